What follows belongs to an exercise in optimizing a design on an open flow for small area, a short achievable clock period and few clock cycles per item; a production flow would make more cautious choices. Function was checked by simulation only, so behaviour that the tests miss may differ from the original. The runs stand in the order in which they began. Some may have run side by side, so a run need not build on the results above it, and the first need not be the original design. Not every run is shown, and edits may drop behaviour that the tests do not exercise.

### design/flow/config.mk
export PLATFORM = sky130hd
export DESIGN_NAME = haraka_s_core
export DESIGN_NICKNAME = haraka_s_core
export VERILOG_FILES = /design/flow/design.v
export SDC_FILE = /design/flow/constraint.sdc
export NUM_CORES = 4
export LEC_CHECK = 0
export CAP_MARGIN = 20
export CORE_MARGIN = 2
export CORE_UTILIZATION = 50
export SETUP_SLACK_MARGIN = 0.3
export SLEW_MARGIN = 20
export SYNTH_HIERARCHICAL = 1
export SYNTH_MINIMUM_KEEP_SIZE = 0
### design/flow/constraint.sdc
create_clock -name core_clock -period 7.8 [get_ports {clk}]
set_input_delay 1.5600 -clock core_clock [delete_from_list [all_inputs] [get_ports {clk}]]
set_output_delay 1.5600 -clock core_clock [all_outputs]
set_load 0.01 [all_outputs]
### design/flow/design.v
module g_xor (a, b, y);
	input a, b;
	output y;
	assign y = a ^ b;
endmodule
module g_xnor (a, b, y);
	input a, b;
	output y;
	assign y = ~(a ^ b);
endmodule
module g_nand (a, b, y);
	input a, b;
	output y;
	assign y = ~(a & b);
endmodule
module g_andn (a, b, y);
	input a, b;
	output y;
	assign y = a & ~b;
endmodule
module haraka_s_core (clk, reset, in_valid, in_ready, in_first, in_block, out_valid, out_rate);
	input clk;
	input reset;
	input in_valid;
	output in_ready;
	input in_first;
	input [256-1:0] in_block;
	output out_valid;
	output [256-1:0] out_rate;
	logic [511:0] st;         
	logic [3:0] rnd;
	logic active;             
	logic ready_q;            
	logic take_q;             
	logic self_q;             
	logic sell_q;             
	logic valid_q;
	logic [511:0] sr;
	wire [511:0] lin, fin, m, nxt, sb, dm;
	wire [3:0] dsel;
	wire acc = take_q & in_valid;
	always_comb
		for (int l = 0; l < 4; l++)
			for (int c = 0; c < 4; c++)
				for (int r = 0; r < 4; r++)
					sr[128*l + 8*(4*c + r) +: 8] = st[128*l + 8*(4*((c + r) % 4) + r) +: 8];
	genvar c;
	generate
		for (c = 0; c < 16; c++) begin : mc
			wire [31:0] mi, mo;
			assign mi = sr[32*c +: 32];
			assign lin[32*c +: 32] = mo;
			wire [7:0] t0, t1, t2, t3, u0, u1, u2, u3, x0, x1, x2, x3;
			g_xor gt0_0 (.a(mi[0]), .b(mi[8]), .y(t0[0]));
			g_xor gt0_1 (.a(mi[1]), .b(mi[9]), .y(t0[1]));
			g_xor gt0_2 (.a(mi[2]), .b(mi[10]), .y(t0[2]));
			g_xor gt0_3 (.a(mi[3]), .b(mi[11]), .y(t0[3]));
			g_xor gt0_4 (.a(mi[4]), .b(mi[12]), .y(t0[4]));
			g_xor gt0_5 (.a(mi[5]), .b(mi[13]), .y(t0[5]));
			g_xor gt0_6 (.a(mi[6]), .b(mi[14]), .y(t0[6]));
			g_xor gt0_7 (.a(mi[7]), .b(mi[15]), .y(t0[7]));
			g_xor gt1_0 (.a(mi[8]), .b(mi[16]), .y(t1[0]));
			g_xor gt1_1 (.a(mi[9]), .b(mi[17]), .y(t1[1]));
			g_xor gt1_2 (.a(mi[10]), .b(mi[18]), .y(t1[2]));
			g_xor gt1_3 (.a(mi[11]), .b(mi[19]), .y(t1[3]));
			g_xor gt1_4 (.a(mi[12]), .b(mi[20]), .y(t1[4]));
			g_xor gt1_5 (.a(mi[13]), .b(mi[21]), .y(t1[5]));
			g_xor gt1_6 (.a(mi[14]), .b(mi[22]), .y(t1[6]));
			g_xor gt1_7 (.a(mi[15]), .b(mi[23]), .y(t1[7]));
			g_xor gt2_0 (.a(mi[16]), .b(mi[24]), .y(t2[0]));
			g_xor gt2_1 (.a(mi[17]), .b(mi[25]), .y(t2[1]));
			g_xor gt2_2 (.a(mi[18]), .b(mi[26]), .y(t2[2]));
			g_xor gt2_3 (.a(mi[19]), .b(mi[27]), .y(t2[3]));
			g_xor gt2_4 (.a(mi[20]), .b(mi[28]), .y(t2[4]));
			g_xor gt2_5 (.a(mi[21]), .b(mi[29]), .y(t2[5]));
			g_xor gt2_6 (.a(mi[22]), .b(mi[30]), .y(t2[6]));
			g_xor gt2_7 (.a(mi[23]), .b(mi[31]), .y(t2[7]));
			g_xor gt3_0 (.a(mi[24]), .b(mi[0]), .y(t3[0]));
			g_xor gt3_1 (.a(mi[25]), .b(mi[1]), .y(t3[1]));
			g_xor gt3_2 (.a(mi[26]), .b(mi[2]), .y(t3[2]));
			g_xor gt3_3 (.a(mi[27]), .b(mi[3]), .y(t3[3]));
			g_xor gt3_4 (.a(mi[28]), .b(mi[4]), .y(t3[4]));
			g_xor gt3_5 (.a(mi[29]), .b(mi[5]), .y(t3[5]));
			g_xor gt3_6 (.a(mi[30]), .b(mi[6]), .y(t3[6]));
			g_xor gt3_7 (.a(mi[31]), .b(mi[7]), .y(t3[7]));
			g_xor gu0_0 (.a(mi[8]), .b(t2[0]), .y(u0[0]));
			g_xor gu0_1 (.a(mi[9]), .b(t2[1]), .y(u0[1]));
			g_xor gu0_2 (.a(mi[10]), .b(t2[2]), .y(u0[2]));
			g_xor gu0_3 (.a(mi[11]), .b(t2[3]), .y(u0[3]));
			g_xor gu0_4 (.a(mi[12]), .b(t2[4]), .y(u0[4]));
			g_xor gu0_5 (.a(mi[13]), .b(t2[5]), .y(u0[5]));
			g_xor gu0_6 (.a(mi[14]), .b(t2[6]), .y(u0[6]));
			g_xor gu0_7 (.a(mi[15]), .b(t2[7]), .y(u0[7]));
			g_xor gu1_0 (.a(mi[16]), .b(t3[0]), .y(u1[0]));
			g_xor gu1_1 (.a(mi[17]), .b(t3[1]), .y(u1[1]));
			g_xor gu1_2 (.a(mi[18]), .b(t3[2]), .y(u1[2]));
			g_xor gu1_3 (.a(mi[19]), .b(t3[3]), .y(u1[3]));
			g_xor gu1_4 (.a(mi[20]), .b(t3[4]), .y(u1[4]));
			g_xor gu1_5 (.a(mi[21]), .b(t3[5]), .y(u1[5]));
			g_xor gu1_6 (.a(mi[22]), .b(t3[6]), .y(u1[6]));
			g_xor gu1_7 (.a(mi[23]), .b(t3[7]), .y(u1[7]));
			g_xor gu2_0 (.a(mi[24]), .b(t0[0]), .y(u2[0]));
			g_xor gu2_1 (.a(mi[25]), .b(t0[1]), .y(u2[1]));
			g_xor gu2_2 (.a(mi[26]), .b(t0[2]), .y(u2[2]));
			g_xor gu2_3 (.a(mi[27]), .b(t0[3]), .y(u2[3]));
			g_xor gu2_4 (.a(mi[28]), .b(t0[4]), .y(u2[4]));
			g_xor gu2_5 (.a(mi[29]), .b(t0[5]), .y(u2[5]));
			g_xor gu2_6 (.a(mi[30]), .b(t0[6]), .y(u2[6]));
			g_xor gu2_7 (.a(mi[31]), .b(t0[7]), .y(u2[7]));
			g_xor gu3_0 (.a(mi[0]), .b(t1[0]), .y(u3[0]));
			g_xor gu3_1 (.a(mi[1]), .b(t1[1]), .y(u3[1]));
			g_xor gu3_2 (.a(mi[2]), .b(t1[2]), .y(u3[2]));
			g_xor gu3_3 (.a(mi[3]), .b(t1[3]), .y(u3[3]));
			g_xor gu3_4 (.a(mi[4]), .b(t1[4]), .y(u3[4]));
			g_xor gu3_5 (.a(mi[5]), .b(t1[5]), .y(u3[5]));
			g_xor gu3_6 (.a(mi[6]), .b(t1[6]), .y(u3[6]));
			g_xor gu3_7 (.a(mi[7]), .b(t1[7]), .y(u3[7]));
			assign x0[0] = t0[7];
			assign x0[2] = t0[1];
			assign x0[7:5] = t0[6:4];
			g_xor gx0_1 (.a(t0[0]), .b(t0[7]), .y(x0[1]));
			g_xor gx0_3 (.a(t0[2]), .b(t0[7]), .y(x0[3]));
			g_xor gx0_4 (.a(t0[3]), .b(t0[7]), .y(x0[4]));
			assign x1[0] = t1[7];
			assign x1[2] = t1[1];
			assign x1[7:5] = t1[6:4];
			g_xor gx1_1 (.a(t1[0]), .b(t1[7]), .y(x1[1]));
			g_xor gx1_3 (.a(t1[2]), .b(t1[7]), .y(x1[3]));
			g_xor gx1_4 (.a(t1[3]), .b(t1[7]), .y(x1[4]));
			assign x2[0] = t2[7];
			assign x2[2] = t2[1];
			assign x2[7:5] = t2[6:4];
			g_xor gx2_1 (.a(t2[0]), .b(t2[7]), .y(x2[1]));
			g_xor gx2_3 (.a(t2[2]), .b(t2[7]), .y(x2[3]));
			g_xor gx2_4 (.a(t2[3]), .b(t2[7]), .y(x2[4]));
			assign x3[0] = t3[7];
			assign x3[2] = t3[1];
			assign x3[7:5] = t3[6:4];
			g_xor gx3_1 (.a(t3[0]), .b(t3[7]), .y(x3[1]));
			g_xor gx3_3 (.a(t3[2]), .b(t3[7]), .y(x3[3]));
			g_xor gx3_4 (.a(t3[3]), .b(t3[7]), .y(x3[4]));
			g_xor go0_0 (.a(x0[0]), .b(u0[0]), .y(mo[0]));
			g_xor go0_1 (.a(x0[1]), .b(u0[1]), .y(mo[1]));
			g_xor go0_2 (.a(x0[2]), .b(u0[2]), .y(mo[2]));
			g_xor go0_3 (.a(x0[3]), .b(u0[3]), .y(mo[3]));
			g_xor go0_4 (.a(x0[4]), .b(u0[4]), .y(mo[4]));
			g_xor go0_5 (.a(x0[5]), .b(u0[5]), .y(mo[5]));
			g_xor go0_6 (.a(x0[6]), .b(u0[6]), .y(mo[6]));
			g_xor go0_7 (.a(x0[7]), .b(u0[7]), .y(mo[7]));
			g_xor go1_0 (.a(x1[0]), .b(u1[0]), .y(mo[8]));
			g_xor go1_1 (.a(x1[1]), .b(u1[1]), .y(mo[9]));
			g_xor go1_2 (.a(x1[2]), .b(u1[2]), .y(mo[10]));
			g_xor go1_3 (.a(x1[3]), .b(u1[3]), .y(mo[11]));
			g_xor go1_4 (.a(x1[4]), .b(u1[4]), .y(mo[12]));
			g_xor go1_5 (.a(x1[5]), .b(u1[5]), .y(mo[13]));
			g_xor go1_6 (.a(x1[6]), .b(u1[6]), .y(mo[14]));
			g_xor go1_7 (.a(x1[7]), .b(u1[7]), .y(mo[15]));
			g_xor go2_0 (.a(x2[0]), .b(u2[0]), .y(mo[16]));
			g_xor go2_1 (.a(x2[1]), .b(u2[1]), .y(mo[17]));
			g_xor go2_2 (.a(x2[2]), .b(u2[2]), .y(mo[18]));
			g_xor go2_3 (.a(x2[3]), .b(u2[3]), .y(mo[19]));
			g_xor go2_4 (.a(x2[4]), .b(u2[4]), .y(mo[20]));
			g_xor go2_5 (.a(x2[5]), .b(u2[5]), .y(mo[21]));
			g_xor go2_6 (.a(x2[6]), .b(u2[6]), .y(mo[22]));
			g_xor go2_7 (.a(x2[7]), .b(u2[7]), .y(mo[23]));
			g_xor go3_0 (.a(x3[0]), .b(u3[0]), .y(mo[24]));
			g_xor go3_1 (.a(x3[1]), .b(u3[1]), .y(mo[25]));
			g_xor go3_2 (.a(x3[2]), .b(u3[2]), .y(mo[26]));
			g_xor go3_3 (.a(x3[3]), .b(u3[3]), .y(mo[27]));
			g_xor go3_4 (.a(x3[4]), .b(u3[4]), .y(mo[28]));
			g_xor go3_5 (.a(x3[5]), .b(u3[5]), .y(mo[29]));
			g_xor go3_6 (.a(x3[6]), .b(u3[6]), .y(mo[30]));
			g_xor go3_7 (.a(x3[7]), .b(u3[7]), .y(mo[31]));
		end
	endgenerate
	function automatic [511:0] mix(input [511:0] x);
		mix = {x[32*14 +: 32], x[32*6 +: 32],  x[32*10 +: 32], x[32*2 +: 32],
		       x[32*5 +: 32],  x[32*13 +: 32], x[32*1 +: 32],  x[32*9 +: 32],
		       x[32*4 +: 32],  x[32*12 +: 32], x[32*0 +: 32],  x[32*8 +: 32],
		       x[32*15 +: 32], x[32*7 +: 32],  x[32*11 +: 32], x[32*3 +: 32]};
	endfunction
	assign fin = mix(lin);
	assign m = (fin & {512{self_q}}) | (lin & {512{sell_q}});
	assign nxt = {m[511:256], m[255:0] ^ (in_block & {256{ready_q}})};
	assign dsel = ready_q ? 4'd0 : rnd + 4'd1;
	assign dm =
		({512{dsel == 4'd0}} & 512'h6cbd3a1056f88bd37f93e5573a8401e172bb3bdb34a340318d654cb9723a4f85b7b0e16eac9f6cf7b282fa483014f8150463ef0068803f41d1af2ea4817379b8) |
		({512{dsel == 4'd1}} & 512'heee9fe6d8458f83ada31311a2cb0bc6fd31036feae715e20b7ad24e14a7d94e74e0c88c0c74719b422b1c5bead650113187e0487969f2ddbf97dab0015d3139f) |
		({512{dsel == 4'd2}} & 512'h4f9371844723fa02cd66f286592885f8628046ff804fc3edcf09aa2ba67bba6451e49dbb223e5b8c0b215f7dbcd0afd3dd3ec3f1eb717f7eada5d6cbf8e6cb9c) |
		({512{dsel == 4'd3}} & 512'h6e5d5070d57c8868fffbbbfbd090fb149078fd00435b506539581c270f6b71a9dd4b560aa7abbd9852042e8528b55175fb25906f4a8c70f29955adc000dfafaa) |
		({512{dsel == 4'd4}} & 512'ha7c57bc70bb2564d1eec976b01b23acbedd32858a2d092caa17e2d5b9b159346d4e5c3f25e9ab2469261d5339757b2ad5e67bd4c50cd8732c83b9566f4c7f022) |
		({512{dsel == 4'd5}} & 512'h13e1523c14d001d8f7c5ef8dad36da4a5a77225f4cbd26502dee17623a772cba0945c713de6757f26a638ba23eb02abf8a3c28f1adec5264a2e17eb0e9f97b28) |
		({512{dsel == 4'd6}} & 512'hba28a87f0c1775e30781aedea94ed5d343b6fcaa727163515761df13379d0d329cef74eb6db5675d95bdfa3aef459adf4b55ff9af922e665971a7382bf040559) |
		({512{dsel == 4'd7}} & 512'ha71fc1b246439eaff0280f62de4699df8d9697c90ad1d27ab83ff39a877247c8e1848fcc95f569813241a1e7b38af49bd76bb958d1659fc820ab284ed0d116c6) |
		({512{dsel == 4'd8}} & 512'h694c030ca234f2dd182651196b844b384babefd7bcc9ed94be8bc8d34370be961a54c5b4dcad746ce801c17d9a6f72db679087b8aa9392a522c7ff3d7769f5e6) |
		({512{dsel == 4'd9}} & 512'h223fc0334186fc1100e176b7a8f143c28ceee4986d4bdf43f61d6d90a06cd4d29dfab33e871c3d3a5ef59c85845a0c88e6f5080f17aad3c1f764efceeb1c170f);
	genvar s;
	generate
		for (s = 0; s < 64; s++) begin : sbox
			wire U0, U1, U2, U3, U4, U5, U6, U7, D0, D1, D2, D3, D4, D5, D6, D7;
			wire T1, T2, T3, T4, T5, T6, T7, T8, T9, T10, T11, T12, T13, T14, T15, T16;
			wire T17, T18, T19, T20, T21, T22, T23, T24, T25, T26, T27, M1, M2, M3, M4, M5;
			wire M6, M7, M8, M9, M10, M11, M12, M13, M14, M15, M16, M17, M18, M19, M20, M21;
			wire M22, M23, M24, M25, M26, M27, M28, M29, M30, M31, M32, M33, M34, M35, M36, M37;
			wire M38, M39, M40, M41, M42, M43, M44, M45, M46, M47, M48, M49, M50, M51, M52, M53;
			wire M54, M55, M56, M57, M58, M59, M60, M61, M62, M63, L0, L1, L2, L3, L4, L5;
			wire L6, L7, L8, L9, L10, L11, L12, L13, L14, L15, L16, P5, L17, L18, L19, L20;
			wire L21, L22, L23, L24, L25, L26, L27, L28, L29, P0, P1, P2, P3, P4, P6, P7;
			wire S0, S1, S2, S3, S4, S5, S6, S7;
			assign {U0, U1, U2, U3, U4, U5, U6, U7} = nxt[8*s +: 8];
			assign {D0, D1, D2, D3, D4, D5, D6, D7} = dm[8*s +: 8];
			assign sb[8*s +: 8] = {S0, S1, S2, S3, S4, S5, S6, S7};
			g_xor gT1 (.a(U0), .b(U3), .y(T1));
			g_xor gT2 (.a(U0), .b(U5), .y(T2));
			g_xor gT3 (.a(U0), .b(U6), .y(T3));
			g_xor gT4 (.a(U3), .b(U5), .y(T4));
			g_xor gT5 (.a(U4), .b(U6), .y(T5));
			g_xor gT6 (.a(T1), .b(T5), .y(T6));
			g_xor gT7 (.a(U1), .b(U2), .y(T7));
			g_xor gT8 (.a(U7), .b(T6), .y(T8));
			g_xor gT9 (.a(U7), .b(T7), .y(T9));
			g_xor gT10 (.a(T6), .b(T7), .y(T10));
			g_xor gT11 (.a(U1), .b(U5), .y(T11));
			g_xor gT12 (.a(U2), .b(U5), .y(T12));
			g_xor gT13 (.a(T3), .b(T4), .y(T13));
			g_xor gT14 (.a(T6), .b(T11), .y(T14));
			g_xor gT15 (.a(T5), .b(T11), .y(T15));
			g_xor gT16 (.a(T5), .b(T12), .y(T16));
			g_xor gT17 (.a(T9), .b(T16), .y(T17));
			g_xor gT18 (.a(U3), .b(U7), .y(T18));
			g_xor gT19 (.a(T7), .b(T18), .y(T19));
			g_xor gT20 (.a(T1), .b(T19), .y(T20));
			g_xor gT21 (.a(U6), .b(U7), .y(T21));
			g_xor gT22 (.a(T7), .b(T21), .y(T22));
			g_xor gT23 (.a(T2), .b(T22), .y(T23));
			g_xor gT24 (.a(T2), .b(T10), .y(T24));
			g_xor gT25 (.a(T20), .b(T17), .y(T25));
			g_xor gT26 (.a(T3), .b(T16), .y(T26));
			g_xor gT27 (.a(T1), .b(T12), .y(T27));
			g_nand gM1 (.a(T13), .b(T6), .y(M1));
			g_nand gM2 (.a(T23), .b(T8), .y(M2));
			g_xnor gM3 (.a(T14), .b(M1), .y(M3));
			g_nand gM4 (.a(T19), .b(U7), .y(M4));
			g_xor gM5 (.a(M4), .b(M1), .y(M5));
			g_nand gM6 (.a(T3), .b(T16), .y(M6));
			g_nand gM7 (.a(T22), .b(T9), .y(M7));
			g_xnor gM8 (.a(T26), .b(M6), .y(M8));
			g_nand gM9 (.a(T20), .b(T17), .y(M9));
			g_xor gM10 (.a(M9), .b(M6), .y(M10));
			g_nand gM11 (.a(T1), .b(T15), .y(M11));
			g_nand gM12 (.a(T4), .b(T27), .y(M12));
			g_xor gM13 (.a(M12), .b(M11), .y(M13));
			g_nand gM14 (.a(T2), .b(T10), .y(M14));
			g_xor gM15 (.a(M14), .b(M11), .y(M15));
			g_xnor gM16 (.a(M3), .b(M2), .y(M16));
			g_xor gM17 (.a(M5), .b(T24), .y(M17));
			g_xnor gM18 (.a(M8), .b(M7), .y(M18));
			g_xor gM19 (.a(M10), .b(M15), .y(M19));
			g_xor gM20 (.a(M16), .b(M13), .y(M20));
			g_xor gM21 (.a(M17), .b(M15), .y(M21));
			g_xor gM22 (.a(M18), .b(M13), .y(M22));
			g_xor gM23 (.a(M19), .b(T25), .y(M23));
			g_xor gM24 (.a(M22), .b(M23), .y(M24));
			g_nand gM25 (.a(M22), .b(M20), .y(M25));
			g_xnor gM26 (.a(M21), .b(M25), .y(M26));
			g_xor gM27 (.a(M20), .b(M21), .y(M27));
			g_xnor gM28 (.a(M23), .b(M25), .y(M28));
			g_nand gM29 (.a(M28), .b(M27), .y(M29));
			g_nand gM30 (.a(M26), .b(M24), .y(M30));
			g_nand gM31 (.a(M20), .b(M23), .y(M31));
			g_andn gM32 (.a(M27), .b(M31), .y(M32));
			g_xnor gM33 (.a(M27), .b(M25), .y(M33));
			g_nand gM34 (.a(M21), .b(M22), .y(M34));
			g_andn gM35 (.a(M24), .b(M34), .y(M35));
			g_xnor gM36 (.a(M24), .b(M25), .y(M36));
			g_xnor gM37 (.a(M21), .b(M29), .y(M37));
			g_xor gM38 (.a(M32), .b(M33), .y(M38));
			g_xnor gM39 (.a(M23), .b(M30), .y(M39));
			g_xor gM40 (.a(M35), .b(M36), .y(M40));
			g_xor gM41 (.a(M38), .b(M40), .y(M41));
			g_xor gM42 (.a(M37), .b(M39), .y(M42));
			g_xor gM43 (.a(M37), .b(M38), .y(M43));
			g_xor gM44 (.a(M39), .b(M40), .y(M44));
			g_xor gM45 (.a(M42), .b(M41), .y(M45));
			g_nand gM46 (.a(M44), .b(T6), .y(M46));
			g_nand gM47 (.a(M40), .b(T8), .y(M47));
			g_nand gM48 (.a(M39), .b(U7), .y(M48));
			g_nand gM49 (.a(M43), .b(T16), .y(M49));
			g_nand gM50 (.a(M38), .b(T9), .y(M50));
			g_nand gM51 (.a(M37), .b(T17), .y(M51));
			g_nand gM52 (.a(M42), .b(T15), .y(M52));
			g_nand gM53 (.a(M45), .b(T27), .y(M53));
			g_nand gM54 (.a(M41), .b(T10), .y(M54));
			g_nand gM55 (.a(M44), .b(T13), .y(M55));
			g_nand gM56 (.a(M40), .b(T23), .y(M56));
			g_nand gM57 (.a(M39), .b(T19), .y(M57));
			g_nand gM58 (.a(M43), .b(T3), .y(M58));
			g_nand gM59 (.a(M38), .b(T22), .y(M59));
			g_nand gM60 (.a(M37), .b(T20), .y(M60));
			g_nand gM61 (.a(M42), .b(T1), .y(M61));
			g_nand gM62 (.a(M45), .b(T4), .y(M62));
			g_nand gM63 (.a(M41), .b(T2), .y(M63));
			g_xor gL0 (.a(M61), .b(M62), .y(L0));
			g_xor gL1 (.a(M50), .b(M56), .y(L1));
			g_xor gL2 (.a(M46), .b(M48), .y(L2));
			g_xor gL3 (.a(M47), .b(M55), .y(L3));
			g_xor gL4 (.a(M54), .b(M58), .y(L4));
			g_xor gL5 (.a(M49), .b(M61), .y(L5));
			g_xnor gL6 (.a(M62), .b(L5), .y(L6));
			g_xnor gL7 (.a(M46), .b(L3), .y(L7));
			g_xor gL8 (.a(M51), .b(M59), .y(L8));
			g_xor gL9 (.a(M52), .b(M53), .y(L9));
			g_xnor gL10 (.a(M53), .b(L4), .y(L10));
			g_xnor gL11 (.a(M60), .b(L2), .y(L11));
			g_xor gL12 (.a(M48), .b(M51), .y(L12));
			g_xnor gL13 (.a(M50), .b(L0), .y(L13));
			g_xor gL14 (.a(M52), .b(M61), .y(L14));
			g_xnor gL15 (.a(M55), .b(L1), .y(L15));
			g_xnor gL16 (.a(M56), .b(L0), .y(L16));
			g_xnor gP5 (.a(M57), .b(D5), .y(P5));
			g_xor gL17 (.a(P5), .b(L1), .y(L17));
			g_xnor gL18 (.a(M58), .b(L8), .y(L18));
			g_xnor gL19 (.a(M63), .b(L4), .y(L19));
			g_xor gL20 (.a(L0), .b(L1), .y(L20));
			g_xor gL21 (.a(L1), .b(L7), .y(L21));
			g_xor gL22 (.a(L3), .b(L12), .y(L22));
			g_xor gL23 (.a(L18), .b(L2), .y(L23));
			g_xor gL24 (.a(L15), .b(L9), .y(L24));
			g_xor gL25 (.a(L6), .b(L10), .y(L25));
			g_xor gL26 (.a(L7), .b(L9), .y(L26));
			g_xor gL27 (.a(L8), .b(L10), .y(L27));
			g_xor gL28 (.a(L11), .b(L14), .y(L28));
			g_xor gL29 (.a(L11), .b(L17), .y(L29));
			g_xor gP0 (.a(L6), .b(D0), .y(P0));
			g_xor gS0 (.a(P0), .b(L24), .y(S0));
			g_xor gP1 (.a(L16), .b(D1), .y(P1));
			g_xnor gS1 (.a(P1), .b(L26), .y(S1));
			g_xor gP2 (.a(L19), .b(D2), .y(P2));
			g_xnor gS2 (.a(P2), .b(L28), .y(S2));
			g_xor gP3 (.a(L6), .b(D3), .y(P3));
			g_xor gS3 (.a(P3), .b(L21), .y(S3));
			g_xor gP4 (.a(L20), .b(D4), .y(P4));
			g_xor gS4 (.a(P4), .b(L22), .y(S4));
			g_xor gS5 (.a(L25), .b(L29), .y(S5));
			g_xor gP6 (.a(L13), .b(D6), .y(P6));
			g_xnor gS6 (.a(P6), .b(L27), .y(S6));
			g_xor gP7 (.a(L6), .b(D7), .y(P7));
			g_xnor gS7 (.a(P7), .b(L23), .y(S7));
		end
	endgenerate
	always_ff @(posedge clk)
		if (acc | ~ready_q)
			st <= sb;
	logic [3:0] rnd_n;
	logic active_n, ready_n;
	always_comb begin
		rnd_n = rnd;
		active_n = active;
		if (acc) begin
			active_n = 1'b1;
			rnd_n = 4'd0;
		end else if (active && rnd != 4'd9)
			rnd_n = rnd + 4'd1;
		else
			active_n = 1'b0;
		ready_n = ~active_n | (rnd_n == 4'd9);
	end
	always_ff @(posedge clk or posedge reset) begin
		if (reset) begin
			rnd <= 4'd9;
			active <= 1'b0;
			ready_q <= 1'b1;
			take_q <= 1'b0;
			self_q <= 1'b1;
			sell_q <= 1'b0;
			valid_q <= 1'b0;
		end else begin
			rnd <= rnd_n;
			active <= active_n;
			ready_q <= ready_n;
			take_q <= ready_n & in_valid & ~acc;
			self_q <= rnd_n[0] & ~(ready_n & in_first);
			sell_q <= ~rnd_n[0];
			valid_q <= active_n & (rnd_n == 4'd9);
		end
	end
	assign in_ready = take_q;
	assign out_valid = valid_q;
	assign out_rate = fin[255:0];
endmodule
### design/flow/run.sh
#!/bin/bash
# synth_recipe.tcl (not shown) runs the flow's synth.tcl, then flattens the netlist and writes it again
# the make line also repeats each setting of config.mk as NAME=value (left out here)
make -C /OpenROAD-flow-scripts/flow DESIGN_CONFIG=/design/flow/config.mk WORK_HOME=/design/flow/orfs CLKGATE_MAP_FILE= SYNTH_SCRIPT=/design/flow/synth_recipe.tcl finish
==> results of run 1 <==
## layer usage
layer | global-route usage | vias to the layer above | wire, um
met5 | 0 | - | 144
met4 | 0.2735 | 20 | 37550
met3 | 0.07548 | 988 | 41740
met2 | 0.6141 | 4422 | 203800
met1 | 0.5213 | 45461 | 193600
li1 | - | 42233 | -
## worst paths after layout
kind | start | to | slack, ns | cells past startpoint
worst min register to register | active | active | 0.59 | 2
worst max-delay path | st[247] | st[361] | 0.58 | 20
max in group asynchronous | reset | rnd[0] | 6.15 | 2
min in group asynchronous | reset | sell_q | 1.33 | 2
worst min-delay path | active | active | 0.59 | 2
worst max register to register | st[247] | st[361] | 0.58 | 20
## modules after synthesis (local to each module, per instance)
module	cells	flip-flops and latches
g_xnor	1	0
g_nand	1	0
g_andn	1	0
g_xor	1	0
haraka_s_core	2630	522
## layout by cell type (no fill, tap or decap), types with 128 or more instances in the layout
cell type / netlist / routed
sky130_fd_sc_hd__a22o_1: 256 / 256
sky130_fd_sc_hd__a22oi_1: 258 / 250
sky130_fd_sc_hd__buf_4: 261 / 583
sky130_fd_sc_hd__clkdlybuf4s50_1: 0 / 517
sky130_fd_sc_hd__edfxtp_1: 512 / 512
sky130_fd_sc_hd__nand2_1: 2470 / 2462
sky130_fd_sc_hd__nand3_1: 168 / 166
sky130_fd_sc_hd__nor2b_4: 128 / 128
sky130_fd_sc_hd__xnor2_1: 1541 / 1539
sky130_fd_sc_hd__xor2_1: 6977 / 6891
## area by class of cell
class	instances	area [um2]
timing repair buffer	1119	9940
clock buffer	86	2046
antenna	10	25.02
multi-input combinational	12004	93100
fill	20168	94860
inverter	29	108.9
sequential	522	15640
clock inverter	57	739.5
tap	2958	3701
## per-stage QoR
stage	instance area, um2	worst slack [ns]	std cells	hold slack, ns	utilization
CTS	124600	0.4795	16775	0.5820	0.5661
global route	125300	0.2018	16776	0.6441	0.5690
floorplan	111000	1.673	13062	0.5200	-
finish	125300	0.5776	16785	0.5927	0.5691
global placement	121800	0.5293	16629	0.5639	0.5532
detailed placement	121800	0.5046	16632	0.5699	0.5534
## logic make-up (layout without fill, tap and decap cells)
logic type	count (synthesis)	count (layout)	synth area share
adders and majority gates	2	2	0.0002254
muxes	1	1	0.0001015
xor gates and xnor gates	8522	8522	0.6729
and+or+nand+nor	2891	2891	0.1141
AOI/OAI and AO/OA	588	588	0.04364
other	0	10	0
DFF	522	522	0.1408
buffers and inverters	536	1291	0.02816
## worst register-to-register path, cell delays in order (launching register included)
cell and delay, ns:
sky130_fd_sc_hd__edfxtp_1 0.71, sky130_fd_sc_hd__xor2_2 0.40, sky130_fd_sc_hd__xor2_1 0.77, sky130_fd_sc_hd__a22o_1 0.63, sky130_fd_sc_hd__xor2_1 0.24, sky130_fd_sc_hd__xor2_1 0.44, sky130_fd_sc_hd__xor2_1 0.33, sky130_fd_sc_hd__nand2_1 0.11
sky130_fd_sc_hd__xor2_1 0.22, sky130_fd_sc_hd__xor2_1 0.19, sky130_fd_sc_hd__xor2_1 0.24, sky130_fd_sc_hd__xor2_1 0.29, sky130_fd_sc_hd__nor2b_4 0.21, sky130_fd_sc_hd__xor2_1 0.36, sky130_fd_sc_hd__xor2_1 0.33, sky130_fd_sc_hd__xor2_1 0.21
sky130_fd_sc_hd__nand2_1 0.13, sky130_fd_sc_hd__xor2_1 0.43, sky130_fd_sc_hd__xnor2_1 0.16, sky130_fd_sc_hd__xor2_1 0.17, sky130_fd_sc_hd__xnor2_1 0.40
## state kept, by name, summed over array words and instances, names as in the netlist
register	cells
rnd	4
take_q	1
active	1
st	512
self_q	1
sell_q	1
ready_q	1
valid_q	1
==> notes.md, run 1 <==
Timing:
- The portion of the clock cycle consumed by the worst path in the final layout is 0.9260.
- Setup repair after global routing could not meet its margin everywhere.
- For the pin with the worst max-slew slack, the measured transition is 1.268 ns.
- Setup violations remaining at the end of the flow were counted as 0.
- The final number of max-transition violations is 0.
- The worst path in the final design needs a cycle of 7.222 ns, including I/O delays and setup.
- The number of hold-slack violations in the final timing report is 0.
- For this run, the top clock speed supported by timing is 138.5 MHz.
- The total negative setup slack is 0 ns.
- The final clock skew is 0.03865 ns.
- The remaining max-slew budget at the tightest pin is 0.1488.

Global routing:
- The global router's overall resource usage is 0.4050.
- The via count of the first global-routing pass is 90860.
- Entering global routing, the biggest net connects 136 pins.
- The total overflow left after global routing is 0.
- The wire length of the first global-routing pass is 655900 um.
- The number of antenna violations at the first check in global routing came to 37.

Clocking:
- The number of levels in the clock H-tree is 3.
- The number of buffers on the longest clock path is 3.
- For this design, the sink count on the clock tree is 522.
- Once the clock tree was built, the setup fixing pass inserted 0 buffers.
- The number of gates resized after CTS was 0.
- Clock tree synthesis inserted a total of between 70 and 80 buffers.
- Hold repair after CTS inserted 0 buffers.
- Clock-pin slew was measured on the worst setup and hold paths at roughly 0.06 ns.
- The TritonCTS clock tree is yes.
- For the worst-skew pair, the clock arrives at the later sink with an insertion delay of around 0.73 ns.
- The root buffer cell is sky130_fd_sc_hd__clkbuf_16.

Setup path:
- The cell family contributing the most delay on the critical path is XOR/XNOR gates.
- By instance count, the cell type seen most on the critical path is sky130_fd_sc_hd__xor2_1.
- STA classifies the critical path endpoint as a flip-flop.
- The critical path goes through xor2_2, xor2_1, a22o_1, xor2_1, xor2_1, xor2_1, nand2_1, xor2_1, xor2_1, xor2_1, xor2_1, nor2b_4, xor2_1, xor2_1, xor2_1, nand2_1, xor2_1, xnor2_1, xor2_1, xnor2_1.
- The worst setup path is of the reg2reg kind.
- The cell at the slowest stage of the critical path is sky130_fd_sc_hd__xor2_1.
- The data arrival time of the critical path is 7.67 ns.
- The number of buffers and inverters on the critical path is 0.
- The biggest cell delay along the critical path is 0.76 ns.
- Of all nets on the critical path, the largest fanout is 6.
- The required time reported for the critical path endpoint is 8.25 ns.
- The worst setup path is launched from a flip-flop.

Drt:
- The count of TritonRoute iterations in the first routing pass is 6.
- The final layout contains routed wiring with a total length of about 480000 um.
- In the final routed layout, each cell accounts on average for between 20 and 30 um.
- The number of DRC markers in iteration 0 is about 10000.
- The number of routed nets with antenna violations is 0.
- The routed layout has 93124 vias.
- After detailed routing, the number of vias per cell comes to 5.548.
- After detailed routing, the number of remaining DRC violations is 0.

Logic synthesis:
- For this run, the number of Yosys warnings is 7.
- The cell type with the highest aggregate area in the netlist is sky130_fd_sc_hd__xor2_1.
- The commonest cells after synthesis are 6977 x sky130_fd_sc_hd__xor2_1, 2470 x sky130_fd_sc_hd__nand2_1, 1541 x sky130_fd_sc_hd__xnor2_1, 512 x sky130_fd_sc_hd__edfxtp_1, 261 x sky130_fd_sc_hd__buf_4.
- The register area share after synthesis is 0.1408.
- Yosys mapped a number of flops with a built-in enable equal to 512.
- The main flop type after synthesis is sky130_fd_sc_hd__edfxtp_1.
- The dominant cell by count in the synthesized netlist is sky130_fd_sc_hd__xor2_1.
- Of the post-synthesis cell area, the dominant cell type holds 0.5506.
- The combined area of all synthesized cells is about 0.11 mm2.
- The synthesis-stage register bit count is between 500 and 600.
- The number of distinct library cells after synthesis is 82.
- The fraction of synthesis flops using an asynchronous set or reset pin is 0.01916.
- The number of nets handed over by synthesis was ~13000.
- Ranked by total cell area, the synthesized netlist is headed by sky130_fd_sc_hd__xor2_1 55%, sky130_fd_sc_hd__edfxtp_1 14%, sky130_fd_sc_hd__xnor2_1 12%, sky130_fd_sc_hd__nand2_1 8.4%, sky130_fd_sc_hd__a22o_1 2.0%.
- Synthesis produced 13062 cells.
- The average instance area after synthesis is 8.497 um2.

Placement:
- Port buffering added between 500 and 600 buffers.
- Summed over all nets, the half-perimeter wirelength after detailed placement is 394700 um.
- The congestion estimate from routability-driven global placement came to 1.074.

Die:
- The top-level I/O count is 518.
- The area inside the core boundary is approximately 0.22 mm2.
- The initial utilization of the core area, before any placement, comes to 0.5041.
- The number of placement rows is 172.
- The floorplan die area is between 0.2 and 0.25 mm2.
- The floorplan die width is 475.1 um.
- The die boundary height is 475.1 um.

Run status:
- The run finished with no timing, DRC or antenna violations.

Final layout:
- At the end of the flow, the number of nets in the layout was 14016.
- Compared with the post-synthesis result, the final layout area differs by 12.90%.
- Of the cells placed in the final design, the portion with a size suffix greater than 1 is 0.07411.

Run:
- The max-capacitance violation count is 0.

Min path:
- The tightest min-delay check is of the reg2reg type.
Testbench counts, summed over its fixed seeds: cycles 12,816, items 1,280.
Power of run 1 is not shown: default switching activity piles up to over one toggle a cycle in this logic, so the estimate is an artifact.
==> inputs of run 2 (changes only) <==
--- a/design/flow/config.mk
+++ b/design/flow/config.mk
@@ -7,7 +7,7 @@
 export LEC_CHECK = 0
 export CAP_MARGIN = 20
 export CORE_MARGIN = 2
-export CORE_UTILIZATION = 50
+export CORE_UTILIZATION = 65
 export SETUP_SLACK_MARGIN = 0.3
 export SLEW_MARGIN = 20
 export SYNTH_HIERARCHICAL = 1
==> run 2 against run 1 <==
Still clean. Via count increased by 4.1%. Clock-buffer cell count decreased by 8. Setup slack got worse by 0.19 ns. Sequential cell count unchanged. Final area decreased by 1.6%. Worst hold slack improved by 0.074 ns. Die area decreased by 23%. Synthesized cell count unchanged. Area after synthesis unchanged.
==> notes.md, run 2 <==
Drt:
- The met1 wire length is 161600 um (-17%).
- The number of remaining DRC errors was 0 (unchanged).
- The routed via count is 96966 (+4.1%).
- The count of TritonRoute iterations in the first routing pass came to 12 (+6).
- The sum of met3 wire segment lengths after detailed routing is 59080 um (+42%).
- The number of DRC markers in iteration 0 came to 12281 (+20%).
- The number of routed nets with antenna violations is 0 (unchanged).
- The per-cell via count in the routed design is 6.093 (+9.8%).
- The final wirelength is 456200 um (-4.3%).
- The detail-routed net length per standard cell came to 28.67 um (+0.90%).
- The wire length on met2 is 184600 um (-9.4%).
- The highest layer touched by signal routing is met5.

Run:
- The max-capacitance violation count was 0 (unchanged).

Global routing:
- The global router's overall resource usage is 0.4963 (+0.09126).
- The maximum number of pins on one net before global-route repair was 155 (+14%).
- The wire length of the first global-routing pass came to 633200 um (-3.5%).
- The overflow left after global routing is 0 (unchanged).
- The number of antenna violations at the first check in global routing is 32 (-14%).
- The via count of the first global-routing pass is 93747 (+3.2%).

Final layout:
- The number of flip-flops under the largest register name was 512 (unchanged).
- The most common library cell in the layout ignoring fill and taps is sky130_fd_sc_hd__xor2_1.
- The count of nets after finishing came to 13880 (-0.97%).
- Leaving out fill and tap cells, the most frequent cells in the layout are 6853 x sky130_fd_sc_hd__xor2_1, 2463 x sky130_fd_sc_hd__nand2_1, 1536 x sky130_fd_sc_hd__xnor2_1.
- The layout overhead on the synthesized area is 11.12%.
- The proportion of layout cells with a drive suffix above 1 is 0.06713 (-0.006982).
- In the final layout, the registers with the most flip-flops are st (512), rnd (4).
- The register ranked first by flip-flop count is st.

Logic synthesis:
- The number of distinct library cells after synthesis is 82 (unchanged).
- The synthesis-stage register bit count is 522 (unchanged).
- The top cell type's share of synthesized area is 0.5506 (unchanged).
- In the synthesized netlist the dominant register cell turns out to be sky130_fd_sc_hd__edfxtp_1.
- The fraction of synthesis flops using an asynchronous set or reset pin is 0.01916 (unchanged).
- The register area share after synthesis is 0.1408 (unchanged).
- The synthesis warning total was 7 (unchanged).
- The cell count after synthesis was 13062 (unchanged).
- The average instance area after synthesis is 8.497 um2 (unchanged).
- The number of synthesized flops with an enable pin is 512 (unchanged).
- The commonest cells after synthesis are 6977 x sky130_fd_sc_hd__xor2_1, 2470 x sky130_fd_sc_hd__nand2_1, 1541 x sky130_fd_sc_hd__xnor2_1, 512 x sky130_fd_sc_hd__edfxtp_1, 261 x sky130_fd_sc_hd__buf_4.
- The combined area of all synthesized cells is 0.1110 mm2 (unchanged).
- Summed over all instances, the cell type with the most area after synthesis is sky130_fd_sc_hd__xor2_1.
- The net count after synthesis was 13324 (unchanged).
- Yosys attributes the largest share of cell area to sky130_fd_sc_hd__xor2_1 55%, sky130_fd_sc_hd__edfxtp_1 14%, sky130_fd_sc_hd__xnor2_1 12%, sky130_fd_sc_hd__nand2_1 8.4%, sky130_fd_sc_hd__a22o_1 2.0%.
- sky130_fd_sc_hd__xor2_1 is the most common cell in the netlist.

Setup path:
- The data arrival time of the critical path is 7.85 ns (+0.18 ns).
- The highest net fanout along the worst path came to 4 (-2).
- The required time reported for the critical path endpoint is 8.23 ns (-0.02 ns).
- In this run the worst setup path begins at st[198].
- The kind of start point of the critical path is a flip-flop.
- The critical path is of the reg2reg type.
- The launch point of the worst reg-to-reg path is st[198].
- STA classifies the critical path endpoint as a flip-flop.

Clocking:
- The cell sitting at the root of the clock tree is a sky130_fd_sc_hd__clkbuf_16.
- The clock latency on the worst-skew pair was 0.73 ns (about the same).
- The clock-pin slew on the worst setup and hold paths is 0.06 ns (about the same).
- The clock sink count is 522 (unchanged).
- The CTS buffer count is 70 (-10%).
- The number of levels in the clock H-tree is 3 (unchanged).
- The number of hold-repair buffers added at the cts stage is 0 (unchanged).
- TritonCTS built the clock tree.
- The number of buffers on the longest clock path is 3 (unchanged).

Timing:
- Setup repair after global routing could not meet its margin everywhere.
- The number of failing setup endpoints in the final timing report is 0 (unchanged).
- The remaining max-slew budget at the tightest pin came to 0.09093 (-0.05789).
- The final clock skew is 0.05331 ns (+0.01467 ns).
- The minimum period implied by the final worst setup slack was 7.414 ns (+0.1919 ns).
- The transition time at the pin with the least slew margin was 1.360 ns (+0.09128 ns).
- The highest achievable clock rate is 134.9 MHz (-2.6%).
- The portion of the clock cycle consumed by the worst path in the final layout is 0.9506 (+0.02460).
- The final number of max-transition violations is 0 (unchanged).
- The number of hold-slack violations in the final timing report is 0 (unchanged).
- The total negative setup slack came to 0 ns (unchanged).

Die:
- The floorplan die area was 0.1741 mm2 (-23%).
- The area inside the core boundary is 0.1695 mm2 (-23%).
- The top-level I/O count is 518 (unchanged).
- The number of placement rows is 151 (-12%).
- The die boundary height is 417.2 um (-12%).
- The floorplan die width is 417.2 um (-12%).
- The initial core utilization is 0.6549 (+0.1508).

Placement:
- The number of I/O port buffers is 517 (unchanged).
- The routability congestion estimate from global placement is 1.121 (+4.3%).
- The HPWL after detailed placement is 369100 um (-6.5%).

Min path:
- In this run the worst hold path is classified as reg2reg.
- The startpoint of the tightest hold check path is active.

Run status:
- The flow ran to the end and the layout has no timing, DRC or antenna violations.
==> run 2: worst max-delay path, stage by stage (launching register included) <==
cell                       delay (ns)
sky130_fd_sc_hd__edfxtp_1        0.55
sky130_fd_sc_hd__xor2_1          0.39
sky130_fd_sc_hd__xor2_1          0.21
sky130_fd_sc_hd__xor2_1          0.64
sky130_fd_sc_hd__a22oi_1         0.31
sky130_fd_sc_hd__xor2_1          0.52
sky130_fd_sc_hd__xor2_1          0.52
sky130_fd_sc_hd__xor2_1          0.31
sky130_fd_sc_hd__xor2_1          0.30
sky130_fd_sc_hd__nand2_1         0.11
sky130_fd_sc_hd__xor2_1          0.18
sky130_fd_sc_hd__xor2_1          0.20
sky130_fd_sc_hd__xor2_1          0.42
sky130_fd_sc_hd__xor2_1          0.31
sky130_fd_sc_hd__nor2b_4         0.20
sky130_fd_sc_hd__xor2_1          0.36
sky130_fd_sc_hd__xor2_1          0.30
sky130_fd_sc_hd__xor2_1          0.21
sky130_fd_sc_hd__nand2_1         0.13
sky130_fd_sc_hd__xor2_1          0.44
sky130_fd_sc_hd__xor2_1          0.23
sky130_fd_sc_hd__xor2_1          0.19
sky130_fd_sc_hd__xor2_1          0.08
==> run 2: timing repair <==
action,CTS,global route
gates resized for setup,0,132
setup endpoints to repair,0,274
buffers inserted,0,4
==> run 2: Yosys stat by module (local to each module, per instance) <==
module | area, um2 | copies in the design
g_andn | 13.76 | 128
g_nand | 3.754 | 2048
g_xnor | 8.758 | 1536
g_xor | 8.758 | 6720
haraka_s_core | 29220 | 1
==> run 2: layout make-up <==
class,count,area (um2)
Timing Repair Buffer,991,8956
Tap cell,2218,2775
Inverter,29,108.9
Sequential cell,522,15640
Antenna cell,22,55.05
Clock buffer,78,1813
Fill cell,12957,46140
Clock inverter,51,613.1
Multi-Input combinational cell,12004,93370
==> run 2: routing by layer <==
metal / global-route usage / up-vias
met5: 0 / -
met1: 0.5846 / 46082
met3: 0.1587 / 2030
met2: 0.7189 / 6856
li1: - / 41974
met4: 0.4454 / 24
==> run 2: metrics by stage <==
stage	instances	utilization	setup WS (ns)	cell area (um2)	hold slack, ns
after global routing	15894	0.7274	0.1927	123300	0.6797
after detailed placement	15760	0.7068	0.3200	119800	0.5832
final	15915	0.7277	0.3856	123300	0.6671
after global placement	15758	0.7067	0.4075	119800	0.5479
after CTS	15889	0.7212	0.3069	122200	0.6015
after floorplan	13062	-	1.673	111000	0.5200
==> run 2: final timing paths <==
kind	cells after the start	slack, ns	end
worst min-delay path	2	0.67	active
min in group asynchronous	2	1.31	rnd[2]
worst min register to register	2	0.67	active
max in group asynchronous	2	6.13	sell_q
worst max-delay path	22	0.39	st[203]
worst max register to register	22	0.39	st[203]
==> run 2: cells by family after synthesis <==
logic type / count (synthesis) / synth area share
compound gates: 588 / 0.04364
simple gates: 2891 / 0.1141
fa+ha+maj: 2 / 0.0002254
buf+inv: 536 / 0.02816
xor+xnor: 8522 / 0.6729
flops: 522 / 0.1408
mux: 1 / 0.0001015
Power of run 2 is left out for the same reason.
==> inputs of run 3 (changes only) <==
--- a/design/flow/design.v
+++ b/design/flow/design.v
@@ -13,10 +13,10 @@
 	output y;
 	assign y = ~(a & b);
 endmodule
-module g_andn (a, b, y);
+module g_nor (a, b, y);
 	input a, b;
 	output y;
-	assign y = a & ~b;
+	assign y = ~(a | b);
 endmodule
 module haraka_s_core (clk, reset, in_valid, in_ready, in_first, in_block, out_valid, out_rate);
 	input clk;
@@ -256,27 +256,27 @@
 			g_xor gM17 (.a(M5), .b(T24), .y(M17));
 			g_xnor gM18 (.a(M8), .b(M7), .y(M18));
 			g_xor gM19 (.a(M10), .b(M15), .y(M19));
-			g_xor gM20 (.a(M16), .b(M13), .y(M20));
-			g_xor gM21 (.a(M17), .b(M15), .y(M21));
-			g_xor gM22 (.a(M18), .b(M13), .y(M22));
-			g_xor gM23 (.a(M19), .b(T25), .y(M23));
+			g_xnor gM20 (.a(M16), .b(M13), .y(M20));
+			g_xnor gM21 (.a(M17), .b(M15), .y(M21));
+			g_xnor gM22 (.a(M18), .b(M13), .y(M22));
+			g_xnor gM23 (.a(M19), .b(T25), .y(M23));
 			g_xor gM24 (.a(M22), .b(M23), .y(M24));
-			g_nand gM25 (.a(M22), .b(M20), .y(M25));
+			g_nor gM25 (.a(M22), .b(M20), .y(M25));
 			g_xnor gM26 (.a(M21), .b(M25), .y(M26));
 			g_xor gM27 (.a(M20), .b(M21), .y(M27));
 			g_xnor gM28 (.a(M23), .b(M25), .y(M28));
 			g_nand gM29 (.a(M28), .b(M27), .y(M29));
 			g_nand gM30 (.a(M26), .b(M24), .y(M30));
-			g_nand gM31 (.a(M20), .b(M23), .y(M31));
-			g_andn gM32 (.a(M27), .b(M31), .y(M32));
-			g_xnor gM33 (.a(M27), .b(M25), .y(M33));
-			g_nand gM34 (.a(M21), .b(M22), .y(M34));
-			g_andn gM35 (.a(M24), .b(M34), .y(M35));
-			g_xnor gM36 (.a(M24), .b(M25), .y(M36));
-			g_xnor gM37 (.a(M21), .b(M29), .y(M37));
-			g_xor gM38 (.a(M32), .b(M33), .y(M38));
-			g_xnor gM39 (.a(M23), .b(M30), .y(M39));
-			g_xor gM40 (.a(M35), .b(M36), .y(M40));
+			g_nor gM31 (.a(M20), .b(M23), .y(M31));
+			g_nand gM32 (.a(M27), .b(M31), .y(M32));
+			g_xor gM33 (.a(M27), .b(M25), .y(M33));
+			g_nor gM34 (.a(M21), .b(M22), .y(M34));
+			g_nand gM35 (.a(M24), .b(M34), .y(M35));
+			g_xor gM36 (.a(M24), .b(M25), .y(M36));
+			g_xor gM37 (.a(M21), .b(M29), .y(M37));
+			g_xnor gM38 (.a(M32), .b(M33), .y(M38));
+			g_xor gM39 (.a(M23), .b(M30), .y(M39));
+			g_xnor gM40 (.a(M35), .b(M36), .y(M40));
 			g_xor gM41 (.a(M38), .b(M40), .y(M41));
 			g_xor gM42 (.a(M37), .b(M39), .y(M42));
 			g_xor gM43 (.a(M37), .b(M38), .y(M43));
--- a/design/flow/config.mk
+++ b/design/flow/config.mk
@@ -7,7 +7,7 @@
 export LEC_CHECK = 0
 export CAP_MARGIN = 20
 export CORE_MARGIN = 2
-export CORE_UTILIZATION = 65
+export CORE_UTILIZATION = 50
 export SETUP_SLACK_MARGIN = 0.3
 export SLEW_MARGIN = 20
 export SYNTH_HIERARCHICAL = 1
==> run 3 against run 2 <==
Still clean. Critical path depth is 1 higher. First-iteration DRC count is 23% lower. Sequential cell count stayed put. Synthesized cell count stayed put. Die area is 28% higher. Register-to-register slack better by 0.17 ns. Area after synthesis is 1.2% lower. Non-clock buffer count is 109 higher. Setup slack better by 0.17 ns. Final area is 0.11% higher. Clock skew is 0.0023 ns lower. Worst hold slack worse by 0.073 ns.
==> notes.md, run 3 <==
Clocking:
- The number of buffers on the longest clock path is 3 (unchanged).
- The clock-pin slew on the worst setup and hold paths is 0.07 ns (about the same).
- The clock sink count is 522 (unchanged).
- Clock tree synthesis selected as its root buffer the cell sky130_fd_sc_hd__clkbuf_16.
- The CTS buffer count was 76 (+8.6%).
- The number of levels in the clock H-tree came to 3 (unchanged).
- The number of hold-repair buffers added at the cts stage is 0 (unchanged).
- The clock latency on the worst-skew pair was 0.76 ns (+0.03 ns).
- TritonCTS built the clock tree.

Timing:
- The highest achievable clock rate was 138.0 MHz (+2.3%).
- The final number of max-transition violations is 0 (unchanged).
- Setup repair after global routing could not meet its margin everywhere.
- The worst slack on hold paths is 0.5941 ns (-0.07302 ns).
- The transition time at the pin with the least slew margin was 1.253 ns (-0.1068 ns).
- The number of failing setup endpoints in the final timing report is 0 (unchanged).
- The portion of the clock cycle consumed by the worst path in the final layout is 0.9294 (-0.02121).
- The final clock skew is 0.05099 ns (-0.002323 ns).
- The total negative setup slack was 0 ns (unchanged).
- The remaining max-slew budget at the tightest pin came to 0.1649 (+0.07393).
- The minimum period implied by the final worst setup slack is 7.249 ns (-0.1654 ns).
- The final worst-path setup slack came to 0.5511 ns (+0.1654 ns).
- The number of hold-slack violations in the final timing report is 0 (unchanged).

Final layout:
- The area of the multi-input gates came to 0.09168 mm2 (-1.8%).
- From synthesis to final layout, the design area changed by 12.55%.
- The count of nets after finishing is 13995 (+0.83%).
- The top cell types in the final layout, fill and taps aside, are 6783 x sky130_fd_sc_hd__xor2_1, 2400 x sky130_fd_sc_hd__nand2_1, 1661 x sky130_fd_sc_hd__xnor2_1.
- The footprint of the flip-flops and latches is 0.01564 mm2 (unchanged).
- The register ranked first by flip-flop count is st.
- The most common library cell in the layout ignoring fill and taps is sky130_fd_sc_hd__xor2_1.
- The largest registers in the layout are st (512), rnd (4).
- The proportion of layout cells with a drive suffix above 1 was 0.06213 (-0.005001).
- The number of inserted filler cells in the final layout is 20232 (+56%).
- The number of flip-flops under the largest register name was 512 (unchanged).

Setup path:
- The buffer and inverter count on the worst path is 1 (+1).
- The cell at the slowest stage of the critical path is sky130_fd_sc_hd__xor2_1.
- The critical path goes through xor2_1, xor2_1, xor2_1, a22oi_1, xor2_1, xor2_1, xor2_1, xor2_1, nand2_1, xor2_1, xor2_1, xnor2_1, buf_4, xor2_1, nand2_1, xor2_1, xor2_1, xor2_1, nand2_1, xor2_1, xnor2_1, xor2_1, xnor2_1.
- The launch point of the worst reg-to-reg path is st[183].
- The worst setup path is captured at a flip-flop.
- The setup path with the least slack is of type reg2reg.
- The critical path's most frequent cell is sky130_fd_sc_hd__xor2_1.
- STA classifies the critical path startpoint as a flip-flop.
- The path depth of the worst reg2reg path is 23 (+4.5%).
- The end of the worst register-to-register path is st[86].
- The highest net fanout along the worst path is 5 (+1).
- The biggest cell delay along the critical path is 0.55 ns (-0.09 ns).
- The required time reported for the critical path endpoint is 8.28 ns (+0.05 ns).
- The data arrival time of the critical path came to 7.73 ns (-0.12 ns).
- The cell family contributing the most delay on the critical path is XOR/XNOR gates.
- The worst reg-to-reg setup slack is 0.55 ns (+0.17 ns).

Global routing:
- The via count of the first global-routing pass is 90914 (-3.0%).
- The wire length of the first global-routing pass was 657900 um (+3.9%).
- The maximum number of pins on one net before global-route repair is 141 (-9.0%).
- The number of antenna violations at the first check in global routing was 33 (+3.1%).
- The global router's overall resource usage was 0.4096 (-0.08669).
- The overflow left after global routing is 0 (unchanged).

Logic synthesis:
- The largest total area in the synthesized netlist belongs to sky130_fd_sc_hd__xor2_1.
- The net count after synthesis is 13324 (unchanged).
- The number of distinct library cells after synthesis was 81 (-1.2%).
- The top cell type's share of synthesized area is 0.5468 (-0.003789).
- The combined area of all synthesized cells was 0.1097 mm2 (-1.2%).
- The dominant cell by count in the synthesized netlist is sky130_fd_sc_hd__xor2_1.
- The average instance area after synthesis is 8.398 um2 (-1.2%).
- The number of synthesized flops with an enable pin was 512 (unchanged).
- The cell count after synthesis is 13062 (unchanged).
- In the synthesized netlist the dominant register cell turns out to be sky130_fd_sc_hd__edfxtp_1.
- By area the synthesized netlist is led by sky130_fd_sc_hd__xor2_1 55%, sky130_fd_sc_hd__edfxtp_1 14%, sky130_fd_sc_hd__xnor2_1 13%, sky130_fd_sc_hd__nand2_1 8.2%, sky130_fd_sc_hd__a22o_1 2.0%.
- The fraction of synthesis flops using an asynchronous set or reset pin is 0.01916 (unchanged).
- The synthesis warning total is 7 (unchanged).
- The synthesis-stage register bit count came to 522 (unchanged).
- The commonest cells after synthesis are 6849 x sky130_fd_sc_hd__xor2_1, 2406 x sky130_fd_sc_hd__nand2_1, 1669 x sky130_fd_sc_hd__xnor2_1, 512 x sky130_fd_sc_hd__edfxtp_1, 261 x sky130_fd_sc_hd__buf_4.
- The register area share after synthesis is 0.1425 (+0.001645).

Drt:
- The count of TritonRoute iterations in the first routing pass is 6 (-6).
- The number of DRC markers in iteration 0 is 9494 (-23%).
- The number of remaining DRC errors is 0 (unchanged).
- The routed via count is 93456 (-3.6%).
- The number of routed nets with antenna violations is 0 (unchanged).
- The detail-routed net length per standard cell is 28.74 um (+0.27%).
- The per-cell via count in the routed design is 5.607 (-8.0%).
- The final wirelength is 479100 um (+5.0%).

Placement:
- The routability congestion estimate from global placement came to 1.092 (-2.6%).
- The number of I/O port buffers is 517 (unchanged).
- The post-placement worst setup slack was 0.3964 ns (+0.07632 ns).
- The HPWL after detailed placement was 398900 um (+8.1%).

Die:
- The floorplan die area came to 0.2232 mm2 (+28%).
- The die boundary height is 472.4 um (+13%).
- The number of placement rows is 171 (+13%).
- The floorplan die width came to 472.4 um (+13%).
- The area inside the core boundary is 0.2176 mm2 (+28%).
- The top-level I/O count is 518 (unchanged).
- The initial core utilization is 0.5042 (-0.1507).

Run:
- The max-capacitance violation count is 0 (unchanged).

Min path:
- The instance count along the most critical hold path is 2 (unchanged).
- The startpoint of the tightest hold check path is active.
- The endpoint of the worst hold-timing path is active.
- The min-delay analysis places its worst path in the category reg2reg.

Run status:
- The flow ran to the end and the layout has no timing, DRC or antenna violations.
run 3: cell count changes after synthesis, sizes merged:
cell,change
xnor2,+128
nor2b,-128
nand2,-64
nor2,+192
xor2,-128
run 3: per-layer routing:
layer / track usage / vias up / share of wire
li1: - / 42243 / -
met1: 0.5212 / 45734 / 0.40
met2: 0.6180 / 4434 / 0.43
met3: 0.08136 / 1025 / 0.086
met4: 0.2901 / 20 / 0.084
met5: 0 / - / 0.00025
run 3: cell families (layout without fill, tap and decap cells):
kind of cell / after synthesis / after routing / share of synthesized area
XOR/XNOR: 8522 / 8522 / 0.6808
buffers and inverters: 536 / 1268 / 0.02849
other: 0 / 20 / 0
multiplexers: 1 / 1 / 0.0001026
adder cells (fa/ha/maj): 2 / 2 / 0.0002281
AO/OA/AOI/OAI: 588 / 588 / 0.04415
AND/OR/NAND/NOR: 2891 / 2891 / 0.1038
flip-flops: 522 / 522 / 0.1425
run 3: worst max-delay path by stage:
stage,start,end,slack (ns),depth (start not counted)
floorplan,in_block[252],st[251],1.77,19
global placement,in_block[168],st[175],0.45,19
detailed placement,in_block[168],st[175],0.40,19
CTS,st[47],st[2],0.42,21
global route,st[47],st[6],0.23,22
finish,st[183],st[86],0.55,23
run 3: Yosys stat by module, one instance, submodules excluded:
module / flops+latches / times used
haraka_s_core: 522 / 1
g_xnor: 0 / 1664
g_xor: 0 / 6592
g_nand: 0 / 1984
g_nor: 0 / 192
run 3: metrics by stage:
stage,cell area [um2],util,std cells
after CTS,122700,0.5638,16640
after global placement,120100,0.5520,16501
final,123500,0.5674,16668
after detailed placement,120100,0.5520,16501
after global routing,123400,0.5672,16650
after floorplan,109700,-,13062
run 3: what timing repair did:
action | CTS | global route
hold endpoints to repair | 0 | 0
buffers inserted | 0 | 7
resized for setup | 0 | 81
setup endpoints to repair | 0 | 159
run 3: worst min-delay path, cell delays in order (launching register included):
cell and delay (ns):
sky130_fd_sc_hd__dfrtp_1 0.38, sky130_fd_sc_hd__nand2_1 0.10, sky130_fd_sc_hd__nand2_1 0.08
run 3: area by class of cell:
cell class,count,area share
Sequential cell,522,0.1267
Multi-Input combinational cell,12004,0.7425
Clock inverter,53,0.004844
Timing Repair Buffer,1100,0.07969
Tap cell,2854,0.02892
Clock buffer,86,0.01605
Inverter,29,0.0008816
Antenna cell,20,0.0004054
Testbench counts for the RTL of run 3, summed over its fixed seeds: cycles 12,816, items 1,280.
Power of run 3 is left out for the same reason.
==> inputs of run 4 (changes only) <==
==> design/flow/flow/run.sh (new file) <==
#!/bin/bash
set -euo pipefail
export BUFFER_PORTS_ARGS="-buffer_cell sky130_fd_sc_hd__buf_1"
bash standard.sh > standard_flow.log 2>&1
==> design/flow/standard.sh (new file) <==
#!/bin/bash
# synth_recipe.tcl (not shown) runs the flow's synth.tcl, then flattens the netlist and writes it again
# the make line also repeats each setting of config.mk as NAME=value (left out here)
make -C /OpenROAD-flow-scripts/flow DESIGN_CONFIG=/design/flow/config.mk WORK_HOME=/design/flow/orfs CLKGATE_MAP_FILE= SYNTH_SCRIPT=/design/flow/synth_recipe.tcl "${@:-finish}"
removed: design/flow/run.sh
==> run 4 against run 3 <==
Highest routed layer unchanged. Sequential share of layout area increased by 0.35 points. Critical path depth decreased by 1. Still clean on timing, DRC and antenna. Critical endpoint is now st[79]. Fmax down 2.3%. Clock-buffer cell count rose by 1. Critical path type unchanged.
==> notes.md, run 4 <==
Run status:
- The run finished with no timing, DRC or antenna violations.

Logic synthesis:
- The number of distinct library cells after synthesis was 81 (unchanged).
- The top cell type's share of synthesized area came to 0.5468 (unchanged).
- Ranked by total cell area, the synthesized netlist is headed by sky130_fd_sc_hd__xor2_1 55%, sky130_fd_sc_hd__edfxtp_1 14%, sky130_fd_sc_hd__xnor2_1 13%, sky130_fd_sc_hd__nand2_1 8.2%, sky130_fd_sc_hd__a22o_1 2.0%.
- The average instance area after synthesis is 8.398 um2 (unchanged).
- The combined area of all synthesized cells is 0.1097 mm2 (unchanged).
- The most used flip-flop cell after synthesis is sky130_fd_sc_hd__edfxtp_1.
- The synthesis warning total is 7 (unchanged).
- The synthesis-stage register bit count is 522 (unchanged).
- In the synthesized netlist, the cells that appear most often are 6849 x sky130_fd_sc_hd__xor2_1, 2406 x sky130_fd_sc_hd__nand2_1, 1669 x sky130_fd_sc_hd__xnor2_1, 512 x sky130_fd_sc_hd__edfxtp_1, 261 x sky130_fd_sc_hd__buf_4.
- The register area share after synthesis is 0.1425 (unchanged).
- The number of synthesized flops with an enable pin is 512 (unchanged).
- The cell type with the highest aggregate area in the netlist is sky130_fd_sc_hd__xor2_1.
- The dominant cell by count in the synthesized netlist is sky130_fd_sc_hd__xor2_1.
- The cell count after synthesis was 13062 (unchanged).
- The fraction of synthesis flops using an asynchronous set or reset pin is 0.01916 (unchanged).
- The net count after synthesis was 13324 (unchanged).

Setup path:
- The data arrival time of the critical path was 7.90 ns (+0.17 ns).
- The category of the critical setup timing path is reg2reg.
- The highest net fanout along the worst path came to 4 (-1).
- The path depth of the worst reg2reg path is 22 (-4.3%).
- The worst reg-to-reg setup slack is 0.38 ns (-0.17 ns).
- In this run the worst setup path begins at st[222].
- The required time reported for the critical path endpoint is 8.28 ns (about the same).
- STA classifies the critical path startpoint as a flip-flop.
- STA classifies the critical path endpoint as a flip-flop.
- The launch point of the worst reg-to-reg path is st[222].

Drt:
- The number of DRC markers in iteration 0 is 10035 (+5.7%).
- The number of routed nets with antenna violations is 0 (unchanged).
- The wire length on met2 is 204400 um (+0.35%).
- The final wirelength came to 487400 um (+1.7%).
- The number of remaining DRC errors is 0 (unchanged).
- The count of TritonRoute iterations in the first routing pass is 8 (+2).
- The met1 wire length is 196400 um (+1.3%).
- The sum of met3 wire segment lengths after detailed routing was 45200 um (+10%).
- The highest layer touched by signal routing is met5.
- The per-cell via count in the routed design is 5.628 (+0.38%).
- The routed via count came to 93449 (-0.0075%).
- The detail-routed net length per standard cell came to 29.36 um (+2.1%).

Timing:
- The minimum period implied by the final worst setup slack was 7.422 ns (+0.1732 ns).
- The number of hold-slack violations in the final timing report is 0 (unchanged).
- The remaining max-slew budget at the tightest pin is 0.1969 (+0.03205).
- The portion of the clock cycle consumed by the worst path in the final layout is 0.9516 (+0.02220).
- The final clock skew was 0.03480 ns (-0.01619 ns).
- The transition time at the pin with the least slew margin was 1.205 ns (-0.04808 ns).
- The highest achievable clock rate was 134.7 MHz (-2.3%).
- The worst slack on hold paths is 0.5818 ns (-0.01223 ns).
- The number of failing setup endpoints in the final timing report is 0 (unchanged).
- Setup repair after global routing could not meet its margin everywhere.
- The final number of max-transition violations is 0 (unchanged).

Placement:
- The number of I/O port buffers is 517 (unchanged).
- The routability congestion estimate from global placement was 1.082 (-0.90%).
- The HPWL after detailed placement is 403500 um (+1.2%).

Run:
- The max-capacitance violation count is 0 (unchanged).

Clocking:
- The number of hold-repair buffers added at the cts stage came to 0 (unchanged).
- TritonCTS built the clock tree.
- The clock latency on the worst-skew pair came to 0.76 ns (about the same).
- The root buffer cell chosen for the clock tree is sky130_fd_sc_hd__clkbuf_16.
- The number of buffers on the longest clock path is 3 (unchanged).
- The number of levels in the clock H-tree was 3 (unchanged).
- The clock-pin slew on the worst setup and hold paths is 0.06 ns (about the same).
- The clock sink count is 522 (unchanged).
- The CTS buffer count is 78 (+2.6%).

Die:
- The initial core utilization is 0.5042 (unchanged).
- The floorplan die width is 472.4 um (unchanged).
- The die boundary height is 472.4 um (unchanged).
- The top-level I/O count is 518 (unchanged).
- The floorplan die area is 0.2232 mm2 (unchanged).
- The area inside the core boundary was 0.2176 mm2 (unchanged).
- The number of placement rows was 171 (unchanged).

Final layout:
- The proportion of layout cells with a drive suffix above 1 was 0.06073 (-0.001403).
- The most common library cell in the layout ignoring fill and taps is sky130_fd_sc_hd__xor2_1.
- The register ranked first by flip-flop count is st.
- From synthesis to final layout, the design area changed by 9.531%.
- The largest registers in the layout are st (512), rnd (4).
- The number of flip-flops under the largest register name came to 512 (unchanged).
- The count of nets after finishing is 13930 (-0.46%).
- The number of inserted filler cells in the final layout is 20565 (+1.6%).
- In the layout the commonest cells are 6749 x sky130_fd_sc_hd__xor2_1, 2399 x sky130_fd_sc_hd__nand2_1, 1655 x sky130_fd_sc_hd__xnor2_1.

Global routing:
- The maximum number of pins on one net before global-route repair is 131 (-7.1%).
- The overflow left after global routing came to 0 (unchanged).
- The via count of the first global-routing pass was 91172 (+0.28%).
- The wire length of the first global-routing pass is 664800 um (+1.0%).
- The global router's overall resource usage was 0.4155 (+0.005901).
- The number of antenna violations at the first check in global routing came to 40 (+21%).

Min path:
- In this run the most critical hold path is launched from active.
- The instance count along the most critical hold path is 2 (unchanged).
- The worst min-delay path class is reg2reg.
-- run 4: cell count changes in the layout (fill, tap and decap cells not counted), sizes merged --
cell | before | now
clkinv | 30 | 29
diode | 20 | 16
inv | 35 | 39
clkdlybuf4s50 | 517 | 0
buf | 583 | 1033
clkinvlp | 6 | 9
clkbuf | 86 | 87
-- run 4: per-module statistics from Yosys (local to each module, per instance) --
module,cells,times used,flops+latches
g_xor,1,6592,0
g_nand,1,1984,0
g_nor,1,192,0
g_xnor,1,1664,0
haraka_s_core,2630,1,522
-- run 4: metal layers --
| layer | up-vias | track usage |
|---|---|---|
| li1 | 42075 | - |
| met1 | 45579 | 0.5294 |
| met2 | 4704 | 0.6222 |
| met3 | 1081 | 0.08680 |
| met4 | 10 | 0.2960 |
| met5 | - | 0 |
-- run 4: kinds of logic (layout without fill, tap and decap cells) --
logic type      count (synthesis)  count (layout)  synth area share
fa+ha+maj                       2               2         0.0002281
simple gates                 2891            2891            0.1038
compound gates                588             588           0.04415
flops                         522             522            0.1425
xor+xnor                     8522            8522            0.6808
buf+inv                       536            1208           0.02849
other cells                     0              16                 0
mux                             1               1         0.0001026
-- run 4: what timing repair did --
action	4_1_cts	5_1_grt
hold endpoints to repair	0	0
resized for setup	15	101
setup buffers	0	6
pin swaps	0	1
setup endpoints to repair	13	144
cloned	0	0
-- run 4: path summary, 6_finish.rpt --
| check | endpoint |
|---|---|
| worst min-delay path | active |
| worst min register to register | active |
| min in group asynchronous | sell_q |
| worst max-delay path | st[79] |
| worst max register to register | st[79] |
| max in group asynchronous | sell_q |
-- run 4: cell type report --
cell class | instances | area [um2] | area share
Antenna cell | 16 | 40.04 | 0.0003332
Tap cell | 2854 | 3571 | 0.02972
Clock buffer | 87 | 2038 | 0.01696
Timing Repair Buffer | 1033 | 6072 | 0.05053
Sequential cell | 522 | 15640 | 0.1302
Multi-Input combinational cell | 12004 | 91990 | 0.7656
Clock inverter | 59 | 693.2 | 0.005769
Inverter | 29 | 108.9 | 0.0009059
-- run 4: through the flow --
stage,std cells,setup slack (ns),cell area [um2],setup TNS [ns],util
final,16604,0.3779,120200,0,0.5522
after detailed placement,16436,-0.2226,116400,-0.2226,0.5349
after CTS,16582,0.2323,119200,0,0.5480
after global routing,16590,0.2418,120100,0,0.5520
after global placement,16435,-0.2308,116400,-0.2308,0.5349
after floorplan,13062,1.766,109700,0,-
-- run 4: worst max-delay path, cell delays in order, from the launching register on --
cell and delay, ns:
sky130_fd_sc_hd__edfxtp_1 0.62, sky130_fd_sc_hd__xor2_1 0.35, sky130_fd_sc_hd__xor2_1 0.27, sky130_fd_sc_hd__xor2_2 0.49
sky130_fd_sc_hd__a22oi_1 0.19, sky130_fd_sc_hd__xor2_1 0.55, sky130_fd_sc_hd__xor2_1 0.24, sky130_fd_sc_hd__buf_4 0.19
sky130_fd_sc_hd__xor2_1 0.41, sky130_fd_sc_hd__xor2_1 0.33, sky130_fd_sc_hd__nand2_1 0.11, sky130_fd_sc_hd__xor2_1 0.17
sky130_fd_sc_hd__xor2_1 0.15, sky130_fd_sc_hd__xnor2_1 0.44, sky130_fd_sc_hd__xor2_1 0.31, sky130_fd_sc_hd__xor2_1 0.13
sky130_fd_sc_hd__xnor2_1 0.43, sky130_fd_sc_hd__xor2_1 0.32, sky130_fd_sc_hd__xor2_1 0.23, sky130_fd_sc_hd__nand2_1 0.15
sky130_fd_sc_hd__xor2_1 0.32, sky130_fd_sc_hd__xor2_1 0.29, sky130_fd_sc_hd__xor2_2 0.45
Power of run 4 is left out for the same reason.
==> inputs of run 5 (changes only) <==
==> design/flow/flow/run.sh (replaced) <==
#!/bin/bash
set -euo pipefail
export BUFFER_PORTS_ARGS="-buffer_cell sky130_fd_sc_hd__buf_1"
sed 's/SETUP_SLACK_MARGIN=[0-9.]*/SETUP_SLACK_MARGIN=1.0/' standard.sh > standard_to_cts.sh
grep -q 'SETUP_SLACK_MARGIN=1.0' standard_to_cts.sh
bash standard_to_cts.sh cts > flow_to_cts.log 2>&1
bash standard.sh > flow_to_finish.log 2>&1
--- a/design/flow/config.mk
+++ b/design/flow/config.mk
@@ -8,7 +8,7 @@
 export CAP_MARGIN = 20
 export CORE_MARGIN = 2
 export CORE_UTILIZATION = 50
-export SETUP_SLACK_MARGIN = 0.3
+export SETUP_SLACK_MARGIN = 0.5
 export SLEW_MARGIN = 20
 export SYNTH_HIERARCHICAL = 1
 export SYNTH_MINIMUM_KEEP_SIZE = 0
==> run 5 against run 4 <==
Still clean on timing, DRC and antenna. Core utilization grew 0.64 points. Clock-buffer cell count stayed put. First-iteration DRC count is 1.9% lower. Sequential share of layout area fell by 0.15 points. Area after synthesis did not move. Final area rose by 1.2%. Setup slack better by 0.34 ns. Non-clock buffer count rose by 11. Synthesized cell count unchanged. Via count fell by 0.20%. Critical path depth did not move. Largest cell class unchanged. Highest routed layer unchanged.
==> notes.md, run 5 <==
Clocking:
- The cell sitting at the root of the clock tree is a sky130_fd_sc_hd__clkbuf_16.
- The number of levels in the clock H-tree came to 3 (unchanged).
- The number of buffers on the longest clock path is 3 (unchanged).
- The clock latency on the worst-skew pair is 0.76 ns (about the same).
- The CTS buffer count was 78 (unchanged).
- The clock-pin slew on the worst setup and hold paths is 0.06 ns (about the same).
- The TritonCTS clock tree is yes.
- The number of hold-repair buffers added at the cts stage is 0 (unchanged).
- The clock sink count is 522 (unchanged).

Timing:
- The highest achievable clock rate came to 141.3 MHz (+4.8%).
- The portion of the clock cycle consumed by the worst path in the final layout is 0.9076 (-0.04393).
- The remaining max-slew budget at the tightest pin is 0.1574 (-0.03954).
- Setup repair after global routing could not meet its margin everywhere.
- The final worst-path setup slack is 0.7206 ns (+0.3427 ns).
- The final clock skew was 0.03832 ns (+0.003519 ns).
- The transition time at the pin with the least slew margin is 1.264 ns (+0.05930 ns).
- The final number of max-transition violations came to 0 (unchanged).
- The number of hold-slack violations in the final timing report is 0 (unchanged).
- The total negative setup slack was 0 ns (unchanged).
- The minimum period implied by the final worst setup slack is 7.079 ns (-0.3427 ns).
- The number of failing setup endpoints in the final timing report is 0 (unchanged).

Final layout:
- The proportion of layout cells with a drive suffix above 1 was 0.07312 (+0.01239).
- The library cell used most frequently in the layout, excluding fill and tap cells, is sky130_fd_sc_hd__xor2_1.
- The area of the multi-input gates came to 0.09324 mm2 (+1.4%).
- The footprint of the flip-flops and latches came to 0.01564 mm2 (unchanged).
- The number of inserted filler cells in the final layout is 20424 (-0.69%).
- The utilization of the core after routing is 0.5586 (+0.006406).
- The count of nets after finishing is 13941 (+0.079%).
- The largest registers in the layout are st (512), rnd (4).
- From synthesis to final layout, the design area changed by 10.80%.
- The number of flip-flops under the largest register name was 512 (unchanged).
- st holds more flip-flops than any other register.
- In the layout the commonest cells are 6611 x sky130_fd_sc_hd__xor2_1, 2399 x sky130_fd_sc_hd__nand2_1, 1642 x sky130_fd_sc_hd__xnor2_1.

Die:
- The die boundary height is 472.4 um (unchanged).
- The number of placement rows is 171 (unchanged).
- The floorplan die width is 472.4 um (unchanged).
- The top-level I/O count is 518 (unchanged).
- The initial core utilization is 0.5042 (unchanged).
- The area inside the core boundary is 0.2176 mm2 (unchanged).
- The floorplan die area is 0.2232 mm2 (unchanged).

Placement:
- The post-placement worst setup slack is -0.2226 ns (unchanged).
- The routability congestion estimate from global placement is 1.082 (unchanged).
- The number of I/O port buffers is 517 (unchanged).
- The HPWL after detailed placement is 403500 um (unchanged).

Logic synthesis:
- The synthesis warning total is 7 (unchanged).
- By count the netlist is led by 6849 x sky130_fd_sc_hd__xor2_1, 2406 x sky130_fd_sc_hd__nand2_1, 1669 x sky130_fd_sc_hd__xnor2_1, 512 x sky130_fd_sc_hd__edfxtp_1, 261 x sky130_fd_sc_hd__buf_4.
- The top cell type's share of synthesized area is 0.5468 (unchanged).
- The cell count after synthesis came to 13062 (unchanged).
- The combined area of all synthesized cells is 0.1097 mm2 (unchanged).
- The number of synthesized flops with an enable pin is 512 (unchanged).
- The compound-cell area share of the yosys netlist is 0.04415 (unchanged).
- The fraction of synthesis flops using an asynchronous set or reset pin is 0.01916 (unchanged).
- The adder-cell share of the synthesized area is 0.0002281 (unchanged).
- The average instance area after synthesis was 8.398 um2 (unchanged).
- The synthesized-area fraction occupied by xor and xnor cells is 0.6808 (unchanged).
- The synthesis-stage register bit count is 522 (unchanged).
- The number of distinct library cells after synthesis is 81 (unchanged).
- The largest total area in the synthesized netlist belongs to sky130_fd_sc_hd__xor2_1.
- The net count after synthesis was 13324 (unchanged).
- The share of synthesized cell area in and, or, nand and nor gates is 0.1038 (unchanged).
- The register area share after synthesis is 0.1425 (unchanged).
- The dominant cell by count in the synthesized netlist is sky130_fd_sc_hd__xor2_1.
- The main flop type after synthesis is sky130_fd_sc_hd__edfxtp_1.
- The main combinational cell family by area after synthesis is XOR/XNOR gates.
- The post-synthesis mux area share came to 0.0001027 (unchanged).
- Ranked by total cell area, the synthesized netlist is headed by sky130_fd_sc_hd__xor2_1 55%, sky130_fd_sc_hd__edfxtp_1 14%, sky130_fd_sc_hd__xnor2_1 13%, sky130_fd_sc_hd__nand2_1 8.2%, sky130_fd_sc_hd__a22o_1 2.0%.

Drt:
- The routed via count was 93265 (-0.20%).
- The per-cell via count in the routed design was 5.611 (-0.30%).
- The count of TritonRoute iterations in the first routing pass is 6 (-2).
- The final wirelength is 487900 um (about the same).
- The number of remaining DRC errors was 0 (unchanged).
- The number of routed nets with antenna violations is 0 (unchanged).
- The number of DRC markers in iteration 0 came to 9849 (-1.9%).
- The detail-routed net length per standard cell came to 29.35 um (about the same).

Global routing:
- The wire length of the first global-routing pass is 668700 um (+0.58%).
- The global router's overall resource usage is 0.4186 (+0.003141).
- The number of antenna violations at the first check in global routing is 52 (+30%).
- The overflow left after global routing is 0 (unchanged).
- The maximum number of pins on one net before global-route repair is 131 (unchanged).
- The via count of the first global-routing pass is 91547 (+0.41%).

Min path:
- The endpoint of the worst hold-timing path is active.
- The worst hold path begins at active.
- The instance count along the most critical hold path was 2 (unchanged).
- The worst min-delay path class is reg2reg.

Setup path:
- The data arrival time of the critical path was 7.56 ns (-0.34 ns).
- The required time reported for the critical path endpoint is 8.28 ns (about the same).
- The launch point of the worst reg-to-reg path is st[168].
- The worst setup path is of the reg2reg kind.
- The worst setup path is captured at a flip-flop.
- The highest net fanout along the worst path is 6 (+2).
- STA classifies the critical path startpoint as a flip-flop.
- The worst reg-to-reg setup slack is 0.72 ns (+0.34 ns).
- The path depth of the worst reg2reg path is 22 (unchanged).
- The end of the worst register-to-register path is st[251].

Run:
- The max-capacitance violation count is 0 (unchanged).

Run status:
- The run finished with no timing, DRC or antenna violations.
## run 5: per-module statistics from Yosys (local to each module, per instance)
module | area (um2) | flip-flops and latches | times used
g_nor | 3.754 | 0 | 192
g_nand | 3.754 | 0 | 1984
haraka_s_core | 29220 | 522 | 1
g_xnor | 8.758 | 0 | 1664
g_xor | 8.758 | 0 | 6592
## run 5: layout make-up
cell class,count,share of cell area
Sequential cell,522,0.1287
Tap cell,2854,0.02938
Timing Repair Buffer,1044,0.05105
Multi-Input combinational cell,12004,0.7671
Clock buffer,87,0.01677
Inverter,29,0.0008955
Antenna cell,22,0.0004529
Clock inverter,59,0.005703
## run 5: through the flow
stage	instance area [um2]	std cells	hold slack, ns
floorplan	109700	13062	0.5200
global placement	116400	16435	0.5690
detailed placement	116400	16436	0.5693
CTS	121200	16599	0.5814
global route	121500	16604	0.6590
finish	121600	16621	0.5790
## run 5: logic make-up (layout without fill, tap and decap cells)
logic type               after synthesis  after routing
flip-flops                           522            522
adder cells (fa/ha/maj)                2              2
AO/OA/AOI/OAI                        588            588
AND/OR/NAND/NOR                     2891           2891
other                                  0             22
XOR/XNOR                            8522           8522
buffers and inverters                536           1219
multiplexers                           1              1
## run 5: layer usage
| layer | global-route usage | share of wire |
|---|---|---|
| met5 | 0 | 0.00028 |
| met4 | 0.3013 | 0.084 |
| met3 | 0.09135 | 0.090 |
| met2 | 0.6262 | 0.42 |
| met1 | 0.5308 | 0.40 |
## run 5: worst max-delay path by stage
stage | start | endpoint | slack, ns | cells after the start
after floorplan | in_block[252] | st[251] | 1.77 | 19
after global routing | st[7] | st[191] | 0.48 | 21
final | st[168] | st[251] | 0.72 | 22
after CTS | st[47] | st[178] | 0.93 | 22
after global placement | st[87] | st[178] | -0.23 | 21
after detailed placement | st[87] | st[178] | -0.22 | 21
## run 5: what timing repair did
item,CTS,global route
endpoints found under the setup margin,328,54
resized for setup,249,32
buffers inserted,17,0
pin swaps,5,2
endpoints found under the hold margin,0,0
## run 5: critical path, cell delays in order (launching register included)
cell and delay, ns:
sky130_fd_sc_hd__edfxtp_1 0.55, sky130_fd_sc_hd__xor2_1 0.31, sky130_fd_sc_hd__xor2_1 0.21, sky130_fd_sc_hd__xor2_1 0.53, sky130_fd_sc_hd__a22oi_1 0.33, sky130_fd_sc_hd__xor2_1 0.64, sky130_fd_sc_hd__xor2_1 0.24, sky130_fd_sc_hd__xor2_1 0.33
sky130_fd_sc_hd__xor2_1 0.38, sky130_fd_sc_hd__nand2_1 0.13, sky130_fd_sc_hd__xor2_1 0.17, sky130_fd_sc_hd__xor2_1 0.15, sky130_fd_sc_hd__xnor2_1 0.41, sky130_fd_sc_hd__xor2_1 0.30, sky130_fd_sc_hd__xor2_1 0.13, sky130_fd_sc_hd__xnor2_1 0.44
sky130_fd_sc_hd__xor2_1 0.33, sky130_fd_sc_hd__xor2_1 0.22, sky130_fd_sc_hd__nand2_1 0.13, sky130_fd_sc_hd__xor2_1 0.37, sky130_fd_sc_hd__xor2_1 0.21, sky130_fd_sc_hd__xor2_1 0.21, sky130_fd_sc_hd__xor2_1 0.09
Power of run 5 is left out for the same reason.
==> inputs of run 6 (changes only) <==
--- a/design/flow/design.v
+++ b/design/flow/design.v
@@ -31,14 +31,14 @@
 	logic [3:0] rnd;
 	logic active;             
 	logic ready_q;            
-	logic take_q;             
 	logic self_q;             
 	logic sell_q;             
 	logic valid_q;
 	logic [511:0] sr;
 	wire [511:0] lin, fin, m, nxt, sb, dm;
 	wire [3:0] dsel;
-	wire acc = take_q & in_valid;
+	wire acc = ready_q & in_valid;
+	wire sel_fin = self_q & ~(ready_q & in_first);    
 	always_comb
 		for (int l = 0; l < 4; l++)
 			for (int c = 0; c < 4; c++)
@@ -180,7 +180,7 @@
 		       x[32*15 +: 32], x[32*7 +: 32],  x[32*11 +: 32], x[32*3 +: 32]};
 	endfunction
 	assign fin = mix(lin);
-	assign m = (fin & {512{self_q}}) | (lin & {512{sell_q}});
+	assign m = (fin & {512{sel_fin}}) | (lin & {512{sell_q}});
 	assign nxt = {m[511:256], m[255:0] ^ (in_block & {256{ready_q}})};
 	assign dsel = ready_q ? 4'd0 : rnd + 4'd1;
 	assign dm =
@@ -370,7 +370,6 @@
 			rnd <= 4'd9;
 			active <= 1'b0;
 			ready_q <= 1'b1;
-			take_q <= 1'b0;
 			self_q <= 1'b1;
 			sell_q <= 1'b0;
 			valid_q <= 1'b0;
@@ -378,13 +377,12 @@
 			rnd <= rnd_n;
 			active <= active_n;
 			ready_q <= ready_n;
-			take_q <= ready_n & in_valid & ~acc;
-			self_q <= rnd_n[0] & ~(ready_n & in_first);
+			self_q <= rnd_n[0];
 			sell_q <= ~rnd_n[0];
 			valid_q <= active_n & (rnd_n == 4'd9);
 		end
 	end
-	assign in_ready = take_q;
+	assign in_ready = ready_q;
 	assign out_valid = valid_q;
 	assign out_rate = fin[255:0];
 endmodule
==> run 6 against run 5 <==
Via count increased by 2.4%. Highest routed layer unchanged. Clock skew fell by 0.011 ns. Still clean on timing, DRC and antenna. Clock-buffer cell count fell by 4. Core utilization up 0.69 points. Wire length is 3.0% higher. Register-to-register slack worse by 0.11 ns. Critical path type unchanged. Die area is 0.43% lower.
==> notes.md, run 6 <==
Clocking:
- The CTS buffer count is 77 (-1.3%).
- The number of buffers on the longest clock path is 3 (unchanged).
- The number of levels in the clock H-tree is 3 (unchanged).
- The number of hold-repair buffers added at the cts stage is 0 (unchanged).
- The clock sink count is 520 (-0.38%).
- The TritonCTS clock tree is yes.
- CTS placed an instance of sky130_fd_sc_hd__clkbuf_16 at the clock tree root.
- The clock latency on the worst-skew pair is 0.75 ns (about the same).
- The clock-pin slew on the worst setup and hold paths came to 0.07 ns (about the same).

Min path:
- The worst min-delay path class is reg2reg.

Global routing:
- The wire length of the first global-routing pass was 687800 um (+2.9%).
- The global router's overall resource usage came to 0.4333 (+0.01462).
- The via count of the first global-routing pass is 93671 (+2.3%).
- The number of antenna violations at the first check in global routing is 46 (-12%).
- The overflow left after global routing was 0 (unchanged).
- The maximum number of pins on one net before global-route repair is 114 (-13%).

Die:
- The area inside the core boundary is 0.2172 mm2 (-0.20%).
- The initial core utilization is 0.5029 (-0.001219).
- The number of placement rows is 171 (unchanged).
- The top-level I/O count is 518 (unchanged).
- The floorplan die area is 0.2222 mm2 (-0.43%).
- The die boundary height is 471.4 um (-0.22%).
- The floorplan die width is 471.4 um (-0.22%).

Timing:
- The minimum period implied by the final worst setup slack came to 7.194 ns (+0.1146 ns).
- The final clock skew is 0.02708 ns (-0.01124 ns).
- The total negative setup slack is 0 ns (unchanged).
- The highest achievable clock rate is 139.0 MHz (-1.6%).
- The remaining max-slew budget at the tightest pin was 0.1654 (+0.007991).
- Setup repair after global routing could not meet its margin everywhere.
- The number of hold-slack violations in the final timing report was 0 (unchanged).
- The final number of max-transition violations was 0 (unchanged).
- The portion of the clock cycle consumed by the worst path in the final layout came to 0.9223 (+0.01469).
- The transition time at the pin with the least slew margin came to 1.251 ns (-0.01333 ns).
- The number of failing setup endpoints in the final timing report is 0 (unchanged).

Placement:
- The routability congestion estimate from global placement is 1.112 (+2.8%).
- The HPWL after detailed placement is 419900 um (+4.1%).
- The number of I/O port buffers was 517 (unchanged).

Logic synthesis:
- The cell type with the highest aggregate area in the netlist is sky130_fd_sc_hd__xor2_1.
- The number of distinct library cells after synthesis was 65 (-20%).
- The number of synthesized flops with an enable pin is 512 (unchanged).
- The cell count after synthesis is 13046 (-0.12%).
- The fraction of synthesis flops using an asynchronous set or reset pin is 0.01538 (-0.003772).
- The main flop type after synthesis is sky130_fd_sc_hd__edfxtp_1.
- The synthesis warning total was 7 (unchanged).
- In the post-synthesis netlist, the biggest area contributors are sky130_fd_sc_hd__xor2_1 55%, sky130_fd_sc_hd__edfxtp_1 14%, sky130_fd_sc_hd__xnor2_1 13%, sky130_fd_sc_hd__nand2_1 8.6%, sky130_fd_sc_hd__a22o_1 2.1%.
- The register area share after synthesis is 0.1426 (+0.0001571).
- The average instance area after synthesis came to 8.372 um2 (-0.32%).
- The combined area of all synthesized cells is 0.1092 mm2 (-0.44%).
- The top cell type's share of synthesized area was 0.5493 (+0.002486).
- Sorting the synthesized cells by how often they occur yields 6850 x sky130_fd_sc_hd__xor2_1, 2515 x sky130_fd_sc_hd__nand2_1, 1667 x sky130_fd_sc_hd__xnor2_1, 512 x sky130_fd_sc_hd__edfxtp_1, 262 x sky130_fd_sc_hd__buf_4.
- The net count after synthesis was 13308 (-0.12%).
- The synthesis-stage register bit count is 520 (-0.38%).
- The dominant cell by count in the synthesized netlist is sky130_fd_sc_hd__xor2_1.

Drt:
- The final wirelength is 502400 um (+3.0%).
- The number of DRC markers in iteration 0 is 11185 (+14%).
- The number of routed nets with antenna violations is 0 (unchanged).
- The detail-routed net length per standard cell is 29.64 um (+0.97%).
- The count of TritonRoute iterations in the first routing pass is 8 (+2).
- The per-cell via count in the routed design was 5.634 (+0.41%).
- The number of remaining DRC errors came to 0 (unchanged).
- The routed via count is 95515 (+2.4%).

Setup path:
- The highest net fanout along the worst path came to 4 (-2).
- For this design, the slowest cell found on the critical path is sky130_fd_sc_hd__edfxtp_1.
- The kind of start point of the critical path is a flip-flop.
- The critical path goes through xor2_1, xor2_1, xor2_2, a22oi_1, xor2_1, xor2_1, buf_4, xor2_1, xor2_1, nand2_1, xor2_1, xor2_1, xnor2_1, xor2_1, xor2_1, xnor2_1, xor2_1, xor2_1, nand2_1, xor2_1, xor2_1, xor2_1, xor2_1.
- The category of the critical setup timing path is reg2reg.
- The required time reported for the critical path endpoint is 8.32 ns (+0.04 ns).
- The biggest cell delay along the critical path is 0.73 ns (+0.09 ns).
- The worst setup path is captured at a flip-flop.
- The critical path's most frequent cell is sky130_fd_sc_hd__xor2_1.
- The data arrival time of the critical path is 7.71 ns (+0.15 ns).

Final layout:
- The layout overhead on the synthesized area is 12.44%.
- The top cell types in the final layout, fill and taps aside, are 6727 x sky130_fd_sc_hd__xor2_1, 2512 x sky130_fd_sc_hd__nand2_1, 1615 x sky130_fd_sc_hd__xnor2_1.
- The proportion of layout cells with a drive suffix above 1 was 0.08643 (+0.01331).
- The count of nets after finishing is 14273 (+2.4%).
- The most common library cell in the layout ignoring fill and taps is sky130_fd_sc_hd__xor2_1.
- The largest registers in the layout are st (512), rnd (4).
- The number of inserted filler cells in the final layout is 20154 (-1.3%).
- The number of flip-flops under the largest register name was 512 (unchanged).
- The register ranked first by flip-flop count is st.

Run:
- The max-capacitance violation count came to 0 (unchanged).

Run status:
- The run finished with no timing, DRC or antenna violations.
[run 6: worst paths after layout]
path / endpoint / depth (start not counted) / from / slack [ns]
setup / recovery: st[203] / 23 / st[187] / 0.61
hold / removal: rnd[3] / 3 / active / 0.73
setup reg to reg: st[203] / 23 / st[187] / 0.61
hold reg to reg: rnd[3] / 3 / active / 0.73
max in group asynchronous: sell_q / 2 / reset / 6.61
min in group asynchronous: rnd[2] / 2 / reset / 0.87
[run 6: cell type report]
class	instances	area, um2	area share
diodes	28	70.07	0.0005706
clock buffers	83	1971	0.01605
clock inverters	55	623.1	0.005074
inverters	45	171.4	0.001396
multi-input cells	12008	92230	0.7511
flip-flops and latches	520	15590	0.1269
well taps	2854	3571	0.02908
repair buffers	1359	8579	0.06986
[run 6: through the flow]
stage / hold WS [ns] / util / instances / area (um2) / worst slack (ns)
3_3_place_gp: 0.6809 / 0.5457 / 16769 / 118500 / 0.1134
6_report: 0.7322 / 0.5655 / 16952 / 122800 / 0.6060
3_5_place_dp: 0.7085 / 0.5457 / 16770 / 118500 / 0.04056
5_1_grt: 0.7619 / 0.5653 / 16932 / 122800 / 0.4388
2_1_floorplan: 0.6279 / - / 13046 / 109200 / 1.054
4_1_cts: 0.7252 / 0.5637 / 16920 / 122400 / 0.9024
[run 6: timing repair]
| action | in CTS | in global routing |
|---|---|---|
| setup buffers | 12 | 2 |
| resized for setup | 146 | 34 |
| endpoints found under the setup margin | 284 | 39 |
| pin swaps | 1 | 1 |
[run 6: routing by layer]
layer  up-vias  routed length (um)  share of wire  track usage
li1      42574                   -              -            -
met1     46539              198300           0.39       0.5433
met2      5146              212300           0.42       0.6533
met3      1236               49380          0.098       0.1007
met4        20               42300          0.084       0.3065
met5         -                 138        0.00027            0
[run 6: per-module statistics from Yosys (local to each module, per instance)]
module	cell area, um2	flops+latches
g_xnor	8.758	0
haraka_s_core	28740	520
g_nand	3.754	0
g_xor	8.758	0
g_nor	3.754	0
[run 6: kinds of logic (layout without fill, tap and decap cells)]
kind of cell | count (synthesis) | count (layout) | share of synthesized area
xor gates and xnor gates | 8518 | 8518 | 0.6832
DFF | 520 | 520 | 0.1426
and+or+nand+nor | 2919 | 2919 | 0.1037
AOI/OAI and AO/OA | 565 | 565 | 0.04180
adders and majority gates | 2 | 2 | 0.0002291
muxes | 4 | 4 | 0.0003895
other | 0 | 28 | 0
buffers and inverters | 518 | 1542 | 0.02804
[run 6: critical path, delay by kind of cell, from the launching register on]
family                    cells  cell delay [ns]
buffers and inverters         1             0.20
xor gates and xnor gates     19             5.58
AOI/OAI and AO/OA             1             0.21
and+or+nand+nor               2             0.26
DFF                           1             0.73
Testbench counts for the RTL of run 6, summed over its fixed seeds: cycles 12,808, items 1,280.
Power of run 6 is left out for the same reason.
==> inputs of run 7 (changes only) <==
--- a/design/flow/design.v
+++ b/design/flow/design.v
@@ -31,14 +31,14 @@
 	logic [3:0] rnd;
 	logic active;             
 	logic ready_q;            
+	logic take_q;             
 	logic self_q;             
 	logic sell_q;             
 	logic valid_q;
 	logic [511:0] sr;
 	wire [511:0] lin, fin, m, nxt, sb, dm;
 	wire [3:0] dsel;
-	wire acc = ready_q & in_valid;
-	wire sel_fin = self_q & ~(ready_q & in_first);    
+	wire acc = take_q & in_valid;
 	always_comb
 		for (int l = 0; l < 4; l++)
 			for (int c = 0; c < 4; c++)
@@ -180,7 +180,7 @@
 		       x[32*15 +: 32], x[32*7 +: 32],  x[32*11 +: 32], x[32*3 +: 32]};
 	endfunction
 	assign fin = mix(lin);
-	assign m = (fin & {512{sel_fin}}) | (lin & {512{sell_q}});
+	assign m = (fin & {512{self_q}}) | (lin & {512{sell_q}});
 	assign nxt = {m[511:256], m[255:0] ^ (in_block & {256{ready_q}})};
 	assign dsel = ready_q ? 4'd0 : rnd + 4'd1;
 	assign dm =
@@ -370,6 +370,7 @@
 			rnd <= 4'd9;
 			active <= 1'b0;
 			ready_q <= 1'b1;
+			take_q <= 1'b0;
 			self_q <= 1'b1;
 			sell_q <= 1'b0;
 			valid_q <= 1'b0;
@@ -377,12 +378,13 @@
 			rnd <= rnd_n;
 			active <= active_n;
 			ready_q <= ready_n;
-			self_q <= rnd_n[0];
+			take_q <= ready_n & in_valid & ~acc;
+			self_q <= rnd_n[0] & ~(ready_n & in_first);
 			sell_q <= ~rnd_n[0];
 			valid_q <= active_n & (rnd_n == 4'd9);
 		end
 	end
-	assign in_ready = ready_q;
+	assign in_ready = take_q;
 	assign out_valid = valid_q;
 	assign out_rate = fin[255:0];
 endmodule
==> design/flow/flow/run.sh (replaced) <==
#!/bin/bash
set -euo pipefail
export BUFFER_PORTS_ARGS="-buffer_cell sky130_fd_sc_hd__buf_1"
sed 's/SETUP_SLACK_MARGIN=[0-9.]*/SETUP_SLACK_MARGIN=1.5/' standard.sh > standard_to_cts.sh
grep -q 'SETUP_SLACK_MARGIN=1.5' standard_to_cts.sh
bash standard_to_cts.sh cts > flow_to_cts.log 2>&1
bash standard.sh > flow_to_finish.log 2>&1
--- a/design/flow/config.mk
+++ b/design/flow/config.mk
@@ -5,10 +5,10 @@
 export SDC_FILE = /design/flow/constraint.sdc
 export NUM_CORES = 4
 export LEC_CHECK = 0
-export CAP_MARGIN = 20
+export CAP_MARGIN = 10
 export CORE_MARGIN = 2
 export CORE_UTILIZATION = 50
 export SETUP_SLACK_MARGIN = 0.5
-export SLEW_MARGIN = 20
+export SLEW_MARGIN = 10
 export SYNTH_HIERARCHICAL = 1
 export SYNTH_MINIMUM_KEEP_SIZE = 0
==> run 7 against run 6 <==
Wire length decreased by 1.7%. Clock skew grew 0.013 ns. Final cell count is 1.1% lower. Fmax is 7.3% higher. Core utilization up 2.0 points. Clock-buffer cell count rose by 5. Die area increased by 0.44%. Synthesized cell count up 0.12%. Area after synthesis grew 0.44%. Highest routed layer unchanged.
==> notes.md, run 7 <==
Run status:
- The run finished with no timing, DRC or antenna violations.

Drt:
- The met1 wire length came to 196100 um (-1.1%).
- The number of routed nets with antenna violations is 0 (unchanged).
- The final wirelength is 493900 um (-1.7%).
- The per-cell via count in the routed design is 5.624 (-0.19%).
- After detailed routing, no signal wire sits above met5.
- The detail-routed net length per standard cell came to 29.46 um (-0.60%).
- The wire length on met2 is 207300 um (-2.3%).
- The count of TritonRoute iterations in the first routing pass came to 8 (unchanged).
- The number of remaining DRC errors is 0 (unchanged).
- The sum of met3 wire segment lengths after detailed routing is 46680 um (-5.5%).
- The number of DRC markers in iteration 0 is 9859 (-12%).
- The routed via count came to 94263 (-1.3%).

Placement:
- The routability congestion estimate from global placement is 1.082 (-2.7%).
- The HPWL after detailed placement was 403800 um (-3.8%).
- The number of placed instances with taps included is 16435 (-2.0%).
- The number of I/O port buffers is 517 (unchanged).

Clocking:
- The number of hold-repair buffers added at the cts stage came to 0 (unchanged).
- The clock-pin slew on the worst setup and hold paths is 0.07 ns (about the same).
- The clock latency on the worst-skew pair was 0.75 ns (about the same).
- The clock sink count came to 522 (+0.38%).
- The number of levels in the clock H-tree was 3 (unchanged).
- The CTS buffer count was 77 (unchanged).
- The number of buffers on the longest clock path came to 3 (unchanged).
- The TritonCTS clock tree is yes.
- The root buffer cell is sky130_fd_sc_hd__clkbuf_16.

Final layout:
- The area growth from synthesis to layout is 16.15%.
- The register ranked first by flip-flop count is st.
- The final instance count without filler cells is 16762 (-1.1%).
- The number of flip-flops under the largest register name is 512 (unchanged).
- The proportion of layout cells with a drive suffix above 1 is 0.1244 (+0.03799).
- The library cell used most frequently in the layout, excluding fill and tap cells, is sky130_fd_sc_hd__xor2_1.
- In the final layout, the registers with the most flip-flops are st (512), rnd (4).
- The count of nets after finishing is 14095 (-1.2%).
- In the layout the commonest cells are 6203 x sky130_fd_sc_hd__xor2_1, 2399 x sky130_fd_sc_hd__nand2_1, 1521 x sky130_fd_sc_hd__xnor2_1.

Die:
- The die boundary height was 472.4 um (+0.22%).
- The area inside the core boundary is 0.2176 mm2 (+0.20%).
- The floorplan die width is 472.4 um (+0.22%).
- The floorplan die area is 0.2232 mm2 (+0.44%).
- The initial core utilization was 0.5042 (+0.001219).
- The top-level I/O count is 518 (unchanged).
- The number of placement rows was 171 (unchanged).

Global routing:
- The maximum number of pins on one net before global-route repair is 131 (+15%).
- The wire length of the first global-routing pass is 680500 um (-1.1%).
- The number of antenna violations at the first check in global routing is 45 (-2.2%).
- The global router's overall resource usage was 0.4266 (-0.006698).
- The via count of the first global-routing pass is 93086 (-0.62%).
- The overflow left after global routing came to 0 (unchanged).

Logic synthesis:
- The register area share after synthesis is 0.1425 (-0.0001571).
- The combined area of all synthesized cells was 0.1097 mm2 (+0.44%).
- The main flop type after synthesis is sky130_fd_sc_hd__edfxtp_1.
- By area the synthesized netlist is led by sky130_fd_sc_hd__xor2_1 55%, sky130_fd_sc_hd__edfxtp_1 14%, sky130_fd_sc_hd__xnor2_1 13%, sky130_fd_sc_hd__nand2_1 8.2%, sky130_fd_sc_hd__a22o_1 2.0%.
- The average instance area after synthesis is 8.398 um2 (+0.32%).
- The number of distinct library cells after synthesis is 81 (+25%).
- The synthesis-stage register bit count is 522 (+0.38%).
- Among all cell types in the netlist, the one instantiated most often is sky130_fd_sc_hd__xor2_1.
- The top cell type's share of synthesized area is 0.5468 (-0.002486).
- The number of synthesized flops with an enable pin came to 512 (unchanged).
- The cell type with the highest aggregate area in the netlist is sky130_fd_sc_hd__xor2_1.
- By count the netlist is led by 6849 x sky130_fd_sc_hd__xor2_1, 2406 x sky130_fd_sc_hd__nand2_1, 1669 x sky130_fd_sc_hd__xnor2_1, 512 x sky130_fd_sc_hd__edfxtp_1, 261 x sky130_fd_sc_hd__buf_4.
- The net count after synthesis is 13324 (+0.12%).
- The synthesis warning total is 7 (unchanged).
- The cell count after synthesis is 13062 (+0.12%).
- The fraction of synthesis flops using an asynchronous set or reset pin is 0.01916 (+0.003772).

Min path:
- The min-delay analysis places its worst path in the category reg2reg.
- The instance count along the most critical hold path is 2 (-1).

Timing:
- The number of failing setup endpoints in the final timing report is 0 (unchanged).
- Setup repair after global routing left no endpoint under its margin.
- The number of hold-slack violations in the final timing report is 0 (unchanged).
- The final number of max-transition violations is 0 (unchanged).
- The transition time at the pin with the least slew margin is 1.364 ns (+0.1130 ns).
- The minimum period implied by the final worst setup slack was 6.708 ns (-0.4863 ns).
- The remaining max-slew budget at the tightest pin is 0.08896 (-0.07640).
- The final clock skew is 0.04037 ns (+0.01329 ns).
- The portion of the clock cycle consumed by the worst path in the final layout was 0.8600 (-0.06234).
- The highest achievable clock rate is 149.1 MHz (+7.3%).

Setup path:
- The path depth of the worst reg2reg path is 22 (-4.3%).
- The category of the critical setup timing path is reg2reg.
- The data arrival time of the critical path was 7.22 ns (-0.49 ns).
- The biggest cell delay along the critical path is 0.59 ns (-0.14 ns).
- The cell family contributing the most delay on the critical path is XOR/XNOR gates.
- The critical path goes through buf_12, xor2_1, xor2_1, xor2_1, a22oi_1, xor2_1, xor2_1, xor2_2, xor2_1, nand2_1, xor2_1, xor2_1, xnor2_2, xor2_1, xor2_1, xnor2_2, xor2_1, xor2_1, nand2_1, xnor2_2, xor2_1, xor2_1.
- STA classifies the critical path startpoint as a flip-flop.
- The buffer and inverter count on the worst path is 1 (unchanged).
- Among all stages on the critical path, the largest delay is contributed by sky130_fd_sc_hd__xor2_1.
- The sort of element at the end of the critical path is a flip-flop.
- The critical path's most frequent cell is sky130_fd_sc_hd__xor2_1.
- The critical path depth in cells is 22 (-4.3%).
- The required time reported for the critical path endpoint was 8.32 ns (about the same).
- The highest net fanout along the worst path is 4 (unchanged).

Run:
- The max-capacitance violation count is 0 (unchanged).
## run 7: cells by family (layout without fill, tap and decap cells)
logic type,count (synthesis),in the layout,share of synthesized area
other,0,11,0
adders and majority gates,2,2,0.0002281
xor gates and xnor gates,8522,8522,0.6808
AOI/OAI and AO/OA,588,588,0.04415
buffers and inverters,536,1371,0.02849
muxes,1,1,0.0001026
and+or+nand+nor,2891,2891,0.1038
DFF,522,522,0.1425
## run 7: per-stage QoR
| step | setup slack, ns | hold slack [ns] | utilization | cell area [um2] | setup TNS (ns) |
|---|---|---|---|---|---|
| after global placement | -0.2308 | 0.5690 | 0.5349 | 116400 | -0.2308 |
| final | 1.092 | 0.5836 | 0.5856 | 127400 | 0 |
| after detailed placement | -0.2090 | 0.5682 | 0.5349 | 116400 | -0.2090 |
| after floorplan | 1.766 | 0.5200 | - | 109700 | 0 |
| after CTS | 1.387 | 0.5802 | 0.5855 | 127400 | 0 |
| after global routing | 0.7257 | 0.6599 | 0.5855 | 127400 | 0 |
## run 7: path summary, 6_finish.rpt
check | to | slack (ns) | start
worst max register to register | st[231] | 1.09 | st[213]
max in group asynchronous | sell_q | 6.59 | reset
min in group asynchronous | sell_q | 0.83 | reset
worst min register to register | active | 0.58 | active
worst min-delay path | active | 0.58 | active
worst max-delay path | st[231] | 1.09 | st[213]
## run 7: layout make-up
| class | count | area, um2 |
|---|---|---|
| diodes | 11 | 27.53 |
| clock buffers | 88 | 2053 |
| clock inverters | 55 | 560.5 |
| fillers | 19868 | 90170 |
| inverters | 29 | 108.9 |
| multi-input cells | 12004 | 97930 |
| flip-flops and latches | 522 | 15640 |
| well taps | 2854 | 3571 |
| repair buffers | 1199 | 7533 |
## run 7: worst min-delay path, stage by stage (launching register included)
cell and delay (ns):
sky130_fd_sc_hd__dfrtp_1 0.38, sky130_fd_sc_hd__nand2_1 0.10, sky130_fd_sc_hd__nand2_1 0.07
## run 7: per-layer routing
layer,GRT usage,vias to the layer above
met2,0.6339,4851
met5,0,-
met3,0.09837,1102
met4,0.3157,24
met1,0.5386,46397
li1,-,41889
## run 7: modules after synthesis, one instance, submodules excluded
module | cells | flip-flops and latches | area [um2]
g_nand | 1 | 0 | 3.754
g_nor | 1 | 0 | 3.754
g_xnor | 1 | 0 | 8.758
g_xor | 1 | 0 | 8.758
haraka_s_core | 2630 | 522 | 29220
## run 7: repair_timing
| item | in CTS | in global routing |
|---|---|---|
| buffers inserted | 173 | 0 |
| hold endpoints to repair | 0 | 0 |
| gates resized for setup | 908 | 0 |
| setup endpoints to repair | 508 | 0 |
Testbench counts for the RTL of run 7, summed over its fixed seeds: cycles 12,816, items 1,280.
Power of run 7 is left out for the same reason.
==> inputs of run 8 (changes only) <==
--- a/design/flow/config.mk
+++ b/design/flow/config.mk
@@ -5,10 +5,10 @@
 export SDC_FILE = /design/flow/constraint.sdc
 export NUM_CORES = 4
 export LEC_CHECK = 0
-export CAP_MARGIN = 10
+export CAP_MARGIN = 20
 export CORE_MARGIN = 2
 export CORE_UTILIZATION = 50
 export SETUP_SLACK_MARGIN = 0.5
-export SLEW_MARGIN = 10
+export SLEW_MARGIN = 20
 export SYNTH_HIERARCHICAL = 1
 export SYNTH_MINIMUM_KEEP_SIZE = 0
==> run 8 against run 7 <==
Global-route usage down 0.11 points. Setup slack worse by 0.031 ns. Critical path depth unchanged. Register-to-register slack worse by 0.03 ns. Wire length down 0.14%. Synthesized cell count unchanged. Worst hold slack worse by 0.0016 ns. Sequential cell count unchanged.
==> notes.md, run 8 <==
Drt:
- The number of DRC markers in iteration 0 is 10206 (+3.5%).
- The detail-routed net length per standard cell is 29.43 um (-0.12%).
- The count of TritonRoute iterations in the first routing pass was 6 (-2).
- The number of routed nets with antenna violations came to 0 (unchanged).
- The routed via count is 94216 (-0.050%).
- The number of remaining DRC errors is 0 (unchanged).
- The final wirelength is 493200 um (-0.14%).
- The per-cell via count in the routed design is 5.622 (about the same).

Clocking:
- The number of buffers on the longest clock path was 3 (unchanged).
- The CTS buffer count is 78 (+1.3%).
- The clock sink count was 522 (unchanged).
- The tree is rooted in a sky130_fd_sc_hd__clkbuf_16.
- The number of levels in the clock H-tree is 3 (unchanged).
- The TritonCTS clock tree is yes.
- The clock-pin slew on the worst setup and hold paths is 0.06 ns (about the same).
- The number of hold-repair buffers added at the cts stage was 0 (unchanged).
- The clock latency on the worst-skew pair was 0.76 ns (about the same).

Final layout:
- The register ranked first by flip-flop count is st.
- The count of nets after finishing is 14072 (-0.16%).
- The proportion of layout cells with a drive suffix above 1 is 0.1167 (-0.007739).
- The number of inserted filler cells in the final layout is 19897 (+0.15%).
- The final instance count without filler cells is 16759 (-0.018%).
- The number of flip-flops under the largest register name was 512 (unchanged).
- The largest registers in the layout are st (512), rnd (4).
- The post-layout instance area is 0.1266 mm2 (-0.64%).
- The most common library cell in the layout ignoring fill and taps is sky130_fd_sc_hd__xor2_1.
- The utilization of the core after routing is 0.5819 (-0.003726).
- From synthesis to final layout, the design area changed by 15.42%.
- In the layout the commonest cells are 6261 x sky130_fd_sc_hd__xor2_1, 2399 x sky130_fd_sc_hd__nand2_1, 1546 x sky130_fd_sc_hd__xnor2_1.

Die:
- The floorplan die area is 0.2232 mm2 (unchanged).
- The floorplan die width is 472.4 um (unchanged).
- The initial core utilization is 0.5042 (unchanged).
- The top-level I/O count is 518 (unchanged).
- The area inside the core boundary is 0.2176 mm2 (unchanged).
- The number of placement rows is 171 (unchanged).
- The die boundary height is 472.4 um (unchanged).

Run:
- The max-capacitance violation count is 0 (unchanged).

Global routing:
- After global routing, the most crowded layer is met2.
- The via count of the first global-routing pass is 93129 (+0.046%).
- The number of antenna violations at the first check in global routing is 47 (+4.4%).
- The met3 usage in global routing came to 0.1036 (+0.005211).
- The global router's overall resource usage came to 0.4254 (-0.001133).
- The maximum number of pins on one net before global-route repair is 131 (unchanged).
- The wire length of the first global-routing pass came to 678600 um (-0.27%).
- The overflow left after global routing is 0 (unchanged).
- The met1 usage in global routing is 0.5326 (-0.006039).
- The met2 usage in global routing is 0.6323 (-0.001619).

Setup path:
- The required time reported for the critical path endpoint is 8.35 ns (+0.03 ns).
- In this design, the critical path's most frequently occurring cell is sky130_fd_sc_hd__xor2_1.
- STA classifies the critical path endpoint as a flip-flop.
- The cell at the slowest stage of the critical path is sky130_fd_sc_hd__xor2_1.
- The data arrival time of the critical path came to 7.29 ns (+0.07 ns).
- Traced cell by cell, the critical path runs through xor2_1, xor2_1, xor2_1, a22oi_1, xor2_1, xor2_1, xor2_1, xor2_1, nand2_1, xor2_1, xor2_1, xnor2_2, xor2_1, xor2_1, xnor2_1, xor2_1, xor2_1, nand2_1, xnor2_1, buf_4, xor2_1, xor2_2.
- The highest net fanout along the worst path was 4 (unchanged).
- The kind of start point of the critical path is a flip-flop.
- The category of the critical setup timing path is reg2reg.
- The biggest cell delay along the critical path is 0.75 ns (+0.16 ns).

Timing:
- The final clock skew is 0.04194 ns (+0.001565 ns).
- The transition time at the pin with the least slew margin is 1.252 ns (-0.1118 ns).
- The number of hold-slack violations in the final timing report came to 0 (unchanged).
- The final number of max-transition violations is 0 (unchanged).
- The total negative setup slack came to 0 ns (unchanged).
- Setup repair after global routing left no endpoint under its margin.
- The minimum period implied by the final worst setup slack is 6.739 ns (+0.03128 ns).
- The portion of the clock cycle consumed by the worst path in the final layout came to 0.8640 (+0.004010).
- The highest achievable clock rate is 148.4 MHz (-0.46%).
- The number of failing setup endpoints in the final timing report came to 0 (unchanged).
- The remaining max-slew budget at the tightest pin is 0.1655 (+0.07650).

Logic synthesis:
- The number of distinct library cells after synthesis is 81 (unchanged).
- By area the synthesized netlist is led by sky130_fd_sc_hd__xor2_1 55%, sky130_fd_sc_hd__edfxtp_1 14%, sky130_fd_sc_hd__xnor2_1 13%, sky130_fd_sc_hd__nand2_1 8.2%, sky130_fd_sc_hd__a22o_1 2.0%.
- The cell type with the highest aggregate area in the netlist is sky130_fd_sc_hd__xor2_1.
- For this run, the leading register cell type out of synthesis is sky130_fd_sc_hd__edfxtp_1.
- Among all cell types in the netlist, the one instantiated most often is sky130_fd_sc_hd__xor2_1.
- The synthesis warning total came to 7 (unchanged).
- The average instance area after synthesis is 8.398 um2 (unchanged).
- The register area share after synthesis is 0.1425 (unchanged).
- The fraction of synthesis flops using an asynchronous set or reset pin is 0.01916 (unchanged).
- The combined area of all synthesized cells is 0.1097 mm2 (unchanged).
- In the synthesized netlist, the cells that appear most often are 6849 x sky130_fd_sc_hd__xor2_1, 2406 x sky130_fd_sc_hd__nand2_1, 1669 x sky130_fd_sc_hd__xnor2_1, 512 x sky130_fd_sc_hd__edfxtp_1, 261 x sky130_fd_sc_hd__buf_4.
- The top cell type's share of synthesized area is 0.5468 (unchanged).
- The number of synthesized flops with an enable pin is 512 (unchanged).
- The net count after synthesis was 13324 (unchanged).
- The synthesis-stage register bit count is 522 (unchanged).
- The cell count after synthesis came to 13062 (unchanged).

Run status:
- The run finished with no timing, DRC or antenna violations.

Placement:
- The HPWL after detailed placement came to 403500 um (about the same).
- The number of I/O port buffers was 517 (unchanged).
- The post-detailed-placement cell area is 0.1164 mm2 (about the same).
- The routability congestion estimate from global placement is 1.082 (unchanged).
- The number of placed instances with taps included is 16436 (+0.0061%).

Min path:
- The tightest min-delay check is of the reg2reg type.
## run 8: cell counts after synthesis
No cell type changed its count.
## run 8: through the flow
stage	setup slack [ns]	hold slack [ns]
final	1.061	0.5819
after global routing	0.6508	0.6590
after CTS	1.313	0.5814
after detailed placement	-0.2226	0.5693
after global placement	-0.2308	0.5690
after floorplan	1.766	0.5200
## run 8: cells by family (layout without fill, tap and decap cells)
family                   after synthesis  in the layout  synth area share
buffers and inverters                536           1350           0.02849
multiplexers                           1              1         0.0001026
other                                  0             29                 0
XOR/XNOR                            8522           8522            0.6808
flip-flops                           522            522            0.1425
AND/OR/NAND/NOR                     2891           2891            0.1038
AO/OA/AOI/OAI                        588            588           0.04415
adder cells (fa/ha/maj)                2              2         0.0002281
## run 8: path summary, 6_finish.rpt
| path | from | endpoint | slack (ns) | cells past startpoint |
|---|---|---|---|---|
| setup / recovery | st[37] | st[44] | 1.06 | 22 |
| hold / removal | active | active | 0.58 | 2 |
| setup reg to reg | st[37] | st[44] | 1.06 | 22 |
| hold reg to reg | active | active | 0.58 | 2 |
| max in group asynchronous | reset | sell_q | 6.61 | 2 |
| min in group asynchronous | reset | sell_q | 0.81 | 2 |
## run 8: modules after synthesis, one instance, submodules excluded
module         copies in the design  cell area (um2)
g_xnor                         1664            8.758
g_nand                         1984            3.754
haraka_s_core                     1            29220
g_xor                          6592            8.758
g_nor                           192            3.754
## run 8: metal layers
layer / vias up / part of all wire
met4: 14 / 0.087
met2: 4758 / 0.42
met3: 1127 / 0.094
met5: - / 0.00018
met1: 46360 / 0.40
li1: 41957 / -
## run 8: worst max-delay path, delay by kind of cell (launching register included)
family	cells	cell delay, ns
buf+inv	1	0.16
flops	1	0.49
compound gates	1	0.20
xor+xnor	18	5.40
simple gates	2	0.25
## run 8: area by class of cell
class                   count  area, um2  share of cell area
flip-flops and latches    522      15640              0.1235
clock buffers              87       2038             0.01610
repair buffers           1175       7375             0.05825
diodes                     29      72.57           0.0005732
well taps                2854       3571             0.02820
inverters                  29      108.9           0.0008598
multi-input cells       12004      97110              0.7670
clock inverters            59      693.2            0.005475
## run 8: timing repair
item | 4_1_cts | 5_1_grt
endpoints found under the setup margin | 509 | 0
endpoints found under the hold margin | 0 | 0
gates resized for setup | 801 | 0
buffers inserted | 147 | 0
Power of run 8 is left out for the same reason.
==> inputs of run 9 (changes only) <==
--- a/design/flow/design.v
+++ b/design/flow/design.v
@@ -31,14 +31,14 @@
 	logic [3:0] rnd;
 	logic active;             
 	logic ready_q;            
-	logic take_q;             
 	logic self_q;             
 	logic sell_q;             
 	logic valid_q;
 	logic [511:0] sr;
 	wire [511:0] lin, fin, m, nxt, sb, dm;
 	wire [3:0] dsel;
-	wire acc = take_q & in_valid;
+	wire acc = ready_q & in_valid;
+	wire sel_fin = self_q & ~(ready_q & in_first);    
 	always_comb
 		for (int l = 0; l < 4; l++)
 			for (int c = 0; c < 4; c++)
@@ -180,7 +180,7 @@
 		       x[32*15 +: 32], x[32*7 +: 32],  x[32*11 +: 32], x[32*3 +: 32]};
 	endfunction
 	assign fin = mix(lin);
-	assign m = (fin & {512{self_q}}) | (lin & {512{sell_q}});
+	assign m = (fin & {512{sel_fin}}) | (lin & {512{sell_q}});
 	assign nxt = {m[511:256], m[255:0] ^ (in_block & {256{ready_q}})};
 	assign dsel = ready_q ? 4'd0 : rnd + 4'd1;
 	assign dm =
@@ -370,7 +370,6 @@
 			rnd <= 4'd9;
 			active <= 1'b0;
 			ready_q <= 1'b1;
-			take_q <= 1'b0;
 			self_q <= 1'b1;
 			sell_q <= 1'b0;
 			valid_q <= 1'b0;
@@ -378,13 +377,12 @@
 			rnd <= rnd_n;
 			active <= active_n;
 			ready_q <= ready_n;
-			take_q <= ready_n & in_valid & ~acc;
-			self_q <= rnd_n[0] & ~(ready_n & in_first);
+			self_q <= rnd_n[0];
 			sell_q <= ~rnd_n[0];
 			valid_q <= active_n & (rnd_n == 4'd9);
 		end
 	end
-	assign in_ready = take_q;
+	assign in_ready = ready_q;
 	assign out_valid = valid_q;
 	assign out_rate = fin[255:0];
 endmodule
==> run 9 against run 8 <==
Still clean. Die area is 0.43% lower. Area after synthesis is 0.44% lower. Synthesized cell count down 0.12%. Register-to-register slack improved by 0.05 ns. Setup slack better by 0.051 ns. Worst hold slack better by 0.12 ns. Global-route usage grew 0.42 points. Core utilization is 2.3 points higher. Final cell count rose by 1.3%. Sequential cell count down 2. First-iteration DRC count is 1.5% lower.
==> notes.md, run 9 <==
Logic synthesis:
- The combined area of all synthesized cells is 0.1092 mm2 (-0.44%).
- The fraction of synthesis flops using an asynchronous set or reset pin is 0.01538 (-0.003772).
- The main flop type after synthesis is sky130_fd_sc_hd__edfxtp_1.
- The average instance area after synthesis was 8.372 um2 (-0.32%).
- The number of distinct library cells after synthesis was 65 (-20%).
- By count the netlist is led by 6850 x sky130_fd_sc_hd__xor2_1, 2515 x sky130_fd_sc_hd__nand2_1, 1667 x sky130_fd_sc_hd__xnor2_1, 512 x sky130_fd_sc_hd__edfxtp_1, 262 x sky130_fd_sc_hd__buf_4.
- The net count after synthesis is 13308 (-0.12%).
- Yosys attributes the largest share of cell area to sky130_fd_sc_hd__xor2_1 55%, sky130_fd_sc_hd__edfxtp_1 14%, sky130_fd_sc_hd__xnor2_1 13%, sky130_fd_sc_hd__nand2_1 8.6%, sky130_fd_sc_hd__a22o_1 2.1%.
- sky130_fd_sc_hd__xor2_1 takes more of the synthesized area than any other cell.
- The register area share after synthesis is 0.1426 (+0.0001571).
- The number of synthesized flops with an enable pin is 512 (unchanged).
- The synthesis-stage register bit count is 520 (-0.38%).
- The cell count after synthesis is 13046 (-0.12%).
- The top cell type's share of synthesized area is 0.5493 (+0.002486).
- The synthesis warning total is 7 (unchanged).
- Among all cell types in the netlist, the one instantiated most often is sky130_fd_sc_hd__xor2_1.

Setup path:
- The buffer and inverter count on the worst path is 1 (unchanged).
- The kind of start point of the critical path is a flip-flop.
- The cell at the slowest stage of the critical path is sky130_fd_sc_hd__edfxtp_1.
- The required time reported for the critical path endpoint is 8.35 ns (about the same).
- The path depth of the worst reg2reg path is 23 (+4.5%).
- The critical path's most frequent cell is sky130_fd_sc_hd__xor2_1.
- Tracing the worst setup path back leads to its startpoint at st[141].
- STA classifies the critical path endpoint as a flip-flop.
- In this run the critical register-to-register path is launched from st[141].
- The end of the worst register-to-register path is st[83].
- The worst setup path is of the reg2reg kind.
- The highest net fanout along the worst path was 4 (unchanged).
- The worst reg-to-reg setup slack is 1.11 ns (+0.05 ns).
- The data arrival time of the critical path is 7.24 ns (-0.05 ns).
- The cell family contributing the most delay on the critical path is XOR/XNOR gates.
- The biggest cell delay along the critical path was 0.54 ns (-0.21 ns).
- Walking the worst path, the cells encountered are xor2_1, xor2_1, xor2_2, a22oi_1, xor2_2, xor2_2, buf_4, xor2_1, xor2_1, nand2_1, xor2_1, xor2_1, xnor2_2, xor2_2, xor2_1, xnor2_2, xor2_1, xor2_1, nand2_1, xor2_2, xor2_1, xor2_1, xor2_1.

Clocking:
- Clock tree synthesis selected as its root buffer the cell sky130_fd_sc_hd__clkbuf_16.
- The number of buffers on the longest clock path is 3 (unchanged).
- The clock sink count is 520 (-0.38%).
- The clock-pin slew on the worst setup and hold paths is 0.06 ns (about the same).
- The clock latency on the worst-skew pair is 0.74 ns (-0.02 ns).
- The CTS buffer count is 75 (-3.8%).
- The TritonCTS clock tree is yes.
- The number of levels in the clock H-tree is 3 (unchanged).

Global routing:
- The number of antenna violations at the first check in global routing is 53 (+13%).
- The met2 usage in global routing is 0.6367 (+0.004450).
- The met3 usage in global routing is 0.1142 (+0.01058).
- The overflow left after global routing is 0 (unchanged).
- The met1 usage in global routing is 0.5392 (+0.006587).
- The via count of the first global-routing pass was 94332 (+1.3%).
- The global router's overall resource usage came to 0.4296 (+0.004181).
- The wire length of the first global-routing pass came to 682100 um (+0.52%).
- The highest-utilization routing layer at the global route stage is met2.
- The maximum number of pins on one net before global-route repair was 140 (+6.9%).

Final layout:
- The area of the multi-input gates was 0.1003 mm2 (+3.3%).
- The footprint of the flip-flops and latches is 0.01559 mm2 (-0.35%).
- The library cell used most frequently in the layout, excluding fill and tap cells, is sky130_fd_sc_hd__xor2_1.
- In the final layout, the registers with the most flip-flops are st (512), rnd (4).
- The number of flip-flops under the largest register name is 512 (unchanged).
- The count of nets after finishing is 14287 (+1.5%).
- The register ranked first by flip-flop count is st.
- The area growth from synthesis to layout is 20.32%.
- The proportion of layout cells with a drive suffix above 1 is 0.1621 (+0.04542).
- In the layout the commonest cells are 5943 x sky130_fd_sc_hd__xor2_1, 2512 x sky130_fd_sc_hd__nand2_1, 1418 x sky130_fd_sc_hd__xnor2_1.
- The number of inserted filler cells in the final layout is 19185 (-3.6%).

Drt:
- The final wirelength is 493700 um (+0.11%).
- The number of routed nets with antenna violations is 0 (unchanged).
- The count of TritonRoute iterations in the first routing pass was 7 (+1).
- The number of remaining DRC errors is 0 (unchanged).
- The number of DRC markers in iteration 0 is 10054 (-1.5%).
- The detail-routed net length per standard cell is 29.10 um (-1.1%).
- The per-cell via count in the routed design is 5.576 (-0.82%).
- The routed via count is 94618 (+0.43%).

Timing:
- The total negative setup slack came to 0 ns (unchanged).
- The transition time at the pin with the least slew margin came to 1.263 ns (+0.01095 ns).
- The final clock skew is 0.03616 ns (-0.005776 ns).
- The minimum period implied by the final worst setup slack is 6.688 ns (-0.05112 ns).
- The portion of the clock cycle consumed by the worst path in the final layout came to 0.8574 (-0.006554).
- The final number of max-transition violations was 0 (unchanged).
- The remaining max-slew budget at the tightest pin is 0.1582 (-0.007301).
- Setup repair after global routing left no endpoint under its margin.
- The highest achievable clock rate was 149.5 MHz (+0.76%).
- The number of hold-slack violations in the final timing report came to 0 (unchanged).
- The number of failing setup endpoints in the final timing report came to 0 (unchanged).

Die:
- The floorplan die area is 0.2222 mm2 (-0.43%).
- The initial core utilization is 0.5029 (-0.001219).
- The top-level I/O count is 518 (unchanged).
- The area inside the core boundary is 0.2172 mm2 (-0.20%).
- The floorplan die width is 471.4 um (-0.22%).
- The number of placement rows is 171 (unchanged).
- The die boundary height is 471.4 um (-0.22%).

Min path:
- The endpoint of the worst hold-timing path is rnd[3].
- The worst min-delay path class is reg2reg.
- The startpoint of the tightest hold check path is active.
- The instance count along the most critical hold path is 3 (+1).

Run:
- The max-capacitance violation count was 0 (unchanged).

Run status:
- The flow ran to the end and the layout has no timing, DRC or antenna violations.

Placement:
- The HPWL after detailed placement was 404800 um (+0.30%).
- The routability congestion estimate from global placement is 1.104 (+2.0%).
- The number of I/O port buffers is 517 (unchanged).
## run 9: changes by cell type in the layout (fill, tap and decap cells not counted), sizes merged, moves of 13 or more
cell   before   now
nand3     170   110
buf      1174  1371
o21ai      20     7
nand4      53     7
nand2    2408  2515
nor2      208   230
## run 9: how the worst max path moves through the flow
stage | end | slack (ns) | cells past startpoint
2_1_floorplan | st[451] | 1.28 | 21
3_3_place_gp | st[88] | 0.04 | 22
3_5_place_dp | st[91] | 0.06 | 24
4_1_cts | st[227] | 1.37 | 24
5_1_grt | st[83] | 0.77 | 23
6_report | st[83] | 1.11 | 23
## run 9: Yosys stat by module (local to each module, per instance)
module | area (um2) | copies in the design
g_nand | 3.754 | 1984
g_xor | 8.758 | 6592
g_xnor | 8.758 | 1664
g_nor | 3.754 | 192
haraka_s_core | 28740 | 1
## run 9: cell families (layout without fill, tap and decap cells)
group / Yosys count / in the layout / share of synthesized area
XOR/XNOR: 8518 / 8518 / 0.6832
buffers and inverters: 518 / 1556 / 0.02804
other: 0 / 31 / 0
AO/OA/AOI/OAI: 565 / 565 / 0.04180
flip-flops: 520 / 520 / 0.1426
multiplexers: 4 / 4 / 0.0003895
adder cells (fa/ha/maj): 2 / 2 / 0.0002291
AND/OR/NAND/NOR: 2919 / 2919 / 0.1037
## run 9: tightest hold or removal path: cells and delay by family (launching register included)
family	cells	cell delay (ns)
DFF	1	0.43
AOI/OAI and AO/OA	1	0.05
and+or+nand+nor	1	0.09
xor gates and xnor gates	1	0.13
## run 9: metrics by stage
| stage | instances | worst slack (ns) | hold WS, ns | utilization | cell area [um2] |
|---|---|---|---|---|---|
| global route | 16941 | 0.7723 | 0.7515 | 0.6048 | 131300 |
| global placement | 16515 | 0.03541 | 0.6851 | 0.5485 | 119100 |
| finish | 16969 | 1.112 | 0.7047 | 0.6051 | 131400 |
| floorplan | 13046 | 1.278 | 0.6279 | - | 111700 |
| detailed placement | 16515 | 0.05782 | 0.6812 | 0.5486 | 119100 |
| CTS | 16937 | 1.373 | 0.6904 | 0.6047 | 131300 |
## run 9: final cells by class
class / count / area share
clock inverters: 43 / 0.004256
repair buffers: 1375 / 0.06881
clock buffers: 93 / 0.01577
flip-flops and latches: 520 / 0.1186
multi-input cells: 12008 / 0.7635
well taps: 2854 / 0.02717
diodes: 31 / 0.0005903
inverters: 45 / 0.001304
## run 9: metal layers
layer / share of wire / routed length, um
met1: 0.39 / 192700
met2: 0.42 / 208500
met3: 0.10 / 50640
met4: 0.085 / 41750
met5: 0.00030 / 147
## run 9: timing repair
item	CTS	global route
endpoints found under the setup margin	507	0
gates resized for setup	961	0
buffers inserted	281	0
hold buffers	0	0
Testbench counts for the RTL of run 9, summed over its fixed seeds: cycles 12,808, items 1,280.
Power of run 9 is left out for the same reason.

## separate check: timing with driven ports
The results above use ideal ports. As a check the final layouts listed here were re-extracted and re-timed, cells and wires unchanged.
Step 1: set_driving_cell puts a clkbuf_16 on clk and a buf_2 on each other input, an assumption about the parent block.
Step 2 also shifts input and output timing later by t, the mid clock arrival at the registers, as if the neighbouring blocks saw the same clock.
Three values: ideal, step 1, step 2; two values: the first two.
run | shift t [ns] | setup slack, ns | pins driven straight from the clock port
run 1 | 0.820 | 0.578 / 0.578 / 0.374 | 1
run 2 | 0.791 | 0.386 / 0.386 / 0.246 | 1
run 3 | 0.821 | 0.551 / 0.551 / 0.246 | 1
run 4 | 0.833 | 0.378 / 0.378 / 0.378 | 1
run 5 | 0.830 | 0.721 / 0.721 / 0.628 | 1
run 6 | 0.851 | 0.606 / 0.606 / -0.119 | 1
run 7 | 0.826 | 1.092 / 1.092 / 0.957 | 1
run 8 | 0.830 | 1.061 / 1.061 / 0.944 | 1
run 9 | 0.809 | 1.112 / 1.112 / 0.414 | 1
With both steps, setup timing fails in run 6, where it was met with ideal ports. The setup slack of run 6, which loses most, moves by 0.000 ns with the drivers and by -0.725 ns with both steps.
